This design comes from an exercise in tuning for small area, a short achievable clock period and few clock cycles on the open sky130 flow, not from production work.
In this exercise RTL edits were held to simulation tests only and were not proved equivalent to the original.
Order is by start time. A run may have started before the one above it ended, and the first run may already hold edits.
Some runs may be left out. An edit can pass the tests and still lose a function that they never use.
Power is estimated from default activity; no workload was simulated.

==> design.v <==
module REGFILE(
  input wire rst, 
  input wire rdy, 
  input wire clk, 
  input wire re1_ID_i,  
  input wire[4:0] raddr1_ID_i,  
  output reg[31:0] rdata1_ID_o, 
  input wire re2_ID_i, 
  input wire[4:0] raddr2_ID_i, 
  output reg[31:0] rdata2_ID_o, 
  input wire we_WB_i, 
  input wire[4:0] waddr_WB_i, 
  input wire[31:0] wdata_WB_i, 
  output wire[31:0] dbg_CPU_o
); 
  integer i;  
  reg[31:0] regs[31:0]; 
	assign dbg_CPU_o = regs[1];  
  always @ (*) begin 
    if (rst == 1'b1) begin  
      rdata1_ID_o = 32'b0;
    end else if (re1_ID_i == 1'b1) begin  
      if (raddr1_ID_i == 5'b0) begin  
        rdata1_ID_o = 32'b0; 
      end else if (we_WB_i == 1'b1 && raddr1_ID_i == waddr_WB_i) begin  
        rdata1_ID_o = wdata_WB_i; 
      end else begin  
        rdata1_ID_o = regs[raddr1_ID_i]; 
      end 
    end else begin  
      rdata1_ID_o = 32'b0; 
    end 
  end 
  always @ (*) begin 
    if (rst == 1'b1) begin  
      rdata2_ID_o = 32'b0;
    end else if (re2_ID_i == 1'b1) begin  
      if (raddr2_ID_i == 5'b0) begin  
        rdata2_ID_o = 32'b0; 
      end else if (we_WB_i == 1'b1 && raddr2_ID_i == waddr_WB_i) begin  
        rdata2_ID_o = wdata_WB_i; 
      end else begin  
        rdata2_ID_o = regs[raddr2_ID_i]; 
      end 
    end else begin  
      rdata2_ID_o = 32'b0; 
    end 
  end 
   always @ (posedge clk) begin 
     if (rst == 1'b1) begin 
       for(i = 0; i < 32; i = i+1) begin 
         regs[i] <= 32'b0; 
       end 
     end else if (rdy && we_WB_i == 1'b1) begin 
       regs[waddr_WB_i] <= wdata_WB_i; 
     end else begin 
     end 
   end 
endmodule 
module IF(
  input wire clk, 
  input wire rst, 
  input wire[1:0] stl_STALLER_i,
  output reg re_CACHE_o,
	output reg[31:0] addr_CACHE_o, 
  input wire[31:0] data_CACHE_i, 
  input wire miss_CACHE_i, 
  input wire JBje_ID_i,  
  input wire[31:0] JBtaraddr_ID_i, 
  output wire[31:0] inst_IFID_o,  
  output wire[31:0] pc_IFID_o  
); 
	reg[31:0] JBtaraddr_temp;  
   reg recover;  
 assign inst_IFID_o = (miss_CACHE_i || recover) ? 32'b0 : data_CACHE_i; 
  assign pc_IFID_o = (miss_CACHE_i || recover) ? 32'b0 : addr_CACHE_o; 
  always @ (posedge clk) begin 
    if (rst == 1'b1) begin 
			re_CACHE_o <= 1'b0; 
			 addr_CACHE_o <= 32'b0;
      JBtaraddr_temp <= 32'hffffffff; 
      recover <= 1'b0; 
    end else if (stl_STALLER_i == 2'b01) begin  
    end else begin 
      re_CACHE_o <= 1'b1; 
      if (JBje_ID_i) begin 
        if (miss_CACHE_i) begin  
          recover <= 1'b1; 
          JBtaraddr_temp <= JBtaraddr_ID_i; 
        end else if (recover) begin 
          recover <= 1'b0; 
          addr_CACHE_o <= JBtaraddr_ID_i;  
          JBtaraddr_temp <= 32'hffffffff;  
        end else begin 
          addr_CACHE_o <= JBtaraddr_ID_i; 
          JBtaraddr_temp <= 32'hffffffff;
        end 
      end else begin 
        if (miss_CACHE_i) begin 
          recover <= 1'b1;
        end else if (recover) begin 
          recover <= 1'b0; 
          addr_CACHE_o <= (JBtaraddr_temp == 32'hffffffff) ? addr_CACHE_o : JBtaraddr_temp; 
          JBtaraddr_temp <= 32'hffffffff;
        end else begin 
          addr_CACHE_o <= (re_CACHE_o) ? addr_CACHE_o + 32'h4 : addr_CACHE_o;  
        end 
      end 
    end 
  end 
endmodule 
module IF_ID(
  input wire clk, 
  input wire rst, 
  input wire[1:0] stl_STALLER_i, 
  input wire[31:0] inst_IF_i, 
  input wire[31:0] pc_IF_i, 
  output reg[31:0] inst_ID_o, 
  output reg[31:0] pc_ID_o  
); 
  always @ (posedge clk) begin 
    if (rst == 1'b1 || stl_STALLER_i == 2'b10) begin 
      inst_ID_o <= 32'b0; 
      pc_ID_o <= 32'b0; 
    end else begin 
      if (stl_STALLER_i == 2'b01) begin  
      end else begin 
        inst_ID_o <= inst_IF_i; 
        pc_ID_o <= pc_IF_i;
      end 
    end 
  end 
endmodule
module ID(
  input wire rst, 
  input wire[31:0] inst_IFID_i, 
  output reg re1_REGFILE_o, 
  output reg[4:0] raddr1_REGFILE_o, 
  input wire[31:0] rdata1_REGFILE_i, 
  output reg re2_REGFILE_o, 
  output reg[4:0] raddr2_REGFILE_o, 
  input wire[31:0] rdata2_REGFILE_i, 
  input wire fwreg_EX_i,
  input wire[4:0] fwaddr_EX_i, 
  input wire[31:0] fwdata_EX_i, 
  input wire fwreg_MEM_i,
  input wire[4:0] fwaddr_MEM_i, 
  input wire[31:0] fwdata_MEM_i, 
  input wire[6:0] faluop_EX_i,  
  input wire[31:0] pc_IFID_i, 
  output wire JBje_IF_o,  
  output reg[31:0] JBtaraddr_IF_o,  
  output reg[6:0] aluop_IDEX_o,  
  output reg[2:0] alusel_IDEX_o,  
  output reg[31:0] regdata1_IDEX_o,  
  output reg[31:0] regdata2_IDEX_o, 
  output reg wreg_IDEX_o,  
  output reg[4:0] waddr_IDEX_o,  
  output reg[31:0] SdataBoffset_IDEX_o,  
  output reg[1:0] rq_STALLER_o, 
  output reg[31:0] pc_IDEX_o 
); 
  wire[6:0] opcode = inst_IFID_i[6:0]; 
  wire[4:0] rs1 = inst_IFID_i[19:15]; 
  wire[4:0] rs2 = inst_IFID_i[24:20]; 
  wire[4:0] rd = inst_IFID_i[11:7]; 
  wire[2:0] funct3 = inst_IFID_i[14:12];
  wire[6:0] funct7 = inst_IFID_i[31:25]; 
  wire[31:0] I_imm = {{20{inst_IFID_i[31]}}, inst_IFID_i[31:20]};
  wire[31:0] S_imm = {{20{inst_IFID_i[31]}}, inst_IFID_i[31:25], inst_IFID_i[11:7]};
  wire[31:0] B_imm = {{20{inst_IFID_i[31]}}, inst_IFID_i[7], inst_IFID_i[30:25], inst_IFID_i[11:8], 1'b0};
  wire[31:0] U_imm = {inst_IFID_i[31:12], 12'h0};
  wire[31:0] J_imm = {{12{inst_IFID_i[31]}}, inst_IFID_i[19:12], inst_IFID_i[20], inst_IFID_i[30:21], 1'b0};
  reg[31:0] imm; 
  initial begin 
  end 
  always @ (*) begin 
    if (rst == 1'b1) begin  
      aluop_IDEX_o = 7'b0000000; 
      alusel_IDEX_o = 3'b000; 
      wreg_IDEX_o = 1'b0; 
    	re1_REGFILE_o = 1'b0; 
    	re2_REGFILE_o = 1'b0; 
    	raddr1_REGFILE_o = 5'b00000; 	 
			raddr2_REGFILE_o = 5'b00000; 	 
			imm = 32'b0; 								 
			waddr_IDEX_o = 5'b00000; 			 
      pc_IDEX_o = 32'b0;  
    end else begin  
      imm = 32'b0; 
      re1_REGFILE_o = 1'b1; 
      re2_REGFILE_o = 1'b1; 
      raddr1_REGFILE_o = rs1; 
      raddr2_REGFILE_o = rs2; 
      waddr_IDEX_o = rd; 
      wreg_IDEX_o = 1'b0;  
      aluop_IDEX_o = 7'b0000000; 
      alusel_IDEX_o = 3'b000; 
      pc_IDEX_o = pc_IFID_i;  
      case (opcode) 
        7'b0110111: begin 
          aluop_IDEX_o = 7'b0000001;
          alusel_IDEX_o = 3'b001; 
          wreg_IDEX_o = 1'b1; 
          re1_REGFILE_o = 1'b0; 
          re2_REGFILE_o = 1'b0; 
          imm = U_imm; 
        end 
        7'b0010111: begin 
          aluop_IDEX_o = 7'b0011100; 
          alusel_IDEX_o = 3'b010; 
          wreg_IDEX_o = 1'b1; 
          re1_REGFILE_o = 1'b0; 
          re2_REGFILE_o = 1'b0; 
          imm = U_imm; 
        end 
        7'b0010011: begin  
          wreg_IDEX_o = 1'b1; 
          re2_REGFILE_o = 1'b0;  
          imm = {{20{inst_IFID_i[31]}}, inst_IFID_i[31:20]};  
          case (funct3) 
            3'b111: begin 
              aluop_IDEX_o = 7'b0000010; 
              alusel_IDEX_o = 3'b001; 
            end 
            3'b100: begin 
              aluop_IDEX_o = 7'b0000100; 
              alusel_IDEX_o = 3'b001; 
            end 
            3'b110: begin 
              aluop_IDEX_o = 7'b0000011; 
              alusel_IDEX_o = 3'b001; 
            end 
            3'b000: begin 
              aluop_IDEX_o = 7'b0000101; 
              alusel_IDEX_o = 3'b010;
            end 
            3'b001: begin 
              imm = {27'b0, inst_IFID_i[24:20]}; 
              aluop_IDEX_o = 7'b0000111; 
              alusel_IDEX_o = 3'b011; 
            end 
            3'b101: begin 
              imm = {27'b0, inst_IFID_i[24:20]}; 
              case (funct7)
                 7'b0000000: begin 
                    aluop_IDEX_o = 7'b0001000; 
                    alusel_IDEX_o = 3'b011; 
                 end 
                 7'b0100000: begin 
                    aluop_IDEX_o = 7'b0001001;
                    alusel_IDEX_o = 3'b011;  
                 end 
                 default: begin 
                  $display("id encounter undefined SRLI_SRAI_FNT3 %b", inst_IFID_i);
                 end 
							 endcase  
            end 
            3'b010: begin 
              aluop_IDEX_o = 7'b0001010; 
              alusel_IDEX_o = 3'b001; 
            end 
            3'b011: begin 
              aluop_IDEX_o = 7'b0001011; 
              alusel_IDEX_o = 3'b001; 
            end 
            default: begin end 
          endcase  
        end 
        7'b0110011: begin 
          wreg_IDEX_o = 1'b1; 
          case (funct3)
            3'b111: begin 
              aluop_IDEX_o = 7'b0000010; 
              alusel_IDEX_o = 3'b001; 
            end 
            3'b100: begin 
              aluop_IDEX_o = 7'b0000100; 
              alusel_IDEX_o = 3'b001; 
            end 
            3'b110: begin 
              aluop_IDEX_o = 7'b0000011; 
              alusel_IDEX_o = 3'b001; 
            end 
            3'b000: begin 
              case (funct7)
                7'b0000000: begin 
                  aluop_IDEX_o = 7'b0000101; 
                  alusel_IDEX_o = 3'b010; 
                end 
                7'b0100000: begin 
                  aluop_IDEX_o = 7'b0000110; 
                  alusel_IDEX_o = 3'b010; 
                end 
                default: begin
                  $display("undefined ADD_SUB_FNT7, simply disable wreg"); 
                end
              endcase 
            end 
            3'b001: begin 
              aluop_IDEX_o = 7'b0000111; 
              alusel_IDEX_o = 3'b011; 
            end 
            3'b101: begin 
              case (funct7)
                 7'b0000000: begin 
                    aluop_IDEX_o = 7'b0001000; 
                    alusel_IDEX_o = 3'b011; 
                 end 
                 7'b0100000: begin 
                    aluop_IDEX_o = 7'b0001001;
                    alusel_IDEX_o = 3'b011;  
                 end 
                 default: begin 
                  $display("id encounter undefined SRL_SRA_FNT3 %b", inst_IFID_i);
                 end 
              endcase
            end 
            3'b010: begin 
              aluop_IDEX_o = 7'b0001010; 
              alusel_IDEX_o = 3'b001; 
            end 
            3'b011: begin 
              aluop_IDEX_o = 7'b0001011; 
              alusel_IDEX_o = 3'b001; 
            end 
						default: begin 
              $display("id encounter undefined LOGIC_REGS_OP %b", inst_IFID_i);
            end 
          endcase  
        end
        7'b0000011: begin  
          wreg_IDEX_o = 1'b1; 
          re2_REGFILE_o = 1'b0; 
          imm = {{20{inst_IFID_i[31]}}, inst_IFID_i[31:20]};  
          alusel_IDEX_o = 3'b010; 
          case (funct3)  
            3'b000: begin 
              aluop_IDEX_o = 7'b0001100; 
            end 
            3'b001: begin 
              aluop_IDEX_o = 7'b0001101; 
            end 
            3'b010: begin 
              aluop_IDEX_o = 7'b0001110; 
            end 
            3'b100: begin 
              aluop_IDEX_o = 7'b0001111; 
            end 
            3'b101: begin 
              aluop_IDEX_o = 7'b0010000; 
            end 
            default: begin end  
          endcase 
        end 
        7'b0100011: begin  
          wreg_IDEX_o = 1'b0; 
          imm = {{20{inst_IFID_i[31]}}, inst_IFID_i[31:25], inst_IFID_i[11:7]};  
          alusel_IDEX_o = 3'b010; 
          case (funct3)  
            3'b000: begin 
              aluop_IDEX_o = 7'b0010001; 
            end 
            3'b001: begin 
              aluop_IDEX_o = 7'b0010010; 
            end 
            3'b010: begin 
              aluop_IDEX_o = 7'b0010011; 
            end 
            default: begin end  
          endcase 
        end 
        7'b1101111: begin  
          aluop_IDEX_o = 7'b0010100; 
          wreg_IDEX_o = 1'b1; 
          alusel_IDEX_o = 3'b010; 
          imm = {{12{inst_IFID_i[31]}}, inst_IFID_i[19:12], inst_IFID_i[20], inst_IFID_i[30:21], 1'b0};  
          re1_REGFILE_o = 1'b0; 
          re2_REGFILE_o = 1'b0;       
        end 
        7'b1100111: begin  
          aluop_IDEX_o = 7'b0010101; 
          wreg_IDEX_o = 1'b1; 
          alusel_IDEX_o = 3'b010; 
          imm = I_imm; 
          re2_REGFILE_o = 1'b0; 
        end 
        7'b1100011: begin
          alusel_IDEX_o = 3'b000; 
          imm = B_imm; 
          case (funct3) 
            3'b000: begin 
              aluop_IDEX_o = 7'b0010110; 
            end 
            3'b001: begin 
              aluop_IDEX_o = 7'b0010111; 
            end 
            3'b100: begin 
              aluop_IDEX_o = 7'b0011000; 
            end 
            3'b101: begin 
              aluop_IDEX_o = 7'b0011001; 
            end 
            3'b110: begin 
              aluop_IDEX_o = 7'b0011010; 
            end 
            3'b111: begin 
              aluop_IDEX_o = 7'b0011011; 
            end 
            default: begin  
            end 
          endcase
        end 
        7'b0000000: begin  
        end 
        default: begin 
 					imm = 32'b0; 		 
				end
      endcase 
    end 
  end 
  wire pre_inst_is_load; 
  assign pre_inst_is_load = (faluop_EX_i == 7'b0001100 || 
                             faluop_EX_i == 7'b0001101 || 
                             faluop_EX_i == 7'b0001110 || 
                             faluop_EX_i == 7'b0001111 || 
                             faluop_EX_i == 7'b0010000); 
  reg[31:0] regdata1_fwrded; 
  reg[31:0] regdata2_fwrded; 
  always @ (*) begin  
    regdata1_fwrded = rdata1_REGFILE_i; 
  	if (re1_REGFILE_o == 1'b1) begin 
			if (fwreg_EX_i == 1'b1 && raddr1_REGFILE_o == fwaddr_EX_i && fwaddr_EX_i != 5'b0) begin  
				regdata1_fwrded = fwdata_EX_i; 
			end else if (fwreg_MEM_i == 1'b1 && raddr1_REGFILE_o == fwaddr_MEM_i && fwaddr_MEM_i != 5'b0) begin  
				regdata1_fwrded = fwdata_MEM_i; 
			end else begin  
				regdata1_fwrded = rdata1_REGFILE_i;
			end 
		end else begin end 
  end 
  always @ (*) begin  
    regdata2_fwrded = rdata2_REGFILE_i; 
		if (re2_REGFILE_o == 1'b1) begin 
			if (fwreg_EX_i == 1'b1 && raddr2_REGFILE_o == fwaddr_EX_i && fwaddr_EX_i != 5'b0) begin  
				regdata2_fwrded = fwdata_EX_i; 
			end else if (fwreg_MEM_i == 1'b1 && raddr2_REGFILE_o == fwaddr_MEM_i && fwaddr_MEM_i != 5'b0) begin  
				regdata2_fwrded = fwdata_MEM_i; 
			end else begin  
				regdata2_fwrded = rdata2_REGFILE_i;
			end 
		end else begin end 
  end 
  always @ (*) begin 
    if (rst == 1'b1) begin  
      regdata1_IDEX_o = 32'b0; 
      SdataBoffset_IDEX_o = 32'b0; 
    end else if (re1_REGFILE_o == 1'b1) begin  
      regdata1_IDEX_o = regdata1_fwrded;
      if (opcode == 7'b0100011) begin 
        SdataBoffset_IDEX_o = regdata2_fwrded;  
      end else if (opcode == 7'b1100011) begin
        SdataBoffset_IDEX_o = imm; 
      end else begin 
        SdataBoffset_IDEX_o = 32'b0; 
      end 
    end else begin  
      regdata1_IDEX_o = imm; 
      SdataBoffset_IDEX_o = 32'b0; 
    end 
  end 
  always @ (*) begin 
    if (rst == 1'b1) begin  
      regdata2_IDEX_o = 32'b0; 
    end else if (re2_REGFILE_o == 1'b1) begin  
      if (opcode == 7'b0100011) begin 
        regdata2_IDEX_o = imm; 
      end else begin 
        regdata2_IDEX_o = regdata2_fwrded;
      end 
    end else begin  
      regdata2_IDEX_o = imm; 
    end 
  end 
  always @ (*) begin 
    if (pre_inst_is_load == 1'b1 && (raddr1_REGFILE_o == fwaddr_EX_i || raddr2_REGFILE_o == fwaddr_EX_i)) begin 
      rq_STALLER_o = 2'b10; 
    end else if (JBje_IF_o == 1'b1) begin 
      rq_STALLER_o = 2'b01; 
    end else begin 
      rq_STALLER_o = 2'b00; 
    end 
  end 
  assign JBje_IF_o = (aluop_IDEX_o == 7'b0010100    ||  
                         aluop_IDEX_o == 7'b0010101   || 
                         ((aluop_IDEX_o == 7'b0010110)   && (regdata1_IDEX_o == regdata2_IDEX_o))                      || 
                         ((aluop_IDEX_o == 7'b0010111)   && (regdata1_IDEX_o != regdata2_IDEX_o))                      || 
                         ((aluop_IDEX_o == 7'b0011000)   && ($signed(regdata1_IDEX_o)   < $signed(regdata2_IDEX_o)))   || 
                         ((aluop_IDEX_o == 7'b0011010)  && ($unsigned(regdata1_IDEX_o) < $unsigned(regdata2_IDEX_o))) || 
                         ((aluop_IDEX_o == 7'b0011001)   && ($signed(regdata1_IDEX_o)   >= $signed(regdata2_IDEX_o)))   || 
                         ((aluop_IDEX_o == 7'b0011011)  && ($unsigned(regdata1_IDEX_o) >= $unsigned(regdata2_IDEX_o)))); 
  always @ (*) begin 
    if (rst == 1'b1) begin 
      JBtaraddr_IF_o <= 32'b0;  
    end else begin 
      case (aluop_IDEX_o)
        7'b0010100: begin  
          JBtaraddr_IF_o = pc_IFID_i + regdata1_IDEX_o;  
        end 
        7'b0010101: begin  
          JBtaraddr_IF_o = regdata1_IDEX_o + regdata2_IDEX_o; 
        end 
        7'b0010110, 7'b0010111, 7'b0011000, 
        7'b0011010, 7'b0011001, 7'b0011011: begin 
          JBtaraddr_IF_o = pc_IFID_i + SdataBoffset_IDEX_o;
        end
        default: begin 
          JBtaraddr_IF_o = 32'b0;
        end 
      endcase 
    end 
  end 
endmodule 
module ID_EX(
  input wire rst, 
  input wire clk, 
  input wire[6:0] aluop_ID_i, 
  input wire[2:0] alusel_ID_i,
  input wire[31:0] regdata1_ID_i, 
  input wire[31:0] regdata2_ID_i, 
  input wire wreg_ID_i, 
  input wire[4:0] waddr_ID_i,
  input wire[31:0] SdataBoffset_ID_i, 
  input wire[1:0] stl_STALLER_i, 
  input wire[31:0] pc_ID_i, 
  output reg[6:0] aluop_EX_o, 
  output reg[2:0] alusel_EX_o,
  output reg[31:0] regdata1_EX_o, 
  output reg[31:0] regdata2_EX_o, 
  output reg wreg_EX_o, 
  output reg[4:0] waddr_EX_o, 
  output reg[31:0] SdataBoffset_EX_o, 
  output reg[31:0] pc_EX_o  
); 
  always @ (posedge clk) begin 
    if (rst == 1'b1 || stl_STALLER_i == 2'b10) begin 
      aluop_EX_o <= 7'b0000000;
      alusel_EX_o <= 3'b000; 
      regdata1_EX_o <= 32'b0;
      regdata2_EX_o <= 32'b0;
      wreg_EX_o <= 1'b0; 
      waddr_EX_o <= 5'b0; 
      SdataBoffset_EX_o <= 32'b0;
      pc_EX_o <= 32'b0;  
    end else if (stl_STALLER_i == 2'b01) begin  
    end else begin
      aluop_EX_o <= aluop_ID_i;
      alusel_EX_o <= alusel_ID_i; 
      regdata1_EX_o <= regdata1_ID_i;
      regdata2_EX_o <= regdata2_ID_i;
      wreg_EX_o <= wreg_ID_i; 
      waddr_EX_o <= waddr_ID_i; 
      SdataBoffset_EX_o <= SdataBoffset_ID_i; 
      pc_EX_o <= pc_ID_i; 
    end 
  end 
endmodule 
module EX(
  input wire rst, 
  input wire[6:0] aluop_IDEX_i, 
  input wire[2:0] alusel_IDEX_i, 
  input wire[31:0] regdata1_IDEX_i, 
  input wire[31:0] regdata2_IDEX_i, 
  input wire wreg_IDEX_i, 
  input wire[4:0] waddr_IDEX_i,
  input wire[31:0] SdataBoffset_IDEX_i, 
  input wire[31:0] pc_IDEX_i, 
  output reg[6:0] aluop_EXMEM_o,  
  output reg wreg_EXMEM_o, 
  output reg[4:0] waddr_EXMEM_o, 
  output reg[31:0] alurslt_EXMEM_o, 
  output reg[31:0] SdataBoffset_EXMEM_o
);
  reg[31:0] arith_rslt; 
  reg[31:0] logic_rslt; 
  reg[31:0] shift_rslt; 
	initial begin 
  end 
  always @ (*) begin 
    arith_rslt = 32'b0; 
    logic_rslt = 32'b0; 
    shift_rslt = 32'b0; 
    case (aluop_IDEX_i)
      7'b0000001: begin 
        logic_rslt = regdata1_IDEX_i; 
      end 
      7'b0000010: begin 
        logic_rslt = regdata1_IDEX_i & regdata2_IDEX_i; 
      end 
      7'b0000011: begin
        logic_rslt = regdata1_IDEX_i | regdata2_IDEX_i; 
      end 
      7'b0000100: begin 
        logic_rslt = regdata1_IDEX_i ^ regdata2_IDEX_i; 
      end 
      7'b0000101: begin 
        arith_rslt = regdata1_IDEX_i + regdata2_IDEX_i; 
      end 
      7'b0011100: begin 
        arith_rslt = regdata1_IDEX_i + pc_IDEX_i; 
      end 
      7'b0000110: begin 
        arith_rslt = regdata1_IDEX_i - regdata2_IDEX_i;
      end 
      7'b0000111: begin 
        shift_rslt = regdata1_IDEX_i << regdata2_IDEX_i[4:0]; 
      end 
      7'b0001000: begin 
        shift_rslt = regdata1_IDEX_i >> regdata2_IDEX_i[4:0]; 
      end 
      7'b0001001: begin 
        shift_rslt = ($signed(regdata1_IDEX_i)) >>> regdata2_IDEX_i[4:0]; 
      end 
      7'b0001010: begin 
        if ($signed(regdata1_IDEX_i) < $signed(regdata2_IDEX_i)) begin 
          logic_rslt = 32'b1; 
        end else begin 
          logic_rslt = 32'b0; 
        end 
      end 
      7'b0001011: begin 
        if (regdata1_IDEX_i < regdata2_IDEX_i) begin 
          logic_rslt = 32'b1; 
        end else begin 
          logic_rslt = 32'b0; 
        end 
      end 
      7'b0001100, 7'b0001101, 7'b0001110, 7'b0001111, 7'b0010000, 
      7'b0010001, 7'b0010010, 7'b0010011: begin  
        arith_rslt = regdata1_IDEX_i + regdata2_IDEX_i; 
      end 
      7'b0010100: begin  
        arith_rslt = pc_IDEX_i + 32'h4; 
      end 
      7'b0010101: begin  
        arith_rslt = pc_IDEX_i + 32'h4; 
      end 
      7'b0010110, 7'b0010111, 7'b0011000, 
      7'b0011010, 7'b0011001, 7'b0011011, 
      7'b0000000: begin  
      end 
      default: begin 
      end 
    endcase 
  end 
  always @ (*) begin 
    if (rst == 1'b1) begin 
      aluop_EXMEM_o = 7'b0000000; 
      wreg_EXMEM_o = 1'b0; 
      waddr_EXMEM_o = 5'b00000; 
      alurslt_EXMEM_o = 32'b0; 
      SdataBoffset_EXMEM_o = 32'b0; 
    end else begin 
      aluop_EXMEM_o = aluop_IDEX_i; 
      wreg_EXMEM_o = wreg_IDEX_i; 
      waddr_EXMEM_o = waddr_IDEX_i; 
      SdataBoffset_EXMEM_o = SdataBoffset_IDEX_i; 
      alurslt_EXMEM_o = 5'b00000; 	 
      case (alusel_IDEX_i) 
        3'b000: begin 
          alurslt_EXMEM_o = 32'b0; 
        end
        3'b010: begin 
          alurslt_EXMEM_o = arith_rslt; 
        end 
        3'b001: begin 
          alurslt_EXMEM_o = logic_rslt; 
        end 
        3'b011: begin 
          alurslt_EXMEM_o = shift_rslt; 
        end 
        default: begin end 
      endcase 
    end
  end 
endmodule 
module EX_MEM(
  input wire rst, 
  input wire clk, 
  input wire[6:0] aluop_EX_i, 
  input wire wreg_EX_i, 
  input wire[4:0] waddr_EX_i, 
  input wire[31:0] alurslt_EX_i, 
  input wire[31:0] SdataBoffset_EX_i, 
  input wire[1:0] stl_STALLER_i, 
  output reg[6:0] aluop_MEM_o, 
  output reg wreg_MEM_o, 
  output reg[4:0] waddr_MEM_o, 
  output reg[31:0] alurslt_MEM_o, 
  output reg[31:0] SdataBoffset_MEM_o
);
  always @ (posedge clk) begin 
    if (rst == 1'b1 || stl_STALLER_i == 2'b10) begin 
      aluop_MEM_o <= 7'b0000000; 
      wreg_MEM_o <= 1'b0; 
      waddr_MEM_o <= 5'b00000;
      alurslt_MEM_o <= 32'b0; 
      SdataBoffset_MEM_o <= 32'b0; 
    end else if (stl_STALLER_i == 2'b01) begin  
    end else begin 
      aluop_MEM_o <= aluop_EX_i; 
      wreg_MEM_o <= wreg_EX_i; 
      waddr_MEM_o <= waddr_EX_i; 
      alurslt_MEM_o <= alurslt_EX_i; 
      SdataBoffset_MEM_o <= SdataBoffset_EX_i; 
    end 
  end   
endmodule 
module MEM(
	input wire rst, 
	input wire clk, 
	input wire[1:0] stl_CTRL_i,
	input wire[6:0] aluop_EXMEM_i, 
	input wire wreg_EXMEM_i, 
	input wire[4:0] waddr_EXMEM_i, 
	input wire[31:0] alurslt_EXMEM_i, 
	input wire[31:0] SdataBoffset_EXMEM_i,  
  output wire re_CTRL_o, 
	output reg[31:0] addr_CTRL_o, 
	input wire[7:0] rdata_RAM_i,
  output wire we_CTRL_o, 
	output reg[7:0] wdata_CTRL_o, 
	output wire wreg_MEMWB_o, 
	output wire[4:0] waddr_MEMWB_o, 
	output reg[31:0] wdata_MEMWB_o 
); 
  wire load = (aluop_EXMEM_i == 7'b0001100)   || (aluop_EXMEM_i == 7'b0001101)  || 
              (aluop_EXMEM_i == 7'b0001111)  || (aluop_EXMEM_i == 7'b0010000) || 
              (aluop_EXMEM_i == 7'b0001110); 
  wire store = (aluop_EXMEM_i == 7'b0010001)  || (aluop_EXMEM_i == 7'b0010010) || 
               (aluop_EXMEM_i == 7'b0010011); 
  wire MEM_ACS = load || store; 
  reg finish;  
  always @ (*) begin 
    if (rst == 1'b1 || (MEM_ACS && !finish)) begin 
      wdata_MEMWB_o = 32'b0; 
    end else if (load && finish) begin 
      wdata_MEMWB_o = load_buffer; 
    end else if (store && finish) begin 
      wdata_MEMWB_o = 32'b0;
    end else begin 
      wdata_MEMWB_o = alurslt_EXMEM_i; 
    end 
  end 
  assign wreg_MEMWB_o = (!rst && (!MEM_ACS || (MEM_ACS && finish))) ? wreg_EXMEM_i : 1'b0; 
  assign waddr_MEMWB_o = (!rst && (!MEM_ACS || (MEM_ACS && finish))) ? waddr_EXMEM_i : 1'b0; 
  assign re_CTRL_o = (load && !finish); 
  assign we_CTRL_o = (store && !finish); 
  reg[31:0] load_buffer;  
  reg[1:0] btsel_flag;  
  always @ (*) begin 
    if (!finish && MEM_ACS) begin 
      case (btsel_flag)
        2'h0: begin 
          addr_CTRL_o = alurslt_EXMEM_i; 
          wdata_CTRL_o = SdataBoffset_EXMEM_i[7:0];  
        end 
        2'h1: begin 
          addr_CTRL_o = alurslt_EXMEM_i + 32'h1; 
          wdata_CTRL_o = SdataBoffset_EXMEM_i[15:8];  
        end 
        2'h2: begin 
          addr_CTRL_o = alurslt_EXMEM_i + 32'h2; 
          wdata_CTRL_o = SdataBoffset_EXMEM_i[23:16];  
        end 
        2'h3: begin 
          addr_CTRL_o = alurslt_EXMEM_i + 32'h3; 
          wdata_CTRL_o = SdataBoffset_EXMEM_i[31:24];  
        end 
        default: begin 
          addr_CTRL_o = 32'b0; 
          wdata_CTRL_o = 8'b0; 
        end 
      endcase 
    end else begin 
      addr_CTRL_o = 32'b0; 
      wdata_CTRL_o = 8'b0; 
    end 
  end 
  wire load_byte = (aluop_EXMEM_i == 7'b0001100 || aluop_EXMEM_i == 7'b0001111); 
  wire load_halfword = (aluop_EXMEM_i == 7'b0001101 || aluop_EXMEM_i == 7'b0010000); 
  wire signed_ext = (aluop_EXMEM_i == 7'b0001101 || aluop_EXMEM_i == 7'b0001100); 
  wire unsigned_ext = (aluop_EXMEM_i == 7'b0010000 || aluop_EXMEM_i == 7'b0001111); 
  reg[4:0] FSM; 
  always @ (posedge clk) begin 
    if (rst == 1'b1) begin
      finish = 1'b0; 
      FSM = 5'b00000; 
      load_buffer = 32'b0; 
      btsel_flag = 2'h0; 
    end else if (stl_CTRL_i == 2'b01) begin 
    end else begin  
      case (FSM) 
        5'b00000: begin  
          if (load == 1'b1 && !finish) begin 
            FSM = 5'b00001;  
          end else if (store == 1'b1 && !finish) begin 
            FSM = 5'b10001; 
          end else begin  
          end 
          finish = 1'b0; 
          load_buffer = 32'b0; 
          btsel_flag = 2'h0; 
        end 
        5'b00001: begin  
          FSM = 5'b00010; 
        end 
        5'b00010: begin  
          load_buffer[7:0] = rdata_RAM_i; 
          if (load_byte == 1'b1) begin 
            load_buffer[31:8] = (signed_ext == 1'b1) ? {24{load_buffer[7]}} : 24'b0; 
            finish = 1'b1; 
            btsel_flag = 2'h0; 
            FSM = 5'b00000; 
          end else begin 
            btsel_flag = 2'h1; 
            FSM = 5'b00011; 
          end 
        end 
        5'b00011: begin 
          FSM = 5'b00100; 
        end 
        5'b00100: begin 
          load_buffer[15:8] = rdata_RAM_i; 
          if (load_halfword == 1'b1) begin 
            load_buffer[31:16] = (signed_ext == 1'b1) ? {16{load_buffer[15]}} : 16'b0; 
            finish = 1'b1; 
            btsel_flag = 2'h0; 
            FSM = 5'b00000; 
          end else begin 
            btsel_flag = 2'h2; 
            FSM = 5'b00101; 
          end 
        end 
        5'b00101: begin 
          FSM = 5'b00110; 
        end 
        5'b00110: begin 
          load_buffer[23:16] = rdata_RAM_i;
          btsel_flag = 2'h3; 
          FSM = 5'b00111; 
        end   
        5'b00111: begin
          FSM = 5'b01000; 
        end 
        5'b01000: begin 
          load_buffer[31:24] = rdata_RAM_i;
          finish = 1'b1; 
          btsel_flag = 2'h0; 
          FSM = 5'b00000; 
        end 
        5'b10001: begin 
          if (aluop_EXMEM_i == 7'b0010001) begin 
            finish = 1'b1;
            btsel_flag = 2'h0; 
            FSM = 5'b00000; 
          end else begin 
            btsel_flag = 2'h1; 
            FSM = 5'b10010; 
          end 
        end 
        5'b10010: begin 
          if (aluop_EXMEM_i == 7'b0010010) begin 
            finish = 1'b1; 
            btsel_flag = 2'h0; 
            FSM = 5'b00000; 
          end else begin 
            btsel_flag = 2'h2; 
            FSM = 5'b10011; 
          end
        end 
        5'b10011: begin 
          btsel_flag = 2'h3; 
          FSM = 5'b10100; 
        end 
        5'b10100: begin 
          finish = 1'b1; 
          btsel_flag = 2'h0; 
          FSM = 5'b00000; 
        end 
        default: begin 
        end 
      endcase 
    end
  end 
endmodule 
module MEM_WB(
  input wire rst, 
  input wire rdy, 
  input wire clk, 
  input wire wreg_MEM_i, 
  input wire[4:0] waddr_MEM_i, 
  input wire[31:0] wdata_MEM_i, 
  output reg wreg_REGFILE_o, 
  output reg[4:0] waddr_REGFILE_o, 
  output reg[31:0] wdata_REGFILE_o 
);
  always @ (posedge clk) begin 
    if (rst == 1'b1) begin 
      wreg_REGFILE_o <= 1'b0; 
      waddr_REGFILE_o <= 5'b00000;
      wdata_REGFILE_o <= 32'b0; 
    end else if (rdy) begin 
      wreg_REGFILE_o <= wreg_MEM_i; 
      waddr_REGFILE_o <= waddr_MEM_i; 
      wdata_REGFILE_o <= wdata_MEM_i; 
    end 
  end 
endmodule 
module ICACHE
#(
	parameter INSTSEL_BIT = 2,  
	parameter ROW_BIT = 2, 
	parameter SET_BIT = 1
)
(
	input wire clk, 
	input wire rst, 
	input wire rdy, 
	input wire re_IF_i, 
	input wire[31:0] addr_IF_i, 
	output reg[31:0] data_IF_o, 
	output wire miss_IF_o,  
	output reg re_CTRL_o,  
	output reg[31:0] addr_CTRL_o, 
	input wire[7:0] data_RAM_i, 
  input wire stl_CTRL_i
); 
	localparam TAG_BIT = 17 - 2 - INSTSEL_BIT - ROW_BIT;  
	localparam ROW_NUM = 1 << ROW_BIT; 
	localparam SET_NUM 	= 1 << SET_BIT;
	localparam INST_NUM = 1 << INSTSEL_BIT; 
	reg[31:0] 									data[ROW_NUM-1:0][SET_NUM-1:0][INST_NUM-1:0];
	reg[TAG_BIT-1:0] 						tag[ROW_NUM-1:0][SET_NUM-1:0]; 
	reg  												valid[ROW_NUM-1:0][SET_NUM-1:0];
	reg 												rectuse[ROW_NUM-1:0];
	wire[INSTSEL_BIT-1:0] 		rinst 	= addr_IF_i[INSTSEL_BIT+2 - 1:2]; 	 
	wire[ROW_BIT-1:0] 				rrow 	= addr_IF_i[ROW_BIT+(INSTSEL_BIT+2) - 1:INSTSEL_BIT+2]; 				 
	wire[TAG_BIT-1:0]				  rtag 		= addr_IF_i[TAG_BIT+(ROW_BIT+INSTSEL_BIT+2) - 1:ROW_BIT+INSTSEL_BIT+2];  
	wire miss; 
	wire[SET_NUM-1:0] miss_in_set;  
	assign miss = &miss_in_set; 
	assign miss_IF_o = miss;  
	generate 
		genvar i; 
		for (i = 0; i < SET_NUM; i = i+1) begin 
			assign miss_in_set[i] =  re_IF_i && (!valid[rrow][i] || tag[rrow][i] != rtag); 
		end 
	endgenerate 
	localparam STATE_INIT 				= 5'h0; 
	localparam STATE_RAM_ACCESS 	= 5'h1; 
	localparam STATE_FINISH       = 5'h2; 
	integer rt, st;  
	reg[4:0] FSM; 
	reg[SET_BIT-1:0] 	      tar_set; 
  reg[31:0] tar_addr;  
  wire[INSTSEL_BIT+1:0]   tar_pos = tar_addr[INSTSEL_BIT+1:0];  
	wire[INSTSEL_BIT-1:0] 	tar_inst = tar_addr[INSTSEL_BIT+1:2]; 
	wire[1:0] 					    tar_byte = tar_addr[1:0]; 
	wire[INSTSEL_BIT+1:0]   saturate_pos = {(INSTSEL_BIT+2){1'b1}}; 
	wire[INSTSEL_BIT+1:0] lowCTRLaddr_pos = addr_CTRL_o[INSTSEL_BIT+1:0]; 
	reg wait_flag; 
	always @ (posedge clk) begin 
		if (rst == 1'b1) begin 			 
			for (rt = 0; rt < ROW_NUM; rt = rt+1)
				for (st = 0; st < SET_NUM; st = st+1) begin 
					valid[rt][st] <= 1'b0; 
					rectuse[rt] <= 1'b0; 
				end 
			re_CTRL_o <= 1'b0; 
			addr_CTRL_o <= 32'b0; 
			tar_set <= 'b0; 
			FSM <= STATE_INIT; 
		end else if (!rdy) begin 
		end else begin 
			case (FSM)
				STATE_INIT: begin 
					if (miss) begin 
						addr_CTRL_o[31:INSTSEL_BIT+2] <= addr_IF_i[31:INSTSEL_BIT+2]; 
						addr_CTRL_o[INSTSEL_BIT+2-1:0] <= 'b0; 
						re_CTRL_o <= 1'b1; 
						tar_set <= ~rectuse[rrow]; 
						FSM <= STATE_RAM_ACCESS; 
						wait_flag <= 1'b1;  
					end else begin 
					end 
				end 
				STATE_RAM_ACCESS: begin  
          if (stl_CTRL_i) begin end 
          else if (wait_flag) begin 
            wait_flag <= 1'b0; 
            tar_addr <= addr_CTRL_o;  
            addr_CTRL_o <= addr_CTRL_o + 1; 
          end else begin 
            data[rrow][tar_set][tar_inst] = data[rrow][tar_set][tar_inst] >> 32'h8; 
						data[rrow][tar_set][tar_inst][31:24] = data_RAM_i; 
            if (lowCTRLaddr_pos != saturate_pos) begin 
							addr_CTRL_o 	<= addr_CTRL_o + 1; 
              tar_addr <= tar_addr + 1; 
           	end else begin  
              addr_CTRL_o 	<= 32'b0; 
							FSM						 	<= STATE_FINISH; 
              tar_addr <= tar_addr + 1;  
            end 
          end 
        end 
        STATE_FINISH: begin 
          data[rrow][tar_set][tar_inst] = data[rrow][tar_set][tar_inst] >> 32'h8; 
          data[rrow][tar_set][tar_inst][31:24] = data_RAM_i; 
          FSM <= STATE_INIT; 
          tag[rrow][tar_set] <= rtag; 
          valid[rrow][tar_set] <= 1'b1; 
          rectuse[rrow] <= tar_set; 
					re_CTRL_o 		<= 1'b0; 
        end 
        default: begin end 
      endcase 
    end 
	end 
	always @ (*) begin 
		if (rst == 1'b1) begin 
			data_IF_o = 32'b0; 
		end else if (!miss_IF_o && re_IF_i) begin 
			data_IF_o = (miss_in_set[0]) ? data[rrow][1][rinst] : data[rrow][0][rinst];
		end else begin 
			data_IF_o = 32'b0; 
		end 
	end 
endmodule 
module CTRL(
  input wire rst, 
  input wire clk, 
  input wire re_CACHE_i, 
  input wire[31:0] addr_CACHE_i, 
  input wire re_MEM_i, 
	input wire[31:0] addr_MEM_i,
  input wire we_MEM_i, 
	input wire[7:0] wdata_MEM_i,
  output reg wr_RAM_o,  
  output reg[31:0] addr_RAM_o, 
  output reg[7:0] wdata_RAM_o, 
  input wire rdy, 
  input wire[1:0] rq_ID_i,  
  input wire[1:0] rq_MEM_i, 
  output reg[1:0] stl_IF_o,  
  output reg[1:0] stl_IFID_o, 
  output reg[1:0] stl_IDEX_o, 
  output reg[1:0] stl_EXMEM_o, 
  output reg[1:0] stl_MEM_o, 
  output reg[1:0] stl_CACHE_o
);
  localparam NOP_ACS = 2'h0; 
  localparam CACHE_ACS = 2'h1; 
  localparam MEM_ACS = 2'h2; 
  reg[1:0] accessor; 
  reg[1:0] accessor_q;  
  always @ (posedge clk) begin 
    if (rst == 1'b1) begin 
      accessor_q <= NOP_ACS; 
    end else if (rdy) begin 
      accessor_q <= accessor; 
    end 
  end 
  localparam NOP_HAZARD = 2'h0; 
  localparam CACHE_BLOCK_MEM = 2'h1; 
  localparam MEM_BLOCK_CACHE = 2'h2; 
  reg[1:0] ramctrl_hazard; 
  wire compete = re_CACHE_i && (re_MEM_i || we_MEM_i);  
  always @ (*) begin 
    wr_RAM_o = 1'b0; 
    addr_RAM_o = 32'b0; 
    wdata_RAM_o = 8'b0; 
    accessor = accessor_q; 
    ramctrl_hazard = NOP_HAZARD; 
    if (rst == 1'b1) begin 
      accessor = NOP_ACS; 
      ramctrl_hazard = NOP_HAZARD; 
    end else if (!compete) begin  
      ramctrl_hazard = NOP_HAZARD;  
      if (we_MEM_i) begin 
        wr_RAM_o = 1'b1; 
        addr_RAM_o = addr_MEM_i; 
        wdata_RAM_o = wdata_MEM_i; 
        accessor = MEM_ACS; 
      end else if (re_MEM_i) begin 
        wr_RAM_o = 1'b0; 
        addr_RAM_o = addr_MEM_i; 
        wdata_RAM_o = 8'b0; 
        accessor = MEM_ACS; 
      end else if (re_CACHE_i) begin 
        wr_RAM_o = 1'b0; 
        addr_RAM_o = addr_CACHE_i; 
        wdata_RAM_o = 8'b0; 
        accessor = CACHE_ACS; 
      end else begin 
        wr_RAM_o = 1'b0; 
        addr_RAM_o = 32'b0; 
        wdata_RAM_o = 8'b0; 
        accessor = NOP_ACS; 
      end 
    end else begin  
      if (accessor == NOP_ACS) begin  
        accessor = MEM_ACS; 
      end 
      if (accessor == MEM_ACS) begin 
        ramctrl_hazard = MEM_BLOCK_CACHE; 
        if (re_MEM_i) begin 
          wr_RAM_o = 1'b0; 
          addr_RAM_o = addr_MEM_i; 
          wdata_RAM_o = 8'b0; 
        end else begin  
          wr_RAM_o = 1'b1; 
          addr_RAM_o = addr_MEM_i; 
          wdata_RAM_o = wdata_MEM_i; 
        end 
      end else begin  
        ramctrl_hazard = CACHE_BLOCK_MEM; 
        wr_RAM_o = 1'b0; 
        addr_RAM_o = addr_CACHE_i; 
        wdata_RAM_o = 8'b0; 
      end 
    end 
  end 
  always @ (*) begin 
    if (rdy == 1'b0) begin 
      stl_IF_o    = 2'b01; 
      stl_CACHE_o = 2'b01; 
      stl_IFID_o  = 2'b01;  
      stl_IDEX_o  = 2'b01;  
      stl_EXMEM_o = 2'b01;  
      stl_MEM_o   = 2'b01; 
    end else if (accessor == MEM_ACS || ramctrl_hazard == MEM_BLOCK_CACHE) begin 
      stl_IF_o    = 2'b01; 
      stl_CACHE_o = 2'b01; 
      stl_IFID_o  = 2'b01; 
      stl_IDEX_o  = 2'b01;   
      stl_EXMEM_o = 2'b01; 
      stl_MEM_o   = 2'b00;  
    end else if (ramctrl_hazard == CACHE_BLOCK_MEM) begin 
      stl_IF_o    = 2'b01; 
      stl_CACHE_o = 2'b00; 
      stl_IFID_o  = 2'b01; 
      stl_IDEX_o  = 2'b01;   
      stl_EXMEM_o = 2'b01; 
      stl_MEM_o   = 2'b01;  
    end else if (rq_ID_i == 2'b01) begin 
      stl_IF_o    = 2'b00;  
      stl_CACHE_o = 2'b00; 
      stl_IFID_o  = 2'b10;  
      stl_IDEX_o  = 2'b00;  
      stl_EXMEM_o = 2'b00; 
      stl_MEM_o   = 2'b00;  
    end else if (rq_ID_i == 2'b10) begin 
      stl_IF_o    = 2'b01; 
      stl_CACHE_o = 2'b00; 
      stl_IFID_o  = 2'b01; 
      stl_IDEX_o  = 2'b10; 
      stl_EXMEM_o = 2'b00; 
      stl_MEM_o   = 2'b00; 
    end else begin 
      stl_IF_o    = 2'b00; 
      stl_CACHE_o = 2'b00; 
      stl_IFID_o  = 2'b00;  
      stl_IDEX_o  = 2'b00;   
      stl_EXMEM_o = 2'b00; 
      stl_MEM_o   = 2'b00;   
    end 
  end
endmodule 
module cpu(
  input  wire                 clk_in,			 
  input  wire                 rst_in,			 
  input  wire			 		        rdy_in,			 
  input  wire [ 7:0]          mem_din,		 
  output wire [ 7:0]          mem_dout,		 
  output wire [31:0]          mem_a,			 
  output wire                 mem_wr,			 
	output wire [31:0]			dbgreg_dout		 
);
reg rdy_q;
reg[7:0] din_hold;
always @(posedge clk_in) begin
  rdy_q <= rdy_in;
  if (rdy_q) din_hold <= mem_din;
end
wire[7:0] din_eff = rdy_q ? mem_din : din_hold;
wire wr_CTRL_o;
assign mem_wr = wr_CTRL_o & rdy_in;
wire[1:0] stl_IF_i;  
wire re_IF_o;  
wire[31:0] addr_IF_o;  
wire[31:0] data_IF_i; 
wire miss_IF_i; 
wire JBjeID_IF_i; 
wire[31:0] JBtaraddrID_IF_i;
wire[31:0] inst_IF_o; 
wire[31:0] pc_IF_o; 
IF IF0(.clk(clk_in),  
       .rst(rst_in),
       .stl_STALLER_i(stl_IF_i),
       .re_CACHE_o(re_IF_o), 
       .addr_CACHE_o(addr_IF_o), 
       .data_CACHE_i(data_IF_i), 
       .miss_CACHE_i(miss_IF_i), 
       .JBje_ID_i(JBjeID_IF_i), 
       .JBtaraddr_ID_i(JBtaraddrID_IF_i), 
       .inst_IFID_o(inst_IF_o), 
       .pc_IFID_o(pc_IF_o));  
wire[31:0] inst_IFID_i; 
wire[1:0] stl_IFID_i; 
wire[31:0] pc_IFID_i; 
assign pc_IFID_i = pc_IF_o; 
assign inst_IFID_i = inst_IF_o; 
wire[31:0] inst_IFID_o; 
wire[31:0] pc_IFID_o; 
IF_ID IF_ID0(.clk(clk_in),  
             .rst(rst_in), 
             .stl_STALLER_i(stl_IFID_i),  
             .inst_IF_i(inst_IFID_i), 
             .pc_IF_i(pc_IFID_i),  
             .inst_ID_o(inst_IFID_o),  
             .pc_ID_o(pc_IFID_o)); 
wire[31:0] inst_ID_i; 
assign inst_ID_i = inst_IFID_o; 
wire re1_ID_o; 
wire[4:0] raddr1_ID_o; 
wire[31:0] rdata1_ID_i; 
wire re2_ID_o; 
wire[4:0] raddr2_ID_o; 
wire[31:0] rdata2_ID_i; 
wire[6:0] aluop_ID_o; 
wire[2:0] alusel_ID_o; 
wire[31:0] regdata1_ID_o; 
wire[31:0] regdata2_ID_o; 
wire wreg_ID_o; 
wire[4:0] waddr_ID_o; 
wire[31:0] SdataBoffset_ID_o; 
wire[1:0] rq_ID_o; 
wire[31:0] rdata1_REGFILE_o; 
wire[31:0] rdata2_REGFILE_o;
assign rdata1_ID_i = rdata1_REGFILE_o; 
assign rdata2_ID_i = rdata2_REGFILE_o; 
wire fwregEX_ID_i;
wire[4:0] fwaddrEX_ID_i;
wire[31:0] fwdataEX_ID_i;
wire fwregMEM_ID_i;
wire[4:0] fwaddrMEM_ID_i;
wire[31:0] fwdataMEM_ID_i;
wire[6:0] faluopEX_ID_i; 
wire[31:0] pc_ID_i; 
wire[31:0] JBtaraddr_ID_o;  
wire JBje_ID_o; 
wire[31:0] pc_ID_o; 
assign JBjeID_IF_i = JBje_ID_o; 
assign JBtaraddrID_IF_i = JBtaraddr_ID_o; 
assign pc_ID_i = pc_IFID_o;  
ID ID0(.rst(rst_in),  
       .inst_IFID_i(inst_ID_i),  
       .re1_REGFILE_o(re1_ID_o),  
       .raddr1_REGFILE_o(raddr1_ID_o), 
       .rdata1_REGFILE_i(rdata1_ID_i), 
       .re2_REGFILE_o(re2_ID_o), 
       .raddr2_REGFILE_o(raddr2_ID_o), 
       .rdata2_REGFILE_i(rdata2_ID_i), 
       .fwreg_EX_i(fwregEX_ID_i),  
       .fwaddr_EX_i(fwaddrEX_ID_i), 
       .fwdata_EX_i(fwdataEX_ID_i), 
       .fwreg_MEM_i(fwregMEM_ID_i),
       .fwaddr_MEM_i(fwaddrMEM_ID_i), 
       .fwdata_MEM_i(fwdataMEM_ID_i), 
       .faluop_EX_i(faluopEX_ID_i), 
       .pc_IFID_i(pc_ID_i), 
       .JBje_IF_o(JBje_ID_o), 
       .JBtaraddr_IF_o(JBtaraddr_ID_o),  
       .aluop_IDEX_o(aluop_ID_o),  
       .alusel_IDEX_o(alusel_ID_o), 
       .regdata1_IDEX_o(regdata1_ID_o), 
       .regdata2_IDEX_o(regdata2_ID_o), 
       .wreg_IDEX_o(wreg_ID_o), 
       .waddr_IDEX_o(waddr_ID_o), 
       .SdataBoffset_IDEX_o(SdataBoffset_ID_o), 
       .rq_STALLER_o(rq_ID_o), 
       .pc_IDEX_o(pc_ID_o)); 
wire[6:0] aluop_IDEX_i; 
wire[2:0] alusel_IDEX_i; 
wire[31:0] regdata1_IDEX_i; 
wire[31:0] regdata2_IDEX_i; 
wire wreg_IDEX_i; 
wire[4:0] waddr_IDEX_i;
wire[31:0] SdataBoffset_IDEX_i; 
wire[1:0] stl_IDEX_i; 
wire[31:0] pc_IDEX_i;
assign pc_IDEX_i = pc_ID_o; 
assign aluop_IDEX_i = aluop_ID_o; 
assign alusel_IDEX_i = alusel_ID_o; 
assign regdata1_IDEX_i = regdata1_ID_o; 
assign regdata2_IDEX_i = regdata2_ID_o; 
assign wreg_IDEX_i = wreg_ID_o; 
assign waddr_IDEX_i = waddr_ID_o; 
assign SdataBoffset_IDEX_i = SdataBoffset_ID_o; 
wire[6:0] aluop_IDEX_o; 
wire[2:0] alusel_IDEX_o; 
wire[31:0] regdata1_IDEX_o; 
wire[31:0] regdata2_IDEX_o; 
wire wreg_IDEX_o; 
wire[4:0] waddr_IDEX_o; 
wire[31:0] SdataBoffset_IDEX_o; 
wire[31:0] pc_IDEX_o;  
ID_EX ID_EX0(.rst(rst_in),  
             .clk(clk_in), 
             .aluop_ID_i(aluop_IDEX_i),  
             .alusel_ID_i(alusel_IDEX_i),
             .regdata1_ID_i(regdata1_IDEX_i), 
             .regdata2_ID_i(regdata2_IDEX_i), 
             .wreg_ID_i(wreg_IDEX_i), 
             .waddr_ID_i(waddr_IDEX_i),
             .SdataBoffset_ID_i(SdataBoffset_IDEX_i),
             .stl_STALLER_i(stl_IDEX_i), 
             .pc_ID_i(pc_IDEX_i), 
             .aluop_EX_o(aluop_IDEX_o),  
             .alusel_EX_o(alusel_IDEX_o), 
             .regdata1_EX_o(regdata1_IDEX_o), 
             .regdata2_EX_o(regdata2_IDEX_o), 
             .wreg_EX_o(wreg_IDEX_o), 
             .waddr_EX_o(waddr_IDEX_o), 
             .SdataBoffset_EX_o(SdataBoffset_IDEX_o), 
             .pc_EX_o(pc_IDEX_o)); 
wire[6:0] aluop_EX_i;  
wire[2:0] alusel_EX_i;  
wire[31:0] regdata1_EX_i;  
wire[31:0] regdata2_EX_i; 
wire wreg_EX_i; 
wire[4:0] waddr_EX_i; 
wire[31:0] SdataBoffset_EX_i; 
wire[31:0] pc_EX_i; 
assign pc_EX_i = pc_IDEX_o; 
assign aluop_EX_i = aluop_IDEX_o; 
assign alusel_EX_i = alusel_IDEX_o; 
assign regdata1_EX_i = regdata1_IDEX_o; 
assign regdata2_EX_i = regdata2_IDEX_o; 
assign wreg_EX_i = wreg_IDEX_o; 
assign waddr_EX_i = waddr_IDEX_o; 
assign SdataBoffset_EX_i = SdataBoffset_IDEX_o; 
wire wreg_EX_o;  
wire[4:0] waddr_EX_o; 
wire[31:0] alurslt_EX_o; 
wire[31:0] SdataBoffset_EX_o; 
wire[6:0] aluop_EX_o; 
assign fwregEX_ID_i = wreg_EX_o;  
assign fwaddrEX_ID_i = waddr_EX_o;
assign fwdataEX_ID_i = alurslt_EX_o;
assign faluopEX_ID_i = aluop_EX_o; 
EX EX0(.rst(rst_in),  
       .aluop_IDEX_i(aluop_EX_i),  
       .alusel_IDEX_i(alusel_EX_i), 
       .regdata1_IDEX_i(regdata1_EX_i), 
       .regdata2_IDEX_i(regdata2_EX_i), 
       .wreg_IDEX_i(wreg_EX_i),
       .waddr_IDEX_i(waddr_EX_i),
       .SdataBoffset_IDEX_i(SdataBoffset_EX_i),
       .pc_IDEX_i(pc_EX_i),   
       .aluop_EXMEM_o(aluop_EX_o),  
       .wreg_EXMEM_o(wreg_EX_o),
       .waddr_EXMEM_o(waddr_EX_o), 
       .alurslt_EXMEM_o(alurslt_EX_o), 
       .SdataBoffset_EXMEM_o(SdataBoffset_EX_o)); 
wire[6:0] aluop_EXMEM_i; 
wire wreg_EXMEM_i; 
wire[4:0] waddr_EXMEM_i; 
wire[31:0] alurslt_EXMEM_i;
wire[31:0] SdataBoffset_EXMEM_i; 
wire[1:0] stl_EXMEM_i; 
assign aluop_EXMEM_i = aluop_EX_o; 
assign wreg_EXMEM_i = wreg_EX_o;  
assign waddr_EXMEM_i = waddr_EX_o; 
assign alurslt_EXMEM_i = alurslt_EX_o; 
assign SdataBoffset_EXMEM_i = SdataBoffset_EX_o; 
wire[6:0] aluop_EXMEM_o; 
wire wreg_EXMEM_o;
wire[4:0] waddr_EXMEM_o; 
wire[31:0] alurslt_EXMEM_o; 
wire[31:0] SdataBoffset_EXMEM_o; 
EX_MEM EX_MEM0(.rst(rst_in),  
               .clk(clk_in), 
               .aluop_EX_i(aluop_EXMEM_i), 
               .wreg_EX_i(wreg_EXMEM_i),  
               .waddr_EX_i(waddr_EXMEM_i), 
               .alurslt_EX_i(alurslt_EXMEM_i),
               .SdataBoffset_EX_i(SdataBoffset_EXMEM_i), 
               .stl_STALLER_i(stl_EXMEM_i), 
               .aluop_MEM_o(aluop_EXMEM_o),  
               .wreg_MEM_o(wreg_EXMEM_o), 
               .waddr_MEM_o(waddr_EXMEM_o), 
               .alurslt_MEM_o(alurslt_EXMEM_o), 
               .SdataBoffset_MEM_o(SdataBoffset_EXMEM_o)); 
wire[6:0] aluop_MEM_i; 
wire wreg_MEM_i; 
wire[4:0] waddr_MEM_i; 
wire[31:0] alurslt_MEM_i; 
wire[31:0] SdataBoffset_MEM_i; 
assign aluop_MEM_i = aluop_EXMEM_o; 
assign wreg_MEM_i = wreg_EXMEM_o; 
assign waddr_MEM_i = waddr_EXMEM_o; 
assign alurslt_MEM_i = alurslt_EXMEM_o; 
assign SdataBoffset_MEM_i = SdataBoffset_EXMEM_o; 
wire re_MEM_o; 
wire[31:0] addr_MEM_o; 
wire[7:0] raddr_MEM_i; 
wire we_MEM_o; 
wire[7:0] wdata_MEM_o; 
wire wreg_MEM_o; 
wire[4:0] wbaddr_MEM_o; 
wire[31:0] wbdata_MEM_o;
wire[1:0]  stl_MEM_i; 
assign fwregMEM_ID_i = wreg_EXMEM_o; 
assign fwaddrMEM_ID_i = waddr_EXMEM_o; 
assign fwdataMEM_ID_i = wbdata_MEM_o; 
MEM MEM0(.rst(rst_in),  
         .clk(clk_in), 
         .stl_CTRL_i(stl_MEM_i), 
         .aluop_EXMEM_i(aluop_MEM_i),  
         .wreg_EXMEM_i(wreg_MEM_i), 
         .waddr_EXMEM_i(waddr_MEM_i), 
         .alurslt_EXMEM_i(alurslt_MEM_i), 
         .SdataBoffset_EXMEM_i(SdataBoffset_MEM_i), 
         .re_CTRL_o(re_MEM_o), 
         .addr_CTRL_o(addr_MEM_o), 
         .rdata_RAM_i(din_eff), 
         .we_CTRL_o(we_MEM_o), 
         .wdata_CTRL_o(wdata_MEM_o), 
         .wreg_MEMWB_o(wreg_MEM_o), 
         .waddr_MEMWB_o(wbaddr_MEM_o), 
         .wdata_MEMWB_o(wbdata_MEM_o));
wire wreg_MEMWB_i; 
wire[4:0] waddr_MEMWB_i; 
wire[31:0] wdata_MEMWB_i; 
assign wreg_MEMWB_i = wreg_MEM_o; 
assign waddr_MEMWB_i = wbaddr_MEM_o; 
assign wdata_MEMWB_i = wbdata_MEM_o; 
wire wreg_MEMWB_o; 
wire[4:0] waddr_MEMWB_o; 
wire[31:0] wdata_MEMWB_o; 
MEM_WB MEM_WB0(.rst(rst_in),  
               .rdy(rdy_in), 
							 .clk(clk_in), 
               .wreg_MEM_i(wreg_MEMWB_i),  
               .waddr_MEM_i(waddr_MEMWB_i), 
               .wdata_MEM_i(wdata_MEMWB_i), 
               .wreg_REGFILE_o(wreg_MEMWB_o),  
               .waddr_REGFILE_o(waddr_MEMWB_o), 
               .wdata_REGFILE_o(wdata_MEMWB_o));
wire re1_REGFILE_i;  
wire[4:0] raddr1_REGFILE_i;  
wire re2_REGFILE_i;
wire[4:0] raddr2_REGFILE_i;
assign re1_REGFILE_i = re1_ID_o; 
assign raddr1_REGFILE_i = raddr1_ID_o; 
assign re2_REGFILE_i = re2_ID_o; 
assign raddr2_REGFILE_i = raddr2_ID_o; 
wire we_REGFILE_i; 
wire[4:0] waddr_REGFILE_i; 
wire[31:0] wdata_REGFILE_i; 
wire[31:0] dbg_REGFILE_o;  
assign we_REGFILE_i = wreg_MEMWB_o; 
assign waddr_REGFILE_i = waddr_MEMWB_o; 
assign wdata_REGFILE_i = wdata_MEMWB_o; 
REGFILE REGFILE0(.rst(rst_in),  
                 .rdy(rdy_in), 
                 .clk(clk_in), 
                 .re1_ID_i(re1_REGFILE_i),  
                 .raddr1_ID_i(raddr1_REGFILE_i), 
                 .rdata1_ID_o(rdata1_REGFILE_o), 
                 .re2_ID_i(re2_REGFILE_i), 
                 .raddr2_ID_i(raddr2_REGFILE_i),
                 .rdata2_ID_o(rdata2_REGFILE_o), 
                 .we_WB_i(we_REGFILE_i),  
                 .waddr_WB_i(waddr_REGFILE_i), 
                 .wdata_WB_i(wdata_REGFILE_i), 
                 .dbg_CPU_o(dbg_REGFILE_o)); 
wire re_CACHE_i; 
wire[31:0] addr_CACHE_i; 
wire[31:0] data_CACHE_o; 
wire miss_CACHE_o;
assign re_CACHE_i = re_IF_o; 
assign addr_CACHE_i = addr_IF_o; 
assign data_IF_i = data_CACHE_o; 
assign miss_IF_i = miss_CACHE_o; 
wire re_CACHE_o; 
wire[31:0] addr_CACHE_o; 
wire[1:0] stl_CACHE_i; 
ICACHE ICACHE0(  
			 .clk(clk_in), 
			 .rst(rst_in), 
			 .rdy(rdy_in), 
			 .re_IF_i(re_CACHE_i), 
			 .addr_IF_i(addr_CACHE_i), 
			 .data_IF_o(data_CACHE_o), 
			 .miss_IF_o(miss_CACHE_o), 
			 .re_CTRL_o(re_CACHE_o), 
			 .addr_CTRL_o(addr_CACHE_o), 
			 .data_RAM_i(din_eff), 
       .stl_CTRL_i(stl_CACHE_i)
); 
wire re_cache_CTRL_i; 
wire[31:0] addr_cache_CTRL_i; 
assign re_cache_CTRL_i = re_CACHE_o; 
assign addr_cache_CTRL_i = addr_CACHE_o; 
wire re_mem_CTRL_i; 
wire we_mem_CTRL_i; 
wire[31:0] addr_mem_CTRL_i; 
wire[7:0] wdata_mem_CTRL_i;
assign re_mem_CTRL_i = re_MEM_o; 
assign we_mem_CTRL_i = we_MEM_o; 
assign addr_mem_CTRL_i = addr_MEM_o; 
assign wdata_mem_CTRL_i = wdata_MEM_o; 
CTRL CTRL0(.rst(rst_in), 
           .clk(clk_in), 
           .re_CACHE_i(re_cache_CTRL_i),  
           .addr_CACHE_i(addr_cache_CTRL_i),
           .re_MEM_i(re_mem_CTRL_i),  
           .addr_MEM_i(addr_mem_CTRL_i), 
           .we_MEM_i(we_mem_CTRL_i), 
           .wdata_MEM_i(wdata_mem_CTRL_i), 
           .wr_RAM_o(wr_CTRL_o), 
           .addr_RAM_o(mem_a), 
           .wdata_RAM_o(mem_dout), 
           .rdy(rdy_in),  
           .rq_ID_i(rq_ID_o), 
           .stl_IF_o(stl_IF_i), 
           .stl_IFID_o(stl_IFID_i), 
           .stl_IDEX_o(stl_IDEX_i), 
           .stl_EXMEM_o(stl_EXMEM_i), 
           .stl_MEM_o(stl_MEM_i), 
           .stl_CACHE_o(stl_CACHE_i)
); 
assign dbgreg_dout = dbg_REGFILE_o;  
always @(posedge clk_in)
  begin
    if (rst_in)
      begin
      end
    else if (!rdy_in)
      begin
      end
    else
      begin
      end
  end
endmodule
==> run.sh <==
#!/bin/bash
# synth_recipe.tcl (not shown) runs the flow's synth.tcl, then flattens the netlist and writes it again
# the make line also repeats each setting of config.mk as NAME=value (left out here)
make -C /OpenROAD-flow-scripts/flow DESIGN_CONFIG=/design/flow/config.mk WORK_HOME=/design/flow/orfs CLKGATE_MAP_FILE= SYNTH_SCRIPT=/design/flow/synth_recipe.tcl finish
==> config.mk <==
export PLATFORM = sky130hd
export DESIGN_NAME = cpu
export DESIGN_NICKNAME = cpu
export VERILOG_FILES = /design/flow/design.v
export SDC_FILE = /design/flow/constraint.sdc
export NUM_CORES = 8
export LEC_CHECK = 0
export CAP_MARGIN = 20
export CORE_MARGIN = 2
export CORE_UTILIZATION = 35
export SLEW_MARGIN = 20
==> constraint.sdc <==
create_clock -name core_clock -period 14.0 [get_ports {clk_in}]
set_input_delay 2.8000 -clock core_clock [delete_from_list [all_inputs] [get_ports {clk_in}]]
set_output_delay 2.8000 -clock core_clock [all_outputs]
set_load 0.01 [all_outputs]
==> results of run 1 <==
routing by layer:
metal / vias up / global-route usage, % / routed length [um]
li1: 48400 / - / -
met1: 59400 / 39.6 / 238000
met2: 10200 / 45.2 / 278000
met3: 2521 / 9.76 / 94400
met4: 34 / 19.8 / 51500
met5: - / 0.106 / 241
worst min-delay path, delay by kind of cell, from the launching register on:
family	cells	cell delay, ps
flops	1	310
simple gates	2	90
worst max-delay path by stage:
stage                                      start                           endpoint  slack (ps)  cells after the start
6_report       ID_EX0.aluop_EX_o[1]$_SDFFE_PP0P_  IF_ID0.inst_ID_o[22]$_SDFFE_PP0P_        2150                     28
2_1_floorplan                             rst_in  IF0.addr_CACHE_o[31]$_SDFFE_PP0P_        5310                     27
3_5_place_dp                              rst_in  IF_ID0.inst_ID_o[22]$_SDFFE_PP0P_        2150                     25
5_1_grt        ID_EX0.aluop_EX_o[1]$_SDFFE_PP0P_  IF_ID0.inst_ID_o[20]$_SDFFE_PP0P_        1880                     28
3_3_place_gp                              rst_in   IF_ID0.inst_ID_o[2]$_SDFFE_PP0P_        2280                     22
4_1_cts        ID_EX0.aluop_EX_o[1]$_SDFFE_PP0P_  IF_ID0.inst_ID_o[22]$_SDFFE_PP0P_        2660                     28
cells in the final DEF, fill, tap and decap left out, types with 160 or more instances in the layout:
cell type,count
buf_4,447
and2_1,978
mux2_2,177
dfxtp_1,465
inv_1,226
nand2_1,1026
mux2i_1,246
nor3_1,224
nand3_1,325
ha_1,236
nor2_1,563
a22o_1,249
o21ai_0,453
a221oi_1,347
mux4_2,391
a21oi_1,714
a211oi_1,160
edfxtp_1,2145
a22oi_1,489
nand4_1,180
clkbuf_16,305
cells in the mapped netlist, drive strengths merged, types with 238 or more instances:
master  number  share of area [%]
a21oi      721                2.5
a221oi     349                2.1
a22o       249                1.5
a22oi      489                2.6
and2       995                4.4
buf        276               0.93
clkbuf     894                2.4
dfxtp      480                6.8
edfxtp    2145                 45
ha         238                2.1
mux2i      248                1.7
mux4       391                6.2
nand2     1033                2.7
nand3      328                1.2
nor2       652                1.7
nor3       260               0.92
o21ai      511                1.8
area by class of cell:
type / count / area [um2] / share of cell area (%)
sequential: 2625 / 74100 / 46.2
multi-input combinational: 8667 / 64200 / 40.0
clock buffer: 374 / 7980 / 4.98
tap: 5428 / 6790 / 4.24
timing repair buffer: 547 / 4530 / 2.83
clock inverter: 163 / 1840 / 1.15
inverter: 236 / 893 / 0.557
antenna: 37 / 92.6 / 0.0577
cells by family after synthesis:
| logic type | synth area share, % |
|---|---|
| and+or+nand+nor | 14.0 |
| AOI/OAI and AO/OA | 17.1 |
| DFF | 52.0 |
| buffers and inverters | 3.91 |
| muxes | 9.34 |
| adders and majority gates | 2.16 |
| xor gates and xnor gates | 1.43 |
power groups by stage:
| stage | combinational [mW] | clock [mW] | sequential (mW) |
|---|---|---|---|
| 6_report | 1.60 | 8.11 | 8.87 |
| 5_1_grt | 1.64 | 8.39 | 8.89 |
| 4_1_cts | 1.53 | 8.11 | 8.87 |
| 3_5_place_dp | 1.52 | 0 | 9.03 |
| 3_3_place_gp | 1.51 | 0 | 9.03 |
| 2_1_floorplan | 0.940 | 0 | 8.95 |
==> run notes, run 1 <==
status no timing/DRC/antenna violations; Die Wd 642 um; total power 18.6 mW; Min-Delay Path Depth 2; setup repair after global routing missed its margin false; Fillers 38,500; critical path buffer and inverter count 1; Buffers on Ports 83; Post-CTS Setup Bufs 0; final hold violations 0; CTS tree yes; worst path required time 14,830 ps; initial antenna violation count 61; WHS 440 ps; global-route wire length before repair 903,000 um; PostCTS Resize Cnt 0; Clock power frac 43.6%; switching power 4.74 mW; combinational power share 8.6%; kind of critical path flop to flop; Pre-antenna DRT Iters 13; deepest clock path buffer count 4; top_reg_cell synth edfxtp_1; design area 160,000 um2; Post-Syn Instances 12,700; layout cells sized above 1 14.3%; fmax 84.4 MHz; vias in the first global route 112,000; sequential share of the synthesized area 52.0%; EDFF count, synth 2,145; clk_skew 121 ps; max incr delay on CP 960 ps; HP Class flop to flop; routed vias/inst 6.67; Reg clk slew, reported paths 60 ps; Root Driver clkbuf_16; initial drt markers 22,300; Final Core Density 39.5%; Final Worst Setup Slack 2150 ps; #FFs+latches synth 2,625; Crit. End Element flop; Cell Pwr Density 116 nW/um2; Routed WL per cell 36.6 um; Die Footprint 412,000 um2; period utilization 84.6%; Post-synth ARST share 0%; pre-CTS WS 2150 ps; Crit path max-delay family compound AO/OA/AOI/OAI gates; reg-to-reg endpoint IF_ID0.inst_ID_o[22]$_SDFFE_PP0P_; pin count of the biggest net entering global routing 129; Hold Path Origin ID_EX0.SdataBoffset_EX_o[16]$_SDFFE_PP0P_; DIE HEIGHT 642 um; sw frac 25.5%; Startpoint Class flop; Slew Viols, Final 0; CTS Hold Buffers Added 0; area grow syn2layout 12.7%; cells on worst reg2reg path 28; dpl cells 17,500; DRC viols 0; Hold Crit Endpoint ID_EX0.SdataBoffset_EX_o[16]$_SDFFE_PP0P_; total core area 406,000 um2; Post-Route Setup TNS 0 ps; routed wire length 662,000 um; Worst R2R Setup Slack 2150 ps; Layout Cells excl Fill 18,100; final setup violation count 0; Num Clock Sinks 2,625; Rel. slew slack 9.12%; arrival time worst endpoint 12,680 ps; Overflow after GRT 0; worst-path fanout max 64; Peak VDD IR 0.000109 V; DP Area 150,000 um2; sequential share of power 47.8%; IO Pins 84; Vias 120,000; Pleak 52.3 nW; NumNets Final 12,600; clock latency (worst-skew pair) 980 ps; Starting Density 35.1%; P_int 13.8 mW; slew of the pin with the lowest slew margin 1360 ps; H-tree depth 5; Synth cell types 108; GRT Resource Usage Total 31.0%; dpl hpwl 400,000 um; syn_area_per_cell 11.2 um2; final worst path period need 11,850 ps; R2R Path Start ID_EX0.aluop_EX_o[1]$_SDFFE_PP0P_; Cell Area, Synth 142,000 um2; Slowest-stage cell, CP o31ai_2; Max Cap Viol 0; Routed Antenna Nets 0; warning count from the yosys run 14; GPL Wtd Cong 1.06; CTS Buf Count 299; row cnt 234
Testbench counts, summed over its fixed seeds: cycles 176,847.
==> run 2, diff against run 1 <==
==> design.v (replaced) <==
module cpu(
  input  wire        clk_in,
  input  wire        rst_in,
  input  wire        rdy_in,
  input  wire [ 7:0] mem_din,
  output wire [ 7:0] mem_dout,
  output wire [31:0] mem_a,
  output wire        mem_wr,
  output wire [31:0] dbgreg_dout
);
  reg [1:0] ph;
  wire ph0 = (ph == 2'd0);
  wire ph1 = (ph == 2'd1);
  wire ph2 = (ph == 2'd2);
  wire ph3 = (ph == 2'd3);
  reg fEX, fLWB, fSWB, fCPY;       
  reg [31:0] ir;                    
  reg [31:0] irn;                   
  reg        irn_full;
  localparam B_NONE = 2'd0, B_FETCH = 2'd1, B_LOAD = 2'd2, B_STORE = 2'd3;
  reg [1:0]  bk;                    
  reg [1:0]  dk;                    
  reg [1:0]  st_sz;
  reg        last_fetch;            
  reg        need_tf;               
  reg        spec_q;                
  reg        go_q;                  
  reg [17:0] ma;                    
  reg        mw;                    
  reg [ 7:0] md;                    
  reg [17:2] ra;                    
  reg [31:0] P;                     
  reg [31:0] T;                     
  reg [15:0] ar;                    
  reg [ 4:0] sh;                    
  reg        sgn_s;                 
  reg        lsgn;                  
  reg        ac, pc_c, cb_q, eq_q;  
  reg [ 7:0] res_q;                 
  reg        we_q;
  reg [ 4:0] rdq;
  reg [31:0] x1;
  wire [4:0] opc = ir[6:2];
  wire iJAL   =  opc[4] &  opc[1];
  wire iJALR  =  opc[4] & ~opc[1] &  opc[0];
  wire iBR    =  opc[4] & ~opc[1] & ~opc[0];
  wire iLD    = ~opc[4] & ~opc[2] & ~opc[3];
  wire iST    = ~opc[4] & ~opc[2] &  opc[3];
  wire iOPI   = ~opc[4] &  opc[2] & ~opc[3] & ~opc[0];
  wire iAUIPC = ~opc[4] &  opc[2] & ~opc[3] &  opc[0];
  wire iOP    = ~opc[4] &  opc[2] &  opc[3] & ~opc[0];
  wire iLUI   = ~opc[4] &  opc[2] &  opc[3] &  opc[0];
  wire [2:0] f3 = ir[14:12];
  wire f7b5 = ir[30];
  wire [4:0] rd  = ir[11:7];
  wire [4:0] rs1 = ir[19:15];
  wire [4:0] rs2 = ir[24:20];
  wire iALU   = iOP | iOPI;
  wire isShift = iALU & (f3[1:0] == 2'b01);
  wire isSLT   = iALU & (f3[2:1] == 2'b01);
  wire rdnz    = (rd != 5'd0);
  reg [31:0] imm;
  always @(*) begin
    if (iST)              imm = {{20{ir[31]}}, ir[31:25], ir[11:7]};
    else if (iBR)         imm = {{19{ir[31]}}, ir[31], ir[7], ir[30:25], ir[11:8], 1'b0};
    else if (iLUI|iAUIPC) imm = {ir[31:12], 12'b0};
    else if (iJAL)        imm = {{11{ir[31]}}, ir[31], ir[19:12], ir[20], ir[30:21], 1'b0};
    else                  imm = {{20{ir[31]}}, ir[31:20]};
  end
  wire [7:0] immb = ph0 ? imm[7:0] : ph1 ? imm[15:8] : ph2 ? imm[23:16] : imm[31:24];
  wire br4 = (ir[31:25] == 7'd0) & (ir[11:7] == 5'b00100);
  wire j4  = (ir[31:12] == 20'h00400);
  wire [7:0] rbyte [0:31];
  assign rbyte[0] = 8'd0;
  assign rbyte[1] = ph0 ? x1[7:0] : ph1 ? x1[15:8] : ph2 ? x1[23:16] : x1[31:24];
  wire [7:0] rd1 = rbyte[rs1];
  wire [7:0] rd2 = rbyte[rs2];
  wire [7:0] opA = (iAUIPC | iJAL | iBR) ? P[7:0] : (iLUI ? 8'd0 : rd1);
  wire [7:0] opB = iOP ? rd2 : immb;
  wire       sub = iOP & f7b5 & (f3 == 3'b000);
  wire [8:0] sum = {1'b0, opA} + {1'b0, opB ^ {8{sub}}} + {8'd0, ph0 ? sub : ac};
  reg  [7:0] aluo;
  always @(*) begin
    if (!iALU || f3 == 3'b000) aluo = sum[7:0];
    else case (f3)
      3'b100:  aluo = opA ^ opB;
      3'b110:  aluo = opA | opB;
      3'b111:  aluo = opA & opB;
      default: aluo = 8'd0;
    endcase
  end
  wire [7:0] cB = (iOP | iBR) ? rd2 : immb;
  wire [8:0] cdiff = {1'b0, rd1} - {1'b0, cB} - {8'd0, ph0 ? 1'b0 : cb_q};
  wire bo = cdiff[8];
  wire eqall = (ph0 | eq_q) & (rd1 == cB);
  wire uns = iBR ? f3[1] : f3[0];
  wire lt_fin = (uns || (rd1[7] == cB[7])) ? bo : rd1[7];
  wire [8:0] pca = {1'b0, P[7:0]} + {6'd0, ph0, 2'b00} + {8'd0, ~ph0 & pc_c};
  wire right = f3[2];
  wire [1:0] plo = right ? sh[4:3] : ~sh[4:3];
  wire [1:0] phi = plo + 2'd1;
  wire [7:0] tlo = (plo == 2'd0) ? T[7:0] : (plo == 2'd1) ? T[15:8] : (plo == 2'd2) ? T[23:16] : T[31:24];
  wire [7:0] thi = (phi == 2'd0) ? T[7:0] : (phi == 2'd1) ? T[15:8] : (phi == 2'd2) ? T[23:16] : T[31:24];
  wire [2:0] kq = {1'b0, ph} + {1'b0, sh[4:3]};
  wire lo_ok = right ? (kq <= 3'd3) : (ph > sh[4:3]);
  wire hi_ok = right ? (kq <= 3'd2) : (ph >= sh[4:3]);
  wire [7:0] fill = {8{right & f7b5 & sgn_s}};
  wire [15:0] win = {hi_ok ? thi : fill, lo_ok ? tlo : fill};
  wire [3:0] samt = right ? {1'b0, sh[2:0]} : (4'd8 - {1'b0, sh[2:0]});
  wire [15:0] wsh = win >> samt;
  wire [7:0] sh_out = wsh[7:0];
  wire lvalid = ph0 | (ph1 & (f3[1:0] != 2'b00)) | f3[1];
  wire [7:0] lwb = lvalid ? mem_din : {8{~f3[2] & lsgn}};
  wire brx   = fEX & iBR & ~br4;
  wire jmp   = fEX & ((iJAL & ~j4) | iJALR);
  wire early = ~f3[2] & ~eqall;                 
  wire pred  = f3[2] ? (ir[31] | f3[0]) : ~f3[0];
  wire spec  = early ? f3[0] : pred;
  wire taken_fin = f3[2] ? (lt_fin ^ f3[0]) : (eqall ^ f3[0]);
  wire taken = brx & taken_fin;
  wire ctrl_taken = jmp | taken;
  wire cancel = ph3 & brx & (spec_q ^ taken_fin);
  wire dk_f = (dk == B_FETCH);
  wire irn_busy = irn_full | dk_f;
  wire no_consume = fEX & (iLD | isShift);
  wire seqf_ok = go_q & ~(no_consume & irn_busy);
  wire ld_st = fEX & (iLD | iST);
  wire tf_alu = jmp | (brx & spec);
  wire [17:0] inc = ma + 18'd1;
  wire nf_LWB = fEX & iLD;
  wire nf_SWB = fEX & isShift;
  wire nf_CPY = ctrl_taken;
  wire ld_ir  = go_q & irn_busy & ~nf_LWB & ~nf_SWB;
  wire nf_EX  = ld_ir & ~nf_CPY;
  wire we_ex = fEX & (iLUI | iAUIPC | iJAL | iJALR | (iALU & ~isShift));
  wire we_now = (we_ex | fLWB | fSWB) & rdnz;
  wire [7:0] res_d = fLWB ? lwb : fSWB ? sh_out : (iJAL | iJALR) ? pca[7:0] : aluo;
  wire sltfix = fEX & ph3 & isSLT & rdnz;
  always @(posedge clk_in) begin
    irn <= {dk_f ? mem_din : irn[7:0], irn[31:8]};
    P   <= {rst_in ? 8'd0 : fEX ? pca[7:0] : fCPY ? {T[7:1], T[0] & ~ph0} : P[7:0],
            rst_in ? 8'd0 : P[31:24], P[23:8]};
    T   <= {(fEX & iST) ? rd2 : (fEX & isShift) ? rd1 : (fEX & (iJAL | iJALR | iBR)) ? aluo : T[7:0], T[31:8]};
    ar  <= {aluo, ar[15:8]};
    md  <= T[23:16];
    ac  <= sum[8];
    pc_c <= pca[8];
    cb_q <= bo;
    eq_q <= eqall;
    res_q <= res_d;
    rdq <= rd;
    if (fEX & isShift & ph0) sh <= iOP ? rd2[4:0] : ir[24:20];
    if (fEX & isShift & ph3) sgn_s <= rd1[7];
    if (fLWB & lvalid) lsgn <= mem_din[7];
    if (rst_in) begin
      ph <= 2'd3;
      fEX <= 1'b0; fLWB <= 1'b0; fSWB <= 1'b0; fCPY <= 1'b0;
      irn_full <= 1'b0;
      bk <= B_FETCH;
      dk <= B_NONE;
      last_fetch <= 1'b1;
      need_tf <= 1'b0;
      spec_q <= 1'b0;
      go_q <= 1'b0;
      ma <= 18'd0;
      mw <= 1'b0;
      we_q <= 1'b0;
    end else begin
      ph <= ph + 2'd1;
      we_q <= we_now;
      if (ph1) go_q <= rdy_in;
      if (ph2) begin
        spec_q <= brx & spec;
        if (ld_st) begin
          bk <= iLD ? B_LOAD : B_STORE;
          ma <= {aluo[1:0], ar};
          mw <= iST;
          st_sz <= f3[1:0];
          last_fetch <= 1'b0;
        end else if (tf_alu) begin
          bk <= B_FETCH;
          ma <= {aluo[1:0], ar[15:2], 2'b00};
          mw <= 1'b0;
          last_fetch <= 1'b1;
        end else if (need_tf) begin
          bk <= B_FETCH;
          ma <= {T[1:0], T[31:24], T[23:18], 2'b00};
          mw <= 1'b0;
          last_fetch <= 1'b1;
          need_tf <= 1'b0;
        end else if (seqf_ok) begin
          bk <= B_FETCH;
          ma <= last_fetch ? inc : {ra, 2'b00};
          mw <= 1'b0;
          last_fetch <= 1'b1;
        end else begin
          bk <= B_NONE;
          ma <= inc;
          mw <= 1'b0;
          last_fetch <= 1'b0;
        end
        if (last_fetch && !(!ld_st && !tf_alu && !need_tf && seqf_ok)) ra <= inc[17:2];
      end else begin
        ma <= inc;
        mw <= (bk == B_STORE) & (ph3 ? (st_sz != 2'b00) : st_sz[1]);
      end
      if (ph3) begin
        dk <= cancel ? B_NONE : bk;
        if (cancel) begin
          bk <= B_NONE;
          last_fetch <= 1'b0;
          if (!spec_q) need_tf <= 1'b1;
        end
        fEX  <= nf_EX;
        fLWB <= nf_LWB;
        fSWB <= nf_SWB;
        fCPY <= nf_CPY;
        irn_full <= (nf_CPY | nf_EX) ? 1'b0 : irn_busy;
        if (ld_ir) ir <= {irn_full ? irn[7:0] : mem_din, irn[31:8]};
      end
    end
  end
  always @(posedge clk_in) begin
    if (we_q && rdq == 5'd1) begin
      case (ph)
        2'd0: x1[31:24] <= res_q;
        2'd1: x1[ 7: 0] <= res_q;
        2'd2: x1[15: 8] <= res_q;
        default: x1[23:16] <= res_q;
      endcase
    end
    if (sltfix && rd == 5'd1) x1[0] <= lt_fin;
  end
  genvar g;
  generate
    for (g = 2; g < 32; g = g + 1) begin : R
      reg [31:0] q;
      wire wr = we_q & (rdq == g);
      wire fx = sltfix & (rd == g);
      always @(posedge clk_in) begin
        q[31:24] <= q[7:0];
        q[23:16] <= wr ? res_q : q[31:24];
        q[15: 8] <= q[23:16];
        q[ 7: 0] <= {q[15:9], fx ? lt_fin : q[8]};
      end
      assign rbyte[g] = q[7:0];
    end
  endgenerate
  assign mem_a = {14'd0, ma};
  assign mem_wr = mw;
  assign mem_dout = md;
  assign dbgreg_dout = x1;
endmodule
==> run 2 against run 1 <==
  * Utilization up 1.2 points
  * Sequential share of layout area up 9.3 points
  * Via count down 78%
  * Flip-flop and latch count down 1414
  * Critical path depth down 6
  * Count of clock-buffer cells in the layout down 209
  * Cell area down 72%
  * Maximum frequency up 76%
  * Register-to-register slack better by 5100 ps
  * Critical endpoint is now dk[0]$_SDFFE_PP0P_
  * Largest cell class unchanged
==> run notes, run 2 <==
status no timing/DRC/antenna violations; Cell Area, Synth 39,300 um2 (-72%); setup repair after global routing missed its margin false; Routed Antenna Nets 0 (unchanged); Post-CTS Setup Bufs 0 (unchanged); pre-CTS WS 7510 ps (+5360 ps); most frequent cell after synthesis dfxtp_1; Rel. slew slack 20.8% (+12 points); Synth top cells by count dfxtp_1, mux2_2, nor2_1; clock latency (worst-skew pair) 720 ps (-260 ps); Max Cap Viol 0 (unchanged); DRC viols 0 (unchanged); top_reg_cell synth dfxtp_1; sequential share of power 51.8% (+4.0 points); Layout Cells excl Fill 4,884 (-73%); worst path required time 14,600 ps (-230 ps); Synth top area share 57.3% (+12 points); top cells by area, synth dfxtp_1, mux2_2, edfxtp_1; Root Driver clkbuf_16; max reg flops 960; fmax 148 MHz (+76%); global-route wire length before repair 193,000 um (-79%); Register Area 25,100 um2 (-66%); DIE HEIGHT 339 um (-47%); Vias 26,300 (-78%); combinational power share 3.8% (-4.8 points); Buffers on Ports 69 (-17%); CTS tree yes; syn_area_per_cell 12.1 um2 (+8.2%); Final Core Density 40.8% (+1.2 points); Clock power frac 44.4% (+0.8 points); IO Pins 84 (unchanged); Num Clock Sinks 1,211 (-54%); routed wire length 137,000 um (-79%); PostCTS Resize Cnt 0 (unchanged); final hold violations 0 (unchanged); initial drt markers 2,720 (-88%); WHS 312 ps (-128 ps); sequential share of the synthesized area 64.0% (+12 points); GRT Resource Usage Total 23.4% (-7.6 points); CTS Hold Buffers Added 0 (unchanged); final setup violation count 0 (unchanged); arrival time worst endpoint 7340 ps (-5340 ps); period utilization 48.1% (-36 points); initial antenna violation count 6 (-90%); dpl cells 4,678 (-73%); switching power 1.54 mW (-68%); warning count from the yosys run 1 (-13); Peak VDD IR 0.000125 V (+15%); Die Footprint 115,000 um2 (-72%); critical-path cell list nand2b_1 > nor2_1 > a22oi_1 > nand4_1 > nor2_1 > nand2_1 > nor2_1 > a21oi_1 > ha_1 > inv_1 > ha_1 > a21o_1 > a21o_1 > a21oi_1 > nor4b_1 > nor4bb_1 > a211oi_4 > buf_4 > mux2i_1 > xnor2_1 > or2_1 > a41o_1; slew of the pin with the lowest slew margin 1190 ps (-170 ps); deepest clock path buffer count 3 (-1); final worst path period need 6740 ps (-5100 ps); layout cells sized above 1 16.1% (+1.8 points); most frequent cells in the layout dfxtp_1, mux2_2, nand2_1; pin count of the biggest net entering global routing 40 (-69%); GPL Wtd Cong 1.01 (-4.5%); Starting Density 35.4% (+0.29 points); dpl hpwl 101,000 um (-75%); Startpoint Class flop; commonest non-fill, non-tap cell in the layout dfxtp_1; Post-Route Setup TNS 0 ps (unchanged); routed vias/inst 5.38 (-19%); Routed WL per cell 28.1 um (-23%); Die Wd 339 um (-47%); P_int 5.44 mW (-61%); sw frac 22.0% (-3.5 points); Post-Syn Instances 3,239 (-74%); Final Worst Setup Slack 7260 ps (+5100 ps); Overflow after GRT 0 (unchanged); area of the multi-input gates 13,100 um2 (-80%); Pleak 17.6 nW (-66%); Pre-antenna DRT Iters 5 (-8); vias in the first global route 25,000 (-78%); clk_skew 50.9 ps (-69.9 ps); HP Class flop to flop; Fillers 10,500 (-73%); Post-synth ARST share 0% (unchanged); row cnt 122 (-48%); area grow syn2layout 15.3%; worst-path fanout max 32 (-50%); Synth cell types 86 (-20%); Slew Viols, Final 0 (unchanged); kind of critical path flop to flop; Reg clk slew, reported paths 70 ps (about the same); Slowest-stage cell, CP edfxtp_1; crit-path most repeated cell nor2_1; NumNets Final 3,367 (-73%); Top reg by flops R.q; CTS Buf Count 113 (-62%); Crit. End Element flop; post-synth top area cell dfxtp_1; max incr delay on CP 890 ps (-70 ps); EDFF count, synth 87 (-96%); #FFs+latches synth 1,211 (-54%); total core area 111,000 um2 (-73%); H-tree depth 3 (-2); Cell Pwr Density 154 nW/um2 (+33%)
run 2: cells by family (layout without fill, tap and decap cells):
kind of cell,Yosys count,count (layout),share of synthesized area [%]
adders and majority gates,51,51,1.68
AOI/OAI and AO/OA,584,584,10.5
other,1,16,0.00955
DFF,1211,1211,64.0
buffers and inverters,256,398,2.85
xor gates and xnor gates,42,42,0.956
muxes,368,368,10.8
and+or+nand+nor,726,726,9.23
run 2: layout make-up:
class	instances	area share (%)
diodes	2	0.0111
clock buffers	165	7.36
clock inverters	39	1.06
inverters	76	0.630
multi-input cells	1785	29.0
flip-flops and latches	1211	55.5
well taps	1488	4.11
repair buffers	118	2.35
run 2: routing by layer:
| metal | vias to the layer above | wire length [um] | global-route usage, % |
|---|---|---|---|
| met3 | 362 | 8990 | 4.06 |
| li1 | 11700 | - | - |
| met5 | - | 13 | 0 |
| met1 | 13000 | 58900 | 30.6 |
| met2 | 1167 | 60700 | 36.4 |
| met4 | 2 | 8660 | 13.2 |
run 2: power groups by stage:
stage / logic [mW] / registers [mW] / clock network, mW
floorplan: 0.169 / 3.66 / 0
global placement: 0.262 / 3.68 / 0
detailed placement: 0.261 / 3.69 / 0
CTS: 0.263 / 3.61 / 3.15
global route: 0.286 / 3.61 / 3.29
finish: 0.265 / 3.61 / 3.10
run 2: metrics by stage:
stage          area, um2  power (mW)
2_1_floorplan      39300        3.83
3_3_place_gp       41400        3.95
3_5_place_dp       41400        3.95
4_1_cts            45300        7.02
5_1_grt            45300        7.19
6_report           45300        6.97
run 2: worst paths after layout:
check,from,end,slack (ps),cells past startpoint
max,ir[24]$_DFFE_PP_,dk[0]$_SDFFE_PP0P_,7260,22
min,R[18].q[9]$_DFF_P_,R[18].q[1]$_DFF_P_,310,0
max reg2reg,ir[24]$_DFFE_PP_,dk[0]$_SDFFE_PP0P_,7260,22
min reg2reg,R[18].q[9]$_DFF_P_,R[18].q[1]$_DFF_P_,310,0
run 2: critical path, delay by kind of cell (launching register included):
kind / cells / cell delay [ps]
fa+ha+maj: 2 / 500
compound gates: 7 / 1530
xor+xnor: 1 / 200
mux: 1 / 220
simple gates: 9 / 2800
buf+inv: 2 / 450
flops: 1 / 890
Testbench counts for the RTL of run 2, summed over its fixed seeds: cycles 276,452.
==> run 3, diff against run 2 <==
--- a/design.v
+++ b/design.v
@@ -57,6 +57,7 @@
   wire [4:0] rs2 = ir[24:20];
   wire iALU   = iOP | iOPI;
   wire isShift = iALU & (f3[1:0] == 2'b01);
+  wire isSR    = isShift & f3[2];
   wire isSLT   = iALU & (f3[2:1] == 2'b01);
   wire rdnz    = (rd != 5'd0);
   reg [31:0] imm;
@@ -72,9 +73,9 @@
   wire j4  = (ir[31:12] == 20'h00400);
   wire [7:0] rbyte [0:31];
   assign rbyte[0] = 8'd0;
-  assign rbyte[1] = ph0 ? x1[7:0] : ph1 ? x1[15:8] : ph2 ? x1[23:16] : x1[31:24];
-  wire [7:0] rd1 = rbyte[rs1];
-  wire [7:0] rd2 = rbyte[rs2];
+  assign rbyte[1] = ph3 ? x1[7:0] : ph0 ? x1[15:8] : ph1 ? x1[23:16] : x1[31:24];
+  reg  [4:0] sel1, sel2;
+  reg  [7:0] rd1, rd2;
   wire [7:0] opA = (iAUIPC | iJAL | iBR) ? P[7:0] : (iLUI ? 8'd0 : rd1);
   wire [7:0] opB = iOP ? rd2 : immb;
   wire       sub = iOP & f7b5 & (f3 == 3'b000);
@@ -97,16 +98,32 @@
   wire lt_fin = (uns || (rd1[7] == cB[7])) ? bo : rd1[7];
   wire [8:0] pca = {1'b0, P[7:0]} + {6'd0, ph0, 2'b00} + {8'd0, ~ph0 & pc_c};
   wire right = f3[2];
-  wire [1:0] plo = right ? sh[4:3] : ~sh[4:3];
-  wire [1:0] phi = plo + 2'd1;
-  wire [7:0] tlo = (plo == 2'd0) ? T[7:0] : (plo == 2'd1) ? T[15:8] : (plo == 2'd2) ? T[23:16] : T[31:24];
-  wire [7:0] thi = (phi == 2'd0) ? T[7:0] : (phi == 2'd1) ? T[15:8] : (phi == 2'd2) ? T[23:16] : T[31:24];
-  wire [2:0] kq = {1'b0, ph} + {1'b0, sh[4:3]};
-  wire lo_ok = right ? (kq <= 3'd3) : (ph > sh[4:3]);
-  wire hi_ok = right ? (kq <= 3'd2) : (ph >= sh[4:3]);
+  wire [4:0] amt = (fEX & ph0) ? (iOP ? rd2[4:0] : ir[24:20]) : sh;
+  wire [1:0] q = amt[4:3];
+  reg [7:0] thi, tlo;
+  always @(*) begin
+    if (right) begin
+      case (q)
+        2'd0: begin tlo = T[7:0];   thi = T[15:8];  end
+        2'd1: begin tlo = T[15:8];  thi = T[23:16]; end
+        2'd2: begin tlo = T[23:16]; thi = T[31:24]; end
+        default: begin tlo = T[31:24]; thi = T[7:0]; end
+      endcase
+    end else begin
+      case (q)
+        2'd0: begin thi = rd1;      tlo = T[31:24]; end
+        2'd1: begin thi = T[31:24]; tlo = T[23:16]; end
+        2'd2: begin thi = T[23:16]; tlo = T[15:8];  end
+        default: begin thi = T[15:8]; tlo = T[15:8]; end
+      endcase
+    end
+  end
+  wire [2:0] kq = {1'b0, ph} + {1'b0, q};
+  wire lo_ok = right ? (kq <= 3'd3) : (ph > q);
+  wire hi_ok = right ? (kq <= 3'd2) : (ph >= q);
   wire [7:0] fill = {8{right & f7b5 & sgn_s}};
   wire [15:0] win = {hi_ok ? thi : fill, lo_ok ? tlo : fill};
-  wire [3:0] samt = right ? {1'b0, sh[2:0]} : (4'd8 - {1'b0, sh[2:0]});
+  wire [3:0] samt = right ? {1'b0, amt[2:0]} : (4'd8 - {1'b0, amt[2:0]});
   wire [15:0] wsh = win >> samt;
   wire [7:0] sh_out = wsh[7:0];
   wire lvalid = ph0 | (ph1 & (f3[1:0] != 2'b00)) | f3[1];
@@ -122,19 +139,20 @@
   wire cancel = ph3 & brx & (spec_q ^ taken_fin);
   wire dk_f = (dk == B_FETCH);
   wire irn_busy = irn_full | dk_f;
-  wire no_consume = fEX & (iLD | isShift);
+  wire no_consume = fEX & (iLD | isSR);
   wire seqf_ok = go_q & ~(no_consume & irn_busy);
   wire ld_st = fEX & (iLD | iST);
   wire tf_alu = jmp | (brx & spec);
-  wire [17:0] inc = ma + 18'd1;
+  wire [17:2] inc = ma[17:2] + 16'd1;
+  wire data_b = bk[1];
   wire nf_LWB = fEX & iLD;
-  wire nf_SWB = fEX & isShift;
+  wire nf_SWB = fEX & isSR;
   wire nf_CPY = ctrl_taken;
   wire ld_ir  = go_q & irn_busy & ~nf_LWB & ~nf_SWB;
   wire nf_EX  = ld_ir & ~nf_CPY;
-  wire we_ex = fEX & (iLUI | iAUIPC | iJAL | iJALR | (iALU & ~isShift));
+  wire we_ex = fEX & (iLUI | iAUIPC | iJAL | iJALR | (iALU & ~isSR));
   wire we_now = (we_ex | fLWB | fSWB) & rdnz;
-  wire [7:0] res_d = fLWB ? lwb : fSWB ? sh_out : (iJAL | iJALR) ? pca[7:0] : aluo;
+  wire [7:0] res_d = fLWB ? lwb : (fSWB | isShift) ? sh_out : (iJAL | iJALR) ? pca[7:0] : aluo;
   wire sltfix = fEX & ph3 & isSLT & rdnz;
   always @(posedge clk_in) begin
     irn <= {dk_f ? mem_din : irn[7:0], irn[31:8]};
@@ -143,13 +161,19 @@
     T   <= {(fEX & iST) ? rd2 : (fEX & isShift) ? rd1 : (fEX & (iJAL | iJALR | iBR)) ? aluo : T[7:0], T[31:8]};
     ar  <= {aluo, ar[15:8]};
     md  <= T[23:16];
+    if (ph2) begin
+      sel1 <= {irn[27:24], irn[23]};
+      sel2 <= {irn_full ? irn[0] : mem_din[0], irn[31:28]};
+    end
+    rd1 <= {rbyte[sel1][7:1], (sltfix && sel1 == rd) ? lt_fin : rbyte[sel1][0]};
+    rd2 <= {rbyte[sel2][7:1], (sltfix && sel2 == rd) ? lt_fin : rbyte[sel2][0]};
     ac  <= sum[8];
     pc_c <= pca[8];
     cb_q <= bo;
     eq_q <= eqall;
     res_q <= res_d;
     rdq <= rd;
-    if (fEX & isShift & ph0) sh <= iOP ? rd2[4:0] : ir[24:20];
+    if (fEX & ph0) sh <= amt;
     if (fEX & isShift & ph3) sgn_s <= rd1[7];
     if (fLWB & lvalid) lsgn <= mem_din[7];
     if (rst_in) begin
@@ -162,7 +186,7 @@
       need_tf <= 1'b0;
       spec_q <= 1'b0;
       go_q <= 1'b0;
-      ma <= 18'd0;
+      ma <= 18'd1;
       mw <= 1'b0;
       we_q <= 1'b0;
     end else begin
@@ -179,29 +203,29 @@
           last_fetch <= 1'b0;
         end else if (tf_alu) begin
           bk <= B_FETCH;
-          ma <= {aluo[1:0], ar[15:2], 2'b00};
+          ma <= {aluo[1:0], ar[15:2], 2'b01};
           mw <= 1'b0;
           last_fetch <= 1'b1;
         end else if (need_tf) begin
           bk <= B_FETCH;
-          ma <= {T[1:0], T[31:24], T[23:18], 2'b00};
+          ma <= {T[1:0], T[31:24], T[23:18], 2'b01};
           mw <= 1'b0;
           last_fetch <= 1'b1;
           need_tf <= 1'b0;
         end else if (seqf_ok) begin
           bk <= B_FETCH;
-          ma <= last_fetch ? inc : {ra, 2'b00};
+          ma <= {last_fetch ? inc : ra, 2'b01};
           mw <= 1'b0;
           last_fetch <= 1'b1;
         end else begin
           bk <= B_NONE;
-          ma <= inc;
+          ma <= {inc, 2'b01};
           mw <= 1'b0;
           last_fetch <= 1'b0;
         end
-        if (last_fetch && !(!ld_st && !tf_alu && !need_tf && seqf_ok)) ra <= inc[17:2];
+        if (last_fetch && !(!ld_st && !tf_alu && !need_tf && seqf_ok)) ra <= inc;
       end else begin
-        ma <= inc;
+        ma <= {(data_b && ma[1:0] == 2'b11) ? inc : ma[17:2], ma[1:0] + 2'd1};
         mw <= (bk == B_STORE) & (ph3 ? (st_sz != 2'b00) : st_sz[1]);
       end
       if (ph3) begin
@@ -216,7 +240,7 @@
         fSWB <= nf_SWB;
         fCPY <= nf_CPY;
         irn_full <= (nf_CPY | nf_EX) ? 1'b0 : irn_busy;
-        if (ld_ir) ir <= {irn_full ? irn[7:0] : mem_din, irn[31:8]};
+        if (ld_ir) ir <= {irn[31:8], irn_full ? irn[7:0] : mem_din};
       end
     end
   end
@@ -238,10 +262,10 @@
       wire wr = we_q & (rdq == g);
       wire fx = sltfix & (rd == g);
       always @(posedge clk_in) begin
-        q[31:24] <= q[7:0];
-        q[23:16] <= wr ? res_q : q[31:24];
-        q[15: 8] <= q[23:16];
-        q[ 7: 0] <= {q[15:9], fx ? lt_fin : q[8]};
+        q[31:24] <= {q[7:1], fx ? lt_fin : q[0]};
+        q[23:16] <= q[31:24];
+        q[15: 8] <= wr ? res_q : q[23:16];
+        q[ 7: 0] <= q[15:8];
       end
       assign rbyte[g] = q[7:0];
     end
==> flow/run.sh (new file) <==
#!/bin/bash
# Standard ORFS layout, with timing repair aimed well below the clock period
# (the constraints are unchanged) so that the achieved period is pushed down.
set -euo pipefail
cat >> config.mk <<'EOC'
export SETUP_SLACK_MARGIN = 10
EOC
bash standard.sh > standard.log 2>&1
==> standard.sh (new file) <==
#!/bin/bash
# synth_recipe.tcl (not shown) runs the flow's synth.tcl, then flattens the netlist and writes it again
# the make line also repeats each setting of config.mk as NAME=value (left out here)
make -C /OpenROAD-flow-scripts/flow DESIGN_CONFIG=/design/flow/config.mk WORK_HOME=/design/flow/orfs CLKGATE_MAP_FILE= SYNTH_SCRIPT=/design/flow/synth_recipe.tcl "${@:-finish}"
--- a/config.mk
+++ b/config.mk
@@ -5,7 +5,9 @@
 export SDC_FILE = /design/flow/constraint.sdc
 export NUM_CORES = 8
 export LEC_CHECK = 0
-export CAP_MARGIN = 20
+export CAP_MARGIN = 30
 export CORE_MARGIN = 2
 export CORE_UTILIZATION = 35
 export SLEW_MARGIN = 20
+export TNS_END_PERCENT = 5
+export SETUP_SLACK_MARGIN = 10
removed: run.sh
==> run 3 against run 2 <==
  * Clock skew up 2.8 ps
  * Flip-flop and latch count up 26
  * Global-route usage up 0.42 points
  * Still clean on timing, DRC and antenna
  * Power up 6.2%
==> run notes, run 3 <==
DRC viols 0 (unchanged); warning count from the yosys run 1 (unchanged); Cell Pwr Density 151 nW/um2 (-1.7%); most frequent cells in the layout dfxtp_1, mux2_2, nand2_1; DIE HEIGHT 344 um (+1.6%); total core area 115,000 um2 (+3.3%); #FFs+latches synth 1,237 (+2.1%); initial drt markers 3,714 (+37%); max reg flops 960 (unchanged); Min-Delay Path Depth 0 (unchanged); fmax 229 MHz (+54%); vias in the first global route 27,100 (+8.2%); Synth top cells by count dfxtp_1, mux2_2, nand2_1; Layout Cells excl Fill 5,248 (+7.5%); Hold Crit Endpoint R[25].q[19]$_DFF_P_; max incr delay on CP 440 ps (-450 ps); slew of the pin with the lowest slew margin 1150 ps (-36.9 ps); Hold Path Origin R[25].q[27]$_DFF_P_; Routed WL per cell 27.5 um (-2.2%); Synth cell types 87 (+1.2%); Worst R2R Setup Slack 9630 ps (+2370 ps); worst-path fanout max 16 (-50%); Peak VDD IR 0.000121 V (-3.3%); H-tree depth 3 (unchanged); syn_area_per_cell 11.9 um2 (-1.6%); Cell Area, Synth 40,500 um2 (+3.3%); pin count of the biggest net entering global routing 38 (-5.0%); crit-path most repeated cell buf_4; Startpoint Class flop; Slowest-stage cell, CP edfxtp_1; row cnt 124 (+1.6%); period utilization 31.2% (-17 points); dpl cells 4,921 (+5.2%); Post-synth ARST share 0% (unchanged); Clock power frac 44.1% (-0.3 points); IO Pins 84 (unchanged); status no timing/DRC/antenna violations; NumNets Final 3,701 (+9.9%); Post-Syn Instances 3,400 (+5.0%); Die Footprint 119,000 um2 (+3.2%); pre-CTS WS 7720 ps (+216 ps); Post-Route Setup TNS 0 ps (unchanged); clk_skew 53.6 ps (+2.79 ps); WHS 307 ps (-5.34 ps); final worst path period need 4370 ps (-2370 ps); sw frac 22.9% (+0.90 points); setup repair after global routing missed its margin true; dpl hpwl 102,000 um (+1.3%); Starting Density 35.4% (about the same); reg-to-reg endpoint ma[14]$_SDFFE_PP0P_; Synth top area share 56.3% (-1.0 points); DP Area 43,300 um2 (+4.5%); sequential share of the synthesized area 63.5% (-0.50 points); arrival time worst endpoint 4980 ps (-2360 ps); most frequent cell after synthesis dfxtp_1; Crit path max-delay family compound AO/OA/AOI/OAI gates; Reg clk slew, reported paths 70 ps (about the same); Root Driver clkbuf_16; switching power 1.70 mW (+11%); layout cells sized above 1 22.6% (+6.5 points); routed vias/inst 5.54 (+3.0%); Top reg by flops R.q; cells on worst reg2reg path 21 (-4.5%); Routed Antenna Nets 0 (unchanged); Final Worst Setup Slack 9630 ps (+2370 ps); GPL Wtd Cong 1.05 (+3.5%); Die Wd 344 um (+1.6%); initial antenna violation count 11 (+5); top_reg_cell synth dfxtp_1; critical path buffer and inverter count 5 (+3); final setup violation count 0 (unchanged); routed wire length 144,000 um (+5.1%); sequential share of power 50.4% (-1.4 points); EDFF count, synth 97 (+11%); Pre-antenna DRT Iters 6 (+1); Buffers on Ports 69 (unchanged); Crit. End Element flop; combinational power share 5.5% (+1.7 points); clock latency (worst-skew pair) 710 ps (about the same); P_int 5.71 mW (+5.0%); Slew Viols, Final 0 (unchanged); Pleak 19.4 nW (+10%); global-route wire length before repair 202,000 um (+4.6%); top cells by area, synth dfxtp_1, mux2_2, edfxtp_1; design area 48,900 um2 (+8.1%); commonest non-fill, non-tap cell in the layout dfxtp_1; Rel. slew slack 23.0% (+2.2 points); worst path required time 14,600 ps (about the same); Overflow after GRT 0 (unchanged); area grow syn2layout 20.7%; GRT Resource Usage Total 23.8% (+0.42 points); CTS tree yes; R2R Path Start ir[2]$_DFFE_PP_; Num Clock Sinks 1,237 (+2.1%); CTS Buf Count 113 (unchanged); Max Cap Viol 0 (unchanged); post-synth top area cell dfxtp_1; final hold violations 0 (unchanged); critical-path cell list and3b_2 > a21oi_4 > nand2b_1 > buf_4 > buf_4 > o211ai_1 > a21oi_1 > a31oi_2 > o21ai_1 > ha_1 > inv_1 > nor4_4 > nand2_1 > a211o_1 > and3_4 > o31a_1 > o31ai_4 > buf_4 > bufbuf_16 > nand4_1 > o221ai_1; deepest clock path buffer count 3 (unchanged); Vias 29,100 (+11%); kind of critical path flop to flop; HP Class flop to flop
## run 3: cell types whose count changed in the layout (fill, tap and decap cells not counted), moves of 16 or more
cell | before | now
mux2i_1 | 88 | 50
mux2_2 | 262 | 282
a221oi_1 | 29 | 62
nand3b_1 | 26 | 6
a22oi_1 | 140 | 114
dlygate4sd2_1 | 0 | 59
a22o_1 | 27 | 63
dfxtp_2 | 3 | 26
clkdlybuf4s50_1 | 69 | 9
nor3_1 | 21 | 48
o221ai_1 | 0 | 16
buf_4 | 48 | 193
o21ai_0 | 100 | 70
nand2_1 | 189 | 235
## run 3: area by class of cell
cell class	instances	area, um2
Inverter	69	280
Sequential cell	1237	25800
Timing Repair inverter	1	5.00
Tap cell	1512	1890
Clock inverter	40	532
Clock buffer	170	3530
Timing Repair Buffer	282	2400
Fill cell	10600	65700
Multi-Input combinational cell	1933	14500
Antenna cell	4	10.0
## run 3: worst max path at each step
| stage | startpoint | to | slack (ps) | cells after the start |
|---|---|---|---|---|
| after floorplan | rst_in | ir[10]$_DFFE_PP_ | 9570 | 2 |
| after global placement | ph[0]$_SDFF_PP1_ | res_q[4]$_DFF_P_ | 7760 | 17 |
| after detailed placement | ph[0]$_SDFF_PP1_ | res_q[4]$_DFF_P_ | 7720 | 17 |
| after CTS | x1[24]$_DFFE_PP_ | dbgreg_dout[24] | 9700 | 1 |
| after global routing | ir[6]$_DFFE_PP_ | T[30]$_DFF_P_ | 9410 | 21 |
| final | ir[2]$_DFFE_PP_ | ma[14]$_SDFFE_PP0P_ | 9630 | 21 |
## run 3: timing repair
item,in CTS,in global routing
endpoints found under the setup margin,161,155
cloned,7,0
endpoints found under the hold margin,0,0
gates resized for setup,218,7
setup buffers,92,10
pin swaps,55,10
hold buffers,0,0
## run 3: logic make-up (layout without fill, tap and decap cells)
kind of cell | after synthesis | after routing | synth area share [%]
AO/OA/AOI/OAI | 672 | 673 | 12.2
AND/OR/NAND/NOR | 794 | 796 | 9.41
buffers and inverters | 246 | 562 | 2.58
flip-flops | 1237 | 1237 | 63.5
adder cells (fa/ha/maj) | 53 | 53 | 1.69
XOR/XNOR | 59 | 59 | 1.27
other | 1 | 18 | 0.00925
multiplexers | 338 | 338 | 9.38
## run 3: power by group through the flow
stage	combinational, mW	sequential (mW)	clock [mW]
floorplan	0.218	3.76	0
global placement	0.350	3.81	0
detailed placement	0.352	3.81	0
CTS	0.395	3.73	3.31
global route	0.431	3.74	3.46
finish	0.410	3.73	3.26
## run 3: through the flow
step	utilization, %	total power [mW]
after floorplan	-	3.98
after global placement	37.7	4.16
after detailed placement	37.8	4.16
after CTS	42.5	7.43
after global routing	42.6	7.63
final	42.7	7.41
## run 3: worst register-to-register path: stages, from the launching register on
cell,delay (ps)
edfxtp_1,440
and3b_2,290
a21oi_4,210
nand2b_1,140
buf_4,150
buf_4,120
o211ai_1,80
a21oi_1,110
a31oi_2,250
o21ai_1,100
ha_1,280
inv_1,70
nor4_4,320
nand2_1,80
a211o_1,240
and3_4,170
o31a_1,330
o31ai_4,250
buf_4,180
bufbuf_16,280
nand4_1,100
o221ai_1,100
## run 3: per-layer routing
layer	part of all wire [%]	routed length [um]	vias up	global-route usage, %
met1	46	65800	14400	34.3
met4	4.3	6250	4	9.16
met3	9.9	14200	343	6.56
li1	-	-	12800	-
met5	0.019	27	-	0
met2	40	58000	1565	33.5
Testbench counts for the RTL of run 3, summed over its fixed seeds: cycles 267,080.
==> run 4, diff against run 3 <==
--- a/config.mk
+++ b/config.mk
@@ -5,9 +5,12 @@
 export SDC_FILE = /design/flow/constraint.sdc
 export NUM_CORES = 8
 export LEC_CHECK = 0
+export ABC_AREA = 1
 export CAP_MARGIN = 30
 export CORE_MARGIN = 2
 export CORE_UTILIZATION = 35
+export CTS_CLUSTER_DIAMETER = 60
+export CTS_CLUSTER_SIZE = 30
 export SLEW_MARGIN = 20
 export TNS_END_PERCENT = 5
 export SETUP_SLACK_MARGIN = 10
==> run 4 against run 3 <==
  * Still clean
  * Die area fell by 0.51%
  * Critical endpoint is now dbgreg_dout[21]
  * Non-clock buffer count fell by 114
  * Global-route usage fell by 2.7 points
  * Synthesized area decreased by 0.52%
==> run notes, run 4 <==
status no timing/DRC/antenna violations; Peak VDD IR 0.0000985 V (-19%); max incr delay on CP 600 ps (+160 ps); max reg flops 960 (unchanged); Overflow after GRT 0 (unchanged); layout cells sized above 1 8.54% (-14 points); vias in the first global route 28,100 (+3.8%); Post-synth ARST share 0% (unchanged); top_reg_cell synth dfxtp_1; Max Cap Viol 0 (unchanged); initial drt markers 3,344 (-10%); metal2 WL 55,700 um (-4.0%); routed vias/inst 5.10 (-7.8%); NumNets Final 4,423 (+20%); total core area 114,000 um2 (-0.27%); Cell Area, Synth 40,300 um2 (-0.52%); global-route wire length before repair 185,000 um (-8.2%); Die Footprint 118,000 um2 (-0.51%); critical path buffer and inverter count 1 (-4); Pleak 18.1 nW (-6.8%); area grow syn2layout 14.2%; H-tree depth 3 (unchanged); top cells by area, synth dfxtp_1, nand2_1, edfxtp_1; warning count from the yosys run 1 (unchanged); CTS tree yes; Routed Antenna Nets 0 (unchanged); most frequent cell after synthesis dfxtp_1; Vias 30,300 (+4.1%); Reg clk slew, reported paths 110 ps (+40 ps); Pre-antenna DRT Iters 8 (+2); Die Wd 343 um (-0.26%); Fillers 11,300 (+6.5%); CTS Hold Buffers Added 0 (unchanged); Startpoint Class flop; period utilization 30.6% (-0.63 points); Starting Density 35.3% (-0.088 points); commonest non-fill, non-tap cell in the layout dfxtp_1; IO Pins 84 (unchanged); area of the multi-input gates 12,600 um2 (-13%); clk_skew 68.3 ps (+14.6 ps); met1 wire length 55,700 um (-15%); routed length on met3 9260 um (-35%); post-synth top area cell dfxtp_1; Top reg by flops R.q; final worst path period need 4290 ps (-88.0 ps); final hold violations 0 (unchanged); kind of critical path flop to output port; fmax 233 MHz (+2.1%); GRT Resource Usage Total 21.0% (-2.7 points); sequential share of the synthesized area 63.8% (+0.33 points); Slowest-stage cell, CP edfxtp_1; #FFs+latches synth 1,237 (unchanged); row cnt 124 (unchanged); Slew Viols, Final 0 (unchanged); syn_area_per_cell 9.46 um2 (-21%); Layout Cells excl Fill 5,928 (+13%); Cell Pwr Density 147 nW/um2 (-3.3%); Num Clock Sinks 1,237 (unchanged); Post-Syn Instances 4,262 (+25%); Synth top cells by count dfxtp_1, nand2_1, o21ai_0; EDFF count, synth 97 (unchanged); dpl hpwl 91,900 um (-9.7%); clock latency (worst-skew pair) 690 ps (-20 ps); Routed WL per cell 21.4 um (-22%); Root Driver clkbuf_16; HP Class flop to flop; dpl cells 5,729 (+16%); pin count of the biggest net entering global routing 37 (-2.6%); DRC viols 0 (unchanged); arrival time worst endpoint 1490 ps (-3490 ps); Post-Route Setup TNS 0 ps (unchanged); Synth cell types 63 (-28%); Synth top area share 56.6% (+0.29 points); most frequent cells in the layout dfxtp_1, nand2_1, o21ai_0; worst path required time 11,200 ps (-3400 ps); Crit. End Element output port; highest metal layer with signal wires met5; final setup violation count 0 (unchanged); GPL Wtd Cong 1.01 (-4.1%); slew of the pin with the lowest slew margin 1150 ps (+3.50 ps); Crit path max-delay family flip-flops; DIE HEIGHT 343 um (-0.26%); routed wire length 127,000 um (-12%); critical-path cell list buf_2; CTS Buf Count 73 (-35%); Buffers on Ports 69 (unchanged); Register Area 25,800 um2 (about the same); deepest clock path buffer count 3 (unchanged); worst-path fanout max 2 (-14); setup repair after global routing missed its margin true; Rel. slew slack 22.3% (-0.66 points); initial antenna violation count 8 (-3)
==> run 4: cell count changes after synthesis, moves of 122 or more <==
cell,previous run,this run
o22ai_1,6,128
nand3_1,74,227
inv_1,64,415
nand2_1,237,852
mux2_2,282,0
o21ai_0,84,459
==> run 4: worst paths after layout <==
check	startpoint	end	slack, ps	cells after the start
max	x1[21]$_DFFE_PP_	dbgreg_dout[21]	9710	1
min	R[4].q[13]$_DFF_P_	R[4].q[5]$_DFF_P_	310	0
max reg2reg	sel2[4]$_DFFE_PP_	rd2[7]$_DFF_P_	9910	8
min reg2reg	R[4].q[13]$_DFF_P_	R[4].q[5]$_DFF_P_	310	0
==> run 4: kinds of logic after synthesis <==
logic type	Yosys count	synth area share, %
AOI/OAI and AO/OA	831	11.8
xor gates and xnor gates	40	0.869
adders and majority gates	53	1.70
buffers and inverters	599	5.97
DFF	1237	63.8
muxes	1	0.0248
other	1	0.00930
and+or+nand+nor	1500	15.8
==> run 4: cell type report <==
class,count,share of cell area [%]
tap,1512,4.11
clock buffer,77,4.09
multi-input combinational,2442,27.5
antenna,2,0.0109
timing repair buffer,168,3.09
clock inverter,53,1.65
timing repair inverter,2,0.0217
sequential,1237,55.9
inverter,435,3.64
==> run 4: where the power goes <==
part           leakage (nW)  switching [mW]  internal [mW]
registers              10.1           0.112           3.69
clock network          1.28            1.37           1.09
logic                  6.68           0.346          0.142
total                  18.1            1.82           4.93
==> run 4: repair_timing <==
item	in CTS	in global routing
gates resized for setup	165	66
pin swaps	9	33
buffers inserted	29	31
setup endpoints to repair	204	152
gates cloned	4	2
==> run 4: per-layer routing <==
layer	global-route usage [%]	vias to the layer above
met3	3.80	313
met2	32.7	1225
li1	-	14300
met5	0	-
met4	9.34	4
met1	28.6	14400
==> run 4: metrics by stage <==
| stage | hold WS (ps) | area, um2 | total power, mW | worst slack (ps) | util [%] |
|---|---|---|---|---|---|
| floorplan | 310 | 40400 | 4.09 | 9640 | - |
| global placement | 310 | 42400 | 4.32 | 8400 | 37.1 |
| detailed placement | 312 | 42500 | 4.32 | 8300 | 37.1 |
| CTS | 321 | 45600 | 6.77 | 9710 | 39.8 |
| global route | 320 | 46100 | 6.98 | 9640 | 40.3 |
| finish | 312 | 46100 | 6.75 | 9710 | 40.3 |

## separate check: timing with driven ports
How much do the figures lean on ideal ports? The routed layouts below were timed once more, with nothing changed but the port constraints. Step 1, drivers: a clkbuf_16 drives clk_in and a buf_2 each remaining input, both assumed. Step 2 times the ports against the registers' clock, not the clock port: input delays grow and output delays shrink by t, the midpoint of the rising clock arrivals with the driver on. Slacks: ideal ports / drivers / drivers and shift; pairs: ideal ports / drivers.
| run | t, ns | setup slack, ns | worst hold slack (ns) |
|---|---|---|---|
| run 1 | 1.048 | 2.155 / 2.155 / 1.770 | 0.440 / 0.440 / 0.440 |
| run 2 | 0.762 | 7.259 / 7.259 / 7.259 | 0.312 / 0.312 / 0.312 |
| run 3 | 0.756 | 9.626 / 9.626 / 9.125 | 0.307 / 0.307 / 0.307 |
| run 4 | 0.727 | 9.714 / 9.645 / 9.398 | 0.312 / 0.312 / 0.312 |
After both steps every run listed still meets setup and hold. The setup slack of run 3, which loses most, moves by 0.000 ns with the drivers and by -0.501 ns with both steps.
